This design comes from an exercise in tuning for small area on the open sky130 flow, not from production work.
Function was checked by simulation only, so behaviour that the tests miss may differ from the original.
Order is by start time. A run may have started before the one above it ended, and the first run may already hold edits.
Some runs may be left out. An edit can pass the tests and still lose a function that they never use.
The clock cells of runs 5 to 9 come from the design's own scripts or RTL, not from TritonCTS.
The clock port is modelled as an ideal driver, which makes a skipped or thinned clock tree look cheaper than it is; a real chip needs a root buffer or a tree.
Power is estimated from default activity; no workload was simulated.

$ cat design/flow/config.mk
export PLATFORM = sky130hd
export DESIGN_NAME = I2S_DAC
export DESIGN_NICKNAME = I2S_DAC
export VERILOG_FILES = /design/flow/design.v
export SDC_FILE = /design/flow/constraint.sdc
export NUM_CORES = 4
export LEC_CHECK = 0
export CAP_MARGIN = 20
export CORE_MARGIN = 2
export CORE_UTILIZATION = 40
export SLEW_MARGIN = 20
$ cat design/flow/constraint.sdc
create_clock -name core_clock -period 20.0 [get_ports {clk50M}]
set_input_delay 4.0000 -clock core_clock [delete_from_list [all_inputs] [get_ports {clk50M}]]
set_output_delay 4.0000 -clock core_clock [all_outputs]
set_load 0.01 [all_outputs]
$ cat design/flow/design.v
module key_filter(
    clk,
    rst_n,
    Key,
    Key_R_Flag
    );
    input clk;
    input rst_n;
    input Key;
    output reg Key_R_Flag;
    reg [1:0]sync_Key;
    always@(posedge clk)
        sync_Key <= {sync_Key[0],Key};
    reg [1:0]r_Key;
    always@(posedge clk)
        r_Key <= {r_Key[0],sync_Key[1]};   
    wire pedge_key;
    assign pedge_key = r_Key == 2'b01;
    wire nedge_key;
    assign nedge_key = r_Key == 2'b10;
    reg [19:0]cnt;
        localparam IDLE = 0;
        localparam P_FILTER = 1;
        localparam WAIT_R = 2;
        localparam R_FILTER = 3;
    reg [1:0]state;
    always@(posedge clk or negedge rst_n)
    if(!rst_n)begin
        state      <= 0;
        Key_R_Flag <= 1'b0;
        cnt <= 0;
    end
    else begin
        case(state)
            IDLE:
                begin
                    Key_R_Flag <= 1'b0;
                if(nedge_key)
                    state <= 1;
                else
                    state <= 0;
                end
            P_FILTER:
                if((pedge_key) && (cnt < 1000000 - 1))begin
                    state <= 1;
                    cnt   <= 0;
                end
                else if(cnt >= 1000000 - 1)begin
                    state <= 2;
                    cnt   <= 0;
                end
                else begin
                    cnt <= cnt + 1'b1;
                    state <= 1;
                end
            WAIT_R:
                begin
                if(pedge_key)
                    state <= 3;
                else
                    state <= 2;
                end
            R_FILTER:
                if((nedge_key) && (cnt < 1000000 - 1))begin
                    state <= 2;
                    cnt   <= 0;
                end
                else if(cnt >= 1000000 - 1)begin
                    state      <= 0;
                    cnt        <= 0;
                    Key_R_Flag <= 1'b1;
                end
                else begin
                    cnt <= cnt + 1'b1;
                    state <= 3;
                end
        endcase
    end
endmodule
module DAC(
    input wire dac_clk,
    input wire rst_n,
    input wire [11:0] din,
    output wire dac_out 
);
    parameter COUNT_MAX = 12'd4095;
    reg [11:0] count;
    always@(posedge	dac_clk or negedge rst_n)
        if(!rst_n)
            count <= 12'd0;
        else if(count == COUNT_MAX)
            count <= 12'd0;
        else
            count <= count + 1'b1;
    assign dac_out = (count <= din)?1'b1:1'b0;
endmodule
module I2S(
    input clk,
    input rst_n,
    output reg [23:0] ldata,
    output reg [23:0] rdata,
    input key,
    output reg State,
    output mic_sck,    
    output mic_ws,     
    input  mic_sd      
);
   wire Key_R_Flag;
   key_filter key_filter_u(
      .clk(clk),
      .rst_n(rst_n),
      .Key(key),
      .Key_R_Flag(Key_R_Flag)
   );
   parameter div_clk = 28;
   parameter div_ws  = div_clk * 64;
   reg [15:0] sck_cnt;
   reg [21:0] ws_cnt;
   reg [23:0] shift_reg_l;
   reg [23:0] shift_reg_r;
   reg led;
   assign mic_sck = (sck_cnt > div_clk/2-1) ? 1'b1 : 1'b0;
   assign mic_ws  = (ws_cnt > div_ws/2-1) ? 1'b1 : 1'b0;
   always @(posedge clk or negedge rst_n) begin
      if(!rst_n) begin
            sck_cnt <= 0;
      end
      else begin
         if(sck_cnt == div_clk-1) begin
            sck_cnt <= 0;
         end
         else begin
            sck_cnt <= sck_cnt + 1;
         end
      end
   end
    always @(posedge clk or negedge rst_n) begin
      if(!rst_n) begin
         ws_cnt <= 0;
      end
      else begin
         if(ws_cnt == div_ws-1) begin
            ws_cnt <= 0;
         end
         else begin
            ws_cnt <= ws_cnt + 1;
         end
      end
   end
   always @(posedge clk or negedge rst_n) begin
      if(!rst_n) begin
         shift_reg_l <= 0;
         shift_reg_r <= 0;
      end
      else begin
         case(ws_cnt)    
            div_clk*1+div_clk/2-1 : begin shift_reg_l <= {shift_reg_l[22:0],mic_sd}; shift_reg_r <= shift_reg_r; end
            div_clk*2+div_clk/2-1 : begin shift_reg_l <= {shift_reg_l[22:0],mic_sd}; shift_reg_r <= shift_reg_r; end
            div_clk*3+div_clk/2-1 : begin shift_reg_l <= {shift_reg_l[22:0],mic_sd}; shift_reg_r <= shift_reg_r; end
            div_clk*4+div_clk/2-1 : begin shift_reg_l <= {shift_reg_l[22:0],mic_sd}; shift_reg_r <= shift_reg_r; end
            div_clk*5+div_clk/2-1 : begin shift_reg_l <= {shift_reg_l[22:0],mic_sd}; shift_reg_r <= shift_reg_r; end
            div_clk*6+div_clk/2-1 : begin shift_reg_l <= {shift_reg_l[22:0],mic_sd}; shift_reg_r <= shift_reg_r; end
            div_clk*7+div_clk/2-1 : begin shift_reg_l <= {shift_reg_l[22:0],mic_sd}; shift_reg_r <= shift_reg_r; end
            div_clk*8+div_clk/2-1 : begin shift_reg_l <= {shift_reg_l[22:0],mic_sd}; shift_reg_r <= shift_reg_r; end
            div_clk*9+div_clk/2-1 : begin shift_reg_l <= {shift_reg_l[22:0],mic_sd}; shift_reg_r <= shift_reg_r; end
            div_clk*10+div_clk/2-1: begin shift_reg_l <= {shift_reg_l[22:0],mic_sd}; shift_reg_r <= shift_reg_r; end
            div_clk*11+div_clk/2-1: begin shift_reg_l <= {shift_reg_l[22:0],mic_sd}; shift_reg_r <= shift_reg_r; end
            div_clk*12+div_clk/2-1: begin shift_reg_l <= {shift_reg_l[22:0],mic_sd}; shift_reg_r <= shift_reg_r; end
            div_clk*13+div_clk/2-1: begin shift_reg_l <= {shift_reg_l[22:0],mic_sd}; shift_reg_r <= shift_reg_r; end
            div_clk*14+div_clk/2-1: begin shift_reg_l <= {shift_reg_l[22:0],mic_sd}; shift_reg_r <= shift_reg_r; end
            div_clk*15+div_clk/2-1: begin shift_reg_l <= {shift_reg_l[22:0],mic_sd}; shift_reg_r <= shift_reg_r; end
            div_clk*16+div_clk/2-1: begin shift_reg_l <= {shift_reg_l[22:0],mic_sd}; shift_reg_r <= shift_reg_r; end
            div_clk*17+div_clk/2-1: begin shift_reg_l <= {shift_reg_l[22:0],mic_sd}; shift_reg_r <= shift_reg_r; end
            div_clk*18+div_clk/2-1: begin shift_reg_l <= {shift_reg_l[22:0],mic_sd}; shift_reg_r <= shift_reg_r; end
            div_clk*19+div_clk/2-1: begin shift_reg_l <= {shift_reg_l[22:0],mic_sd}; shift_reg_r <= shift_reg_r; end
            div_clk*20+div_clk/2-1: begin shift_reg_l <= {shift_reg_l[22:0],mic_sd}; shift_reg_r <= shift_reg_r; end
            div_clk*21+div_clk/2-1: begin shift_reg_l <= {shift_reg_l[22:0],mic_sd}; shift_reg_r <= shift_reg_r; end
            div_clk*22+div_clk/2-1: begin shift_reg_l <= {shift_reg_l[22:0],mic_sd}; shift_reg_r <= shift_reg_r; end
            div_clk*23+div_clk/2-1: begin shift_reg_l <= {shift_reg_l[22:0],mic_sd}; shift_reg_r <= shift_reg_r; end
            div_clk*24+div_clk/2-1: begin shift_reg_l <= {shift_reg_l[22:0],mic_sd}; shift_reg_r <= shift_reg_r; end
            div_clk*33+div_clk/2-1: begin shift_reg_l <= shift_reg_l; shift_reg_r <= {shift_reg_r[22:0],mic_sd}; end
            div_clk*34+div_clk/2-1: begin shift_reg_l <= shift_reg_l; shift_reg_r <= {shift_reg_r[22:0],mic_sd}; end
            div_clk*35+div_clk/2-1: begin shift_reg_l <= shift_reg_l; shift_reg_r <= {shift_reg_r[22:0],mic_sd}; end
            div_clk*36+div_clk/2-1: begin shift_reg_l <= shift_reg_l; shift_reg_r <= {shift_reg_r[22:0],mic_sd}; end
            div_clk*37+div_clk/2-1: begin shift_reg_l <= shift_reg_l; shift_reg_r <= {shift_reg_r[22:0],mic_sd}; end
            div_clk*38+div_clk/2-1: begin shift_reg_l <= shift_reg_l; shift_reg_r <= {shift_reg_r[22:0],mic_sd}; end
            div_clk*39+div_clk/2-1: begin shift_reg_l <= shift_reg_l; shift_reg_r <= {shift_reg_r[22:0],mic_sd}; end
            div_clk*40+div_clk/2-1: begin shift_reg_l <= shift_reg_l; shift_reg_r <= {shift_reg_r[22:0],mic_sd}; end
            div_clk*41+div_clk/2-1: begin shift_reg_l <= shift_reg_l; shift_reg_r <= {shift_reg_r[22:0],mic_sd}; end
            div_clk*42+div_clk/2-1: begin shift_reg_l <= shift_reg_l; shift_reg_r <= {shift_reg_r[22:0],mic_sd}; end
            div_clk*43+div_clk/2-1: begin shift_reg_l <= shift_reg_l; shift_reg_r <= {shift_reg_r[22:0],mic_sd}; end
            div_clk*44+div_clk/2-1: begin shift_reg_l <= shift_reg_l; shift_reg_r <= {shift_reg_r[22:0],mic_sd}; end
            div_clk*45+div_clk/2-1: begin shift_reg_l <= shift_reg_l; shift_reg_r <= {shift_reg_r[22:0],mic_sd}; end
            div_clk*46+div_clk/2-1: begin shift_reg_l <= shift_reg_l; shift_reg_r <= {shift_reg_r[22:0],mic_sd}; end
            div_clk*47+div_clk/2-1: begin shift_reg_l <= shift_reg_l; shift_reg_r <= {shift_reg_r[22:0],mic_sd}; end
            div_clk*48+div_clk/2-1: begin shift_reg_l <= shift_reg_l; shift_reg_r <= {shift_reg_r[22:0],mic_sd}; end
            div_clk*49+div_clk/2-1: begin shift_reg_l <= shift_reg_l; shift_reg_r <= {shift_reg_r[22:0],mic_sd}; end
            div_clk*50+div_clk/2-1: begin shift_reg_l <= shift_reg_l; shift_reg_r <= {shift_reg_r[22:0],mic_sd}; end
            div_clk*51+div_clk/2-1: begin shift_reg_l <= shift_reg_l; shift_reg_r <= {shift_reg_r[22:0],mic_sd}; end
            div_clk*52+div_clk/2-1: begin shift_reg_l <= shift_reg_l; shift_reg_r <= {shift_reg_r[22:0],mic_sd}; end
            div_clk*53+div_clk/2-1: begin shift_reg_l <= shift_reg_l; shift_reg_r <= {shift_reg_r[22:0],mic_sd}; end
            div_clk*54+div_clk/2-1: begin shift_reg_l <= shift_reg_l; shift_reg_r <= {shift_reg_r[22:0],mic_sd}; end
            div_clk*55+div_clk/2-1: begin shift_reg_l <= shift_reg_l; shift_reg_r <= {shift_reg_r[22:0],mic_sd}; end
            div_clk*56+div_clk/2-1: begin shift_reg_l <= shift_reg_l; shift_reg_r <= {shift_reg_r[22:0],mic_sd}; end
            default: begin shift_reg_l <= shift_reg_l; shift_reg_r <= shift_reg_r; end
         endcase
      end
   end
   always @(posedge clk or negedge rst_n) begin
      if(!rst_n)
         State <= 1'b0;
      else if(Key_R_Flag)
         State <= ~State;
   end
   always @(posedge clk or negedge rst_n) begin
      if(!rst_n) begin
         ldata <= 0;
         rdata <= 0;
      end
      else begin
         if(State) begin
            if((ws_cnt == div_clk*56+div_clk/2)) begin
               ldata <= shift_reg_l;
               rdata <= shift_reg_r;
            end
            else begin
               ldata <= ldata;
               rdata <= rdata;
            end
         end
         else begin
            ldata <= 0;
            rdata <= 0;
         end
      end
   end
endmodule
module I2S_DAC(
   input  clk50M,
   input  rst_n,
   input  Key,
   input  mic_sd,
   output mic_sck,
   output mic_ws,
   output led,
   output mic_out
);
   wire signed [23:0] mic_data;
   wire [11:0] dac_data;
   assign dac_data = $unsigned((mic_data >>> 12) + 2047);
I2S I2S_under(
   .clk(clk50M),
   .rst_n(rst_n),
   .ldata(),
   .rdata(mic_data[23:0]),
   .key(Key),
   .State(led),
   .mic_sck(mic_sck),
   .mic_ws(mic_ws),
   .mic_sd(mic_sd)
);
DAC DAC_under(
   .dac_clk(clk50M),
   .rst_n(rst_n),
   .din(dac_data),
   .dac_out(mic_out)
);
endmodule
$ cat design/flow/run.sh
#!/bin/bash
# synth_recipe.tcl (not shown) runs the flow's synth.tcl, then flattens the netlist and writes it again
# the make line also repeats each setting of config.mk as NAME=value (left out here)
make -C /OpenROAD-flow-scripts/flow DESIGN_CONFIG=/design/flow/config.mk WORK_HOME=/design/flow/orfs CLKGATE_MAP_FILE= SYNTH_SCRIPT=/design/flow/synth_recipe.tcl finish
==> flow_summary.yaml, run 1 <==
synth:
  synth_area_leaders: "dfrtp_1 47%, xnor2_1 5.3%, ha_1 4.4%"
  syn_area_mm2: 0.00592
  synth_top_area_share_pct: 46.5
  synth_cells: 564
  ys_ff_latch: 114
  yosysTopAreaCell: "dfrtp_1"
  async_reset_ff_share_pct: 96.5
  ys_types: 57
  synth-seq-area-share_pct: 47.9
  synth_flop_cell: "dfrtp_1"
  synthesis.nets: 589
  ys_warn_count: 3
  avgSynthCellArea_um2: 10.5
  synth-edff-count: 0
sta:
  whs_ns: 0.325
  setup_violations: 0
  clock_skew_ns: 0.00676
  post-route-min-period_ns: 7.59
  post-route-period-util_pct: 38.0
  tns_ns: 0
  report.final.hold_viol_count: 0
  tightest_slew_ns: 0.885
  fmax_mhz: 132
  slew_violations: 0
  rsz0062_at_grt: "no"
  slew_headroom_pct: 41.0
clock_network:
  clk_pin_slew_worst_paths_ns: 0.05
  cts-root-buf: "clkbuf_16"
  insertion_delay_ns: 0.41
  cts_buffers: 17
  h-tree-depth: 4
  post_cts_buffers: 0
  numClockSinks: 114
  cts_tree: "yes"
  cts_max_path_buffers: 2
  cts_hold_buf: 0
  cts_resized: 0
power_and_ir_drop:
  internal_power_uw: 469
  power.density_mw_per_mm2: 85.9
  switching_share_pct: 19.6
  vdd_drop_max_mv: 0.0609
  netSwitchingPower_uw: 114
  pwr-share-clk_pct: 57.2
  p_leak_uw: 0.00306
  seqPwrFrac_pct: 40.8
  combinationalPowerShare_pct: 2.1
finish:
  nets: 596
  fin_cells: 768
  syn_to_final_growth_pct: 14.8
  drive_above_1_share_pct: 11.5
  n_antenna_cell: 0
worst_setup_path:
  crit_chain: "nor3_1 -> nand2_1 -> or2_2 -> nor4_1 -> xnor2_1 -> ha_1 -> a21o_1 -> a21o_1 -> a21oi_1 -> o221ai_1 -> o21ai_0 -> clkdlybuf4s50_1"
  slowest_stage: "clkdlybuf4s50_1"
  worstSetupEndpointType: "output pin"
  r2r_slack_ns: 17.11
  crit_cells: 12
  crit_family: "simple AND/OR/NAND/NOR gates"
  critPathMaxFanout: 4
  crit_type: "register to output pin"
  cp.arrival_ns: 3.59
  r2r_cells: 7
  critical-path-max-stage-delay_ns: 0.57
  r2r_end: "I2S_under.key_filter_u.cnt[2]$_DFFE_PN0P_"
  cp-start-kind: "register"
  cp_common_cell: "a21o_1"
  crit_required_ns: 16.00
  crit-reg2reg-launch: "I2S_under.key_filter_u.cnt[0]$_DFFE_PN0P_"
  critPathBufInv: 1
grt:
  grt_max_degree: 73
  antenna_found_initial: 0
  grt_pass1_wl_um: 19200
  grt_usage_pct: 14.8
  grt-ovfl-total: 0
  grt_pass1_vias: 4142
route:
  num_vias: 4113
  antenna_left: 0
  drc: 0
  drt-initial-drc-count: 253
  wl_per_cell_um: 14.2
  wl_um: 10900
  dr.pass1.iters: 5
  viasPerCell: 5.36
worst_hold_path:
  min_path_cells: 0
  min_from: "I2S_under.key_filter_u.sync_Key[0]$_DFF_P_"
  min_to: "I2S_under.key_filter_u.sync_Key[1]$_DFF_P_"
  hp-class: "register to register"
run:
  drv_cap: 0
placed_design:
  dp.cells: 736
  io_buffer_count: 7
  hpwl_um: 7270
  place.gp.congestion: 0.787
floorplan:
  die_y_um: 126
  placementRows: 44
  io_pins: 8
  die_w_um: 126
  core-area_mm2: 0.0145
  die-area_mm2: 0.0158
  start_util_pct: 40.9
run_status:
  status: "no timing/DRC/antenna violations"
[cells in the final DEF, fill, tap and decap left out, types with 4 or more instances in the layout]
cell and n:
o31ai_1 9, mux2_2 23, dfrtp_1 110, ha_1 21, o21ai_0 20, xor2_1 25, a21o_1 6, buf_4 4
and4_1 5, nor3b_1 5, dfxtp_1 4, or2_2 5, nor2b_1 25, nand2b_1 5, a21oi_1 8, bufinv_16 5
nor4b_1 5, nor4_1 7, inv_1 15, nand4_1 15, mux2i_1 13, a31oi_1 6, clkbuf_16 17, and3_1 17
xnor2_1 36, clkdlybuf4s50_1 6, nand3_1 29, nor2_1 43, nor3_1 8, nand2_1 35
[per-stage QoR]
stage,utilization (%),power (uW),area [um2],setup slack [ns]
final,46.9,583,6790,12.41
after global routing,46.9,605,6790,12.22
after CTS,46.9,591,6790,12.41
after detailed placement,42.4,254,6140,12.85
after global placement,42.4,253,6140,12.94
after floorplan,-,247,5920,13.59
[area by class of cell]
class | count | area [um2]
clock inverters | 9 | 176
inverters | 15 | 56.3
multi-input cells | 413 | 2930
fillers | 1325 | 7690
repair buffers | 10 | 90.1
clock buffers | 23 | 478
well taps | 184 | 230
flip-flops and latches | 114 | 2830
[Yosys cell counts, drive strengths merged, types with 2 or more instances]
| library cell | n |
|---|---|
| nor2b | 25 |
| o2111ai | 3 |
| nand2b | 5 |
| and4 | 5 |
| dfxtp | 4 |
| nand3b | 2 |
| and4b | 2 |
| or2 | 5 |
| a21o | 6 |
| o211ai | 2 |
| nand2 | 35 |
| nand4 | 15 |
| nor3 | 8 |
| o21ai | 20 |
| o21a | 2 |
| clkbuf | 18 |
| a2111oi | 2 |
| xor2 | 25 |
| and2 | 3 |
| nor4 | 8 |
| or3 | 3 |
| nor3b | 5 |
| xnor2 | 36 |
| mux2i | 13 |
| buf | 4 |
| a31oi | 6 |
| mux2 | 25 |
| dfrtp | 110 |
| nor4b | 5 |
| nand3 | 29 |
| nor2 | 43 |
| nor4bb | 2 |
| and3b | 2 |
| ha | 21 |
| a21oi | 8 |
| inv | 15 |
| o311ai | 2 |
| o31ai | 9 |
| and3 | 17 |
[power groups by stage]
stage	clock network [uW]	registers (uW)	logic, uW
5_1_grt	352	238	14.8
4_1_cts	341	238	12.6
6_report	333	238	12.0
2_1_floorplan	0	241	6.20
3_3_place_gp	0	241	12.1
3_5_place_dp	0	241	12.5
[cells by family after synthesis]
logic type	count (synthesis)	synth area share, %
buf+inv	37	2.75
fa+ha+maj	21	4.44
flops	114	47.9
simple gates	222	20.5
xor+xnor	61	9.03
mux	38	6.96
compound gates	71	8.44
[registers in the layout, summed over array words and instances (netlist names)]
name / flops
I2S_under.ws_cnt: 22
I2S_under.sck_cnt: 16
I2S_under.key_filter_u.r_Key: 2
I2S_under.key_filter_u.sync_Key: 2
I2S_under.key_filter_u.Key_R_Flag: 1
I2S_under.key_filter_u.cnt: 20
I2S_under.shift_reg_r: 24
I2S_under.rdata: 12
I2S_under.key_filter_u.state: 2
DAC_under.count: 12
I2S_under.State: 1
[metal layers]
| metal | track usage (%) | vias up | routed length (um) |
|---|---|---|---|
| met2 | 23.9 | 42 | 5260 |
| met4 | 5.69 | 0 | 134 |
| met5 | 0 | - | 0 |
| li1 | - | 2028 | - |
| met3 | 4.59 | 12 | 346 |
| met1 | 18.6 | 2031 | 5180 |
[worst max-delay path by stage]
stage | to | start
finish | mic_out | I2S_under.rdata[14]$_DFFE_PN0P_
global route | mic_out | I2S_under.rdata[14]$_DFFE_PN0P_
detailed placement | mic_out | I2S_under.rdata[14]$_DFFE_PN0P_
CTS | mic_out | I2S_under.rdata[14]$_DFFE_PN0P_
global placement | mic_out | I2S_under.rdata[14]$_DFFE_PN0P_
floorplan | mic_out | I2S_under.rdata[14]$_DFFE_PN0P_
==> inputs of run 2 (changes only) <==
==> design/flow/design.v (replaced) <==
module I2S_DAC(
   input  clk50M,
   input  rst_n,
   input  Key,
   input  mic_sd,
   output mic_sck,
   output mic_ws,
   output led,
   output mic_out
);
   reg [11:0] c;
   reg [2:0]  m;
   reg        ws;
   wire tog = (c[6:0] == 7'd127) && (m == 3'b100);
   always @(posedge clk50M or negedge rst_n)
      if (!rst_n) begin
         c  <= 12'd0;
         m  <= 3'b000;
         ws <= 1'b0;
      end
      else begin
         c  <= c + 1'b1;
         m  <= {m[1:0], ~(m[2] ^ m[1])};
         ws <= ws ^ tog;
      end
   assign mic_ws = ws;
   reg sck;
   always @* begin
      case ({c[1:0], m})
         5'b00000: sck = 1'b0;  
         5'b00001: sck = 1'b0;  
         5'b00011: sck = 1'b1;  
         5'b00110: sck = 1'b1;  
         5'b00101: sck = 1'b0;  
         5'b00010: sck = 1'b0;  
         5'b00100: sck = 1'b1;  
         5'b01000: sck = 1'b1;  
         5'b01001: sck = 1'b0;  
         5'b01011: sck = 1'b0;  
         5'b01110: sck = 1'b1;  
         5'b01101: sck = 1'b1;  
         5'b01010: sck = 1'b0;  
         5'b01100: sck = 1'b0;  
         5'b10000: sck = 1'b1;  
         5'b10001: sck = 1'b1;  
         5'b10011: sck = 1'b0;  
         5'b10110: sck = 1'b0;  
         5'b10101: sck = 1'b1;  
         5'b10010: sck = 1'b1;  
         5'b10100: sck = 1'b0;  
         5'b11000: sck = 1'b0;  
         5'b11001: sck = 1'b1;  
         5'b11011: sck = 1'b1;  
         5'b11110: sck = 1'b0;  
         5'b11101: sck = 1'b0;  
         5'b11010: sck = 1'b1;  
         5'b11100: sck = 1'b1;  
         default: sck = 1'b0;
      endcase
   end
   assign mic_sck = sck;
   wire sh_evt = (c[1:0] == 2'b01) && (m == 3'b100);
   wire w_set  = sh_evt && (c[7:2] == 6'b110111);
   wire cap    = (c[7:0] == 8'd46) && (m == 3'b000);
   reg w;
   always @(posedge clk50M)
      w <= w_set | (w & ~tog);
   reg [11:0] s;
   always @(posedge clk50M)
      if (sh_evt && !w)
         s <= {s[10:0], mic_sd};
   reg        led_r;
   reg [11:0] p;
   always @(posedge clk50M)
      if (!led_r)
         p <= 12'd0;
      else if (cap)
         p <= s;
   wire [11:0] d = p + 12'd2047;
   assign mic_out = (c <= d);
   reg [1:0] k;
   reg [1:0] r;
   always @(posedge clk50M) begin
      k <= {k[0], Key};
      r <= {r[0], k[1]};
   end
   wire pedge = ~r[1] &  r[0];
   wire nedge =  r[1] & ~r[0];
   reg [1:0]  st;
   reg [19:0] cnt;       
   reg        flag;
   wire done = (cnt == 20'hc3af5);    
   wire run  = st[0] & ~done & ~(st[1] ? nedge : pedge);
   always @(posedge clk50M or negedge rst_n)
      if (!rst_n)
         st <= 2'd0;
      else
         case (st)
            2'd0: st <= nedge ? 2'd1 : 2'd0;
            2'd1: st <= done ? 2'd2 : 2'd1;
            2'd2: st <= pedge ? 2'd3 : 2'd2;
            2'd3: st <= done ? 2'd0 : (nedge ? 2'd2 : 2'd3);
         endcase
   always @(posedge clk50M) begin
      cnt  <= run ? {cnt[18:0], ~(cnt[19] ^ cnt[16])} : 20'd0;
      flag <= (st == 2'd3) & done;
   end
   always @(posedge clk50M or negedge rst_n)
      if (!rst_n)
         led_r <= 1'b0;
      else if (flag)
         led_r <= ~led_r;
   assign led = led_r;
endmodule
==> run 2 against run 1 <==
Still clean. Die area down 48%. Global-route usage decreased by 2.1 points. Non-clock buffer count is 2 lower. Critical path type unchanged. Largest power group is now registers.
==> flow_summary.yaml, run 2 <==
grt:
  globalRouteMet1Util_pct: 15.7
  met2_usage_pct: 20.1
  grt_max_degree: 22
  grt-ovfl-total: 0
  grt_pass1_vias: 1774
  antenna_found_initial: 0
  grt_busiest_layer: "met2"
  grtUsageMet3_pct: 4.59
  grt_usage_pct: 12.6
  grt_pass1_wl_um: 8250
sta:
  rsz0062_at_grt: "no"
  slew_headroom_pct: 29.3
  report.final.hold_viol_count: 0
  clock_skew_ns: 0.0104
  slew_violations: 0
  tns_ns: 0
  fmax_mhz: 136
  post-route-min-period_ns: 7.33
  setup_violations: 0
  tightest_slew_ns: 1.05
  post-route-period-util_pct: 36.7
finish:
  syn_to_final_growth_pct: 12.3
  largest_reg_flops: 20
  drive_above_1_share_pct: 8.71
  top_register: "cnt"
  nets: 306
  layout_common_cells: "38 x dfxtp_1, 28 x inv_1, 23 x nor3_1"
  final_common_cell: "dfxtp_1"
  n_antenna_cell: 0
  fill_cells: 711
  fin_cells: 386
route:
  dr.pass1.iters: 4
  wl_um: 4700
  wl_per_cell_um: 12.2
  drc: 0
  viasPerCell: 4.86
  num_vias: 1875
  drt-initial-drc-count: 64
  antenna_left: 0
worst_hold_path:
  hp-class: "register to register"
clock_network:
  cts-root-buf: "clkbuf_8"
  cts_tree: "yes"
  cts_max_path_buffers: 2
  clk_pin_slew_worst_paths_ns: 0.07
  numClockSinks: 69
  cts_resized: 0
  cts_hold_buf: 0
  insertion_delay_ns: 0.34
  cts_buffers: 9
  h-tree-depth: 3
  post_cts_buffers: 0
floorplan:
  die_w_um: 90.5
  die_y_um: 90.5
  die-area_mm2: 0.00819
  start_util_pct: 41.3
  core-area_mm2: 0.00725
  io_pins: 8
  placementRows: 31
power_and_ir_drop:
  vdd_drop_max_mv: 0.0421
  power.density_mw_per_mm2: 76.2
  p_leak_uw: 0.00137
synth:
  synth_cells: 269
  synth-seq-area-share_pct: 53.3
  ys_ff_latch: 69
  synth_area_leaders: "dfxtp_1 25%, dfrtp_1 16%, edfxtp_1 12%"
  synth_commonest_cells: "38 x dfxtp_1, 28 x inv_1, 23 x nor3_1"
  synth_top_area_share_pct: 25.4
  synth_most_common_cell: "dfxtp_1"
  async_reset_ff_share_pct: 27.5
  synth-edff-count: 12
  synthesis.nets: 293
  yosysTopAreaCell: "dfxtp_1"
  ys_warn_count: 1
  synth_flop_cell: "dfxtp_1"
  avgSynthCellArea_um2: 11.1
  syn_area_mm2: 0.00299
  ys_types: 39
worst_setup_path:
  crit_required_ns: 16.00
  critPathMaxFanout: 4
  worstSetupEndpointType: "output pin"
  crit_type: "register to output pin"
  cp-start-kind: "register"
  cp.arrival_ns: 3.33
run_status:
  status: "no timing/DRC/antenna violations"
placed_design:
  place.gp.congestion: 0.717
  io_buffer_count: 7
  hpwl_um: 3280
  dp.cells: 370
run:
  drv_cap: 0
[run 2: cell count changes after synthesis, moves of 13 or more]
cell and delta:
dfrtp_1 -91, nor2_1 -36, dfxtp_1 +34, nand2_1 -24, mux2_2 -23, nand3_1 -19
o21ai_0 -19, xnor2_1 -19, xor2_1 -18, clkbuf_1 -15, nor3_1 +15, and3_1 -13
inv_1 +13
[run 2: worst paths after layout]
kind                              startpoint                end  slack (ns)  cells after the start
setup reg to reg              m[0]$_DFF_PN0_  p[8]$_SDFFE_PN0P_       17.71                      7
max in group asynchronous              rst_n    st[1]$_DFF_PN0_       15.32                      1
setup / recovery           p[0]$_SDFFE_PN0P_            mic_out       12.67                     12
min in group asynchronous              rst_n     c[8]$_DFF_PN0_        4.14                      1
hold / removal                  k[0]$_DFF_P_       k[1]$_DFF_P_        0.33                      0
hold reg to reg                 k[0]$_DFF_P_       k[1]$_DFF_P_        0.33                      0
[run 2: cells by family (layout without fill, tap and decap cells)]
group	Yosys count	in the layout	share of synthesized area, %
muxes	13	13	4.77
and+or+nand+nor	91	91	17.3
xor gates and xnor gates	24	24	7.02
adders and majority gates	20	20	8.36
DFF	69	69	53.3
buffers and inverters	34	52	4.89
AOI/OAI and AO/OA	18	18	4.35
[run 2: layout make-up]
type	instances	area [um2]	share of cell area, %
tap	99	124	3.68
sequential	69	1600	47.5
inverter	28	105	3.13
multi-input combinational	166	1270	37.7
clock inverter	5	30.0	0.893
timing repair buffer	8	77.6	2.31
clock buffer	11	163	4.84
[run 2: stage by stage]
stage	cell area [um2]	util [%]	setup WS (ns)	hold WS (ns)	power (uW)
2_1_floorplan	2990	-	13.69	0.310	150
3_3_place_gp	3170	43.7	13.12	0.310	152
3_5_place_dp	3170	43.7	13.04	0.312	152
4_1_cts	3360	46.3	12.65	0.331	260
5_1_grt	3360	46.4	12.42	0.349	267
6_report	3360	46.4	12.67	0.330	256
[run 2: worst max-delay path: stages, from the launching register on]
cell	delay (ns)
dfxtp_1	0.33
inv_1	0.08
ha_1	0.17
nor3b_1	0.40
nand2_1	0.14
nor4_1	0.26
xnor2_1	0.16
ha_1	0.27
a21oi_1	0.15
nand2_1	0.07
a21o_1	0.18
o31ai_1	0.21
clkdlybuf4s50_1	0.58
[run 2: per-layer routing]
layer,vias up,part of all wire (%)
met5,-,0
met3,6,3.6
met4,0,1.4
met1,889,48
met2,23,47
li1,957,-
[run 2: report_power, final]
part           internal (uW)  total [uW]  switching [uW]
Combinational           1.91        4.23            2.32
Clock                   55.8         107            51.5
Sequential               144         145            1.17
==> inputs of run 3 (changes only) <==
--- a/design/flow/design.v
+++ b/design/flow/design.v
@@ -76,8 +76,14 @@
          p <= 12'd0;
       else if (cap)
          p <= s;
-   wire [11:0] d = p + 12'd2047;
-   assign mic_out = (c <= d);
+   wire [11:0] q = p ^ 12'h800;
+   wire [12:0] lt;
+   assign lt[0] = 1'b0;
+   genvar i;
+   generate for (i = 0; i < 12; i = i + 1) begin : g_cmp
+      assign lt[i+1] = q[i] ? (~c[i] | lt[i]) : (~c[i] & lt[i]);
+   end endgenerate
+   assign mic_out = lt[12] | (q == 12'd0);
    reg [1:0] k;
    reg [1:0] r;
    always @(posedge clk50M) begin
@@ -87,7 +93,9 @@
    wire pedge = ~r[1] &  r[0];
    wire nedge =  r[1] & ~r[0];
    reg [1:0]  st;
-   reg [19:0] cnt;       
+   localparam [19:0] INV = 20'haaaaa;
+   reg  [19:0] y;
+   wire [19:0] cnt = y ^ INV;
    reg        flag;
    wire done = (cnt == 20'hc3af5);    
    wire run  = st[0] & ~done & ~(st[1] ? nedge : pedge);
@@ -102,7 +110,7 @@
             2'd3: st <= done ? 2'd0 : (nedge ? 2'd2 : 2'd3);
          endcase
    always @(posedge clk50M) begin
-      cnt  <= run ? {cnt[18:0], ~(cnt[19] ^ cnt[16])} : 20'd0;
+      y    <= (run ? {cnt[18:0], ~(cnt[19] ^ cnt[16])} : 20'd0) ^ INV;
       flag <= (st == 2'd3) & done;
    end
    always @(posedge clk50M or negedge rst_n)
--- a/design/flow/config.mk
+++ b/design/flow/config.mk
@@ -5,6 +5,7 @@
 export SDC_FILE = /design/flow/constraint.sdc
 export NUM_CORES = 4
 export LEC_CHECK = 0
+export ABC_AREA = 1
 export CAP_MARGIN = 20
 export CORE_MARGIN = 2
 export CORE_UTILIZATION = 40
==> run 3 against run 2 <==
Critical path depth grew 6. Global-route usage grew 0.70 points. Total power shrank 2.3%. Critical path type unchanged. Synthesized cell count grew 3.3%. Sequential power is essentially flat. Hold slack gained 0.00089 ns. Core utilization grew 0.24 points. Die area shrank 11%. Clock skew shrank 0.00090 ns. Still clean. Critical endpoint unchanged. Setup slack gained 1.1 ns.
==> flow_summary.yaml, run 3 <==
run_status:
  status: "no timing/DRC/antenna violations"
grt:
  grt-ovfl-total: 0
  grt_usage_pct: 13.3
  antenna_found_initial: 0
  grt_busiest_layer: "met1"
  grt_pass1_wl_um: 7580
  grt_max_degree: 21
  grtUsageMet3_pct: 3.50
  grt_pass1_vias: 1655
  met2_usage_pct: 17.8
  globalRouteMet1Util_pct: 19.3
clock_network:
  cts_tree: "yes"
  insertion_delay_ns: 0.35
  cts_max_path_buffers: 2
  cts_hold_buf: 0
  post_cts_buffers: 0
  cts_resized: 0
  cts_buffers: 9
  clk_pin_slew_worst_paths_ns: 0.08
  h-tree-depth: 3
  cts-root-buf: "clkbuf_8"
  numClockSinks: 69
synth:
  synth_most_common_cell: "nand2_1"
  syn_area_mm2: 0.00265
  synth-edff-count: 12
  yosysTopAreaCell: "dfxtp_1"
  synth_cells: 278
  synth_flop_cell: "dfxtp_1"
  synthesis.nets: 289
  synth_compound_area_share_pct: 7.75
  ys_warn_count: 1
  synthMuxAreaShare_pct: 0
  avgSynthCellArea_um2: 9.52
  synth_top_area_share_pct: 28.7
  async_reset_ff_share_pct: 27.5
  synth-seq-area-share_pct: 60.3
  synthSimpleGateAreaFrac_pct: 18.4
  synth_commonest_cells: "56 x nand2_1, 38 x dfxtp_1, 34 x nor2_1"
  ys_types: 27
  synthXorXnorAreaFrac_pct: 4.63
  synthAdderAreaFrac_pct: 3.31
  ys_ff_latch: 69
  synth_area_leaders: "dfxtp_1 29%, dfrtp_1 18%, edfxtp_1 14%"
  synth_top_family_by_area: "simple AND/OR/NAND/NOR gates"
placed_design:
  io_buffer_count: 7
  place.gp.congestion: 0.738
  hpwl_um: 2970
floorplan:
  io_pins: 8
  die-area_mm2: 0.00728
  placementRows: 29
  core-area_mm2: 0.00639
  start_util_pct: 41.4
  die_y_um: 85.3
  die_w_um: 85.3
route:
  antenna_left: 0
  drc: 0
  dr.pass1.iters: 4
  wl_per_cell_um: 11.2
  num_vias: 1740
  drt-initial-drc-count: 76
  viasPerCell: 4.65
  wl_um: 4190
worst_hold_path:
  min_from: "k[1]$_DFF_P_"
  hp-class: "register to register"
  min_path_cells: 0
  min_to: "r[0]$_DFF_P_"
sta:
  fmax_mhz: 160
  setup_violations: 0
  slew_headroom_pct: 32.6
  post-route-period-util_pct: 31.3
  post-route-min-period_ns: 6.26
  tns_ns: 0
  rsz0062_at_grt: "no"
  clock_skew_ns: 0.00953
  report.final.hold_viol_count: 0
  tightest_slew_ns: 1.01
  slew_violations: 0
finish:
  n_antenna_cell: 0
  drive_above_1_share_pct: 8.75
  nets: 303
  layout_common_cells: "56 x nand2_1, 38 x dfxtp_1, 34 x nor2_1"
  top_register: "y"
  final_common_cell: "nand2_1"
  largest_reg_flops: 20
  syn_to_final_growth_pct: 12.4
worst_setup_path:
  r2r_slack_ns: 17.87
  cp-start-kind: "register"
  crit_required_ns: 16.00
  r2r_end: "s[0]$_DFFE_PP_"
  r2r_cells: 5
  critPathMaxFanout: 5
  crit_type: "register to output pin"
  worstSetupEndpointType: "output pin"
  cp.arrival_ns: 2.26
  crit-reg2reg-launch: "m[1]$_DFF_PN0_"
power_and_ir_drop:
  power.density_mw_per_mm2: 84.2
  total_power_uw: 250
  vdd_drop_max_mv: 0.0485
  p_leak_uw: 0.00125
run:
  drv_cap: 0
-- run 3: layout make-up --
class / instances / area (um2)
fillers: 617 / 3410
flip-flops and latches: 69 / 1600
multi-input cells: 170 / 902
inverters: 35 / 131
clock buffers: 9 / 124
well taps: 77 / 96.3
repair buffers: 7 / 70.1
clock inverters: 7 / 55.1
-- run 3: worst max-delay path, stage by stage (launching register included) --
cell and delay, ns:
dfrtp_1 0.41, inv_1 0.19, nand2_1 0.07, nand2_1 0.06, inv_1 0.03, nand2_1 0.05, nand2_1 0.04, nand2_1 0.05
nand2_1 0.05, nand2_1 0.05, nand2_1 0.05, nand2_1 0.05, nand2_1 0.05, nand2_1 0.05, nand2_1 0.05, nand2_1 0.05
nand2_1 0.04, nand2_1 0.05, clkdlybuf4s50_1 0.52
-- run 3: how the worst max path moves through the flow --
stage	startpoint	slack, ns	depth (start not counted)	end
after floorplan	c[1]$_DFF_PN0_	14.72	17	mic_out
final	c[1]$_DFF_PN0_	13.74	18	mic_out
after detailed placement	c[1]$_DFF_PN0_	14.11	18	mic_out
after CTS	c[1]$_DFF_PN0_	13.71	18	mic_out
after global placement	c[1]$_DFF_PN0_	14.13	18	mic_out
after global routing	c[1]$_DFF_PN0_	13.52	18	mic_out
-- run 3: metrics by stage --
step	cell area [um2]	hold WS, ns	std cells	worst slack (ns)	util (%)
after global routing	2980	0.341	374	13.52	46.6
final	2980	0.331	374	13.74	46.6
after global placement	2800	0.312	358	14.13	43.8
after detailed placement	2800	0.316	358	14.11	43.8
after CTS	2980	0.334	374	13.71	46.6
after floorplan	2650	0.310	278	14.72	-
-- run 3: cells by family (layout without fill, tap and decap cells) --
kind of cell               after synthesis  in the layout
AOI/OAI and AO/OA                       38             38
buffers and inverters                   39             58
adders and majority gates                7              7
and+or+nand+nor                        111            111
xor gates and xnor gates                14             14
DFF                                     69             69
-- run 3: where the power goes --
part           switching [uW]  internal, uW
Sequential               1.06           143
Combinational            2.09          1.21
Clock                    56.1          46.5
-- run 3: routing by layer --
metal  vias up  share of wire [%]
li1        923                  -
met1       788                 54
met2        18                 40
met3        11                2.8
met4         0                2.9
met5         -                  0
==> inputs of run 4 (changes only) <==
--- a/design/flow/design.v
+++ b/design/flow/design.v
@@ -24,42 +24,15 @@
          ws <= ws ^ tog;
       end
    assign mic_ws = ws;
-   reg sck;
-   always @* begin
-      case ({c[1:0], m})
-         5'b00000: sck = 1'b0;  
-         5'b00001: sck = 1'b0;  
-         5'b00011: sck = 1'b1;  
-         5'b00110: sck = 1'b1;  
-         5'b00101: sck = 1'b0;  
-         5'b00010: sck = 1'b0;  
-         5'b00100: sck = 1'b1;  
-         5'b01000: sck = 1'b1;  
-         5'b01001: sck = 1'b0;  
-         5'b01011: sck = 1'b0;  
-         5'b01110: sck = 1'b1;  
-         5'b01101: sck = 1'b1;  
-         5'b01010: sck = 1'b0;  
-         5'b01100: sck = 1'b0;  
-         5'b10000: sck = 1'b1;  
-         5'b10001: sck = 1'b1;  
-         5'b10011: sck = 1'b0;  
-         5'b10110: sck = 1'b0;  
-         5'b10101: sck = 1'b1;  
-         5'b10010: sck = 1'b1;  
-         5'b10100: sck = 1'b0;  
-         5'b11000: sck = 1'b0;  
-         5'b11001: sck = 1'b1;  
-         5'b11011: sck = 1'b1;  
-         5'b11110: sck = 1'b0;  
-         5'b11101: sck = 1'b0;  
-         5'b11010: sck = 1'b1;  
-         5'b11100: sck = 1'b1;  
-         default: sck = 1'b0;
-      endcase
-   end
+   wire sck_tog = c[0] && (m == 3'b100);
+   reg  sck;
+   always @(posedge clk50M or negedge rst_n)
+      if (!rst_n)
+         sck <= 1'b0;
+      else
+         sck <= sck ^ sck_tog;
    assign mic_sck = sck;
-   wire sh_evt = (c[1:0] == 2'b01) && (m == 3'b100);
+   wire sh_evt = sck_tog && !sck;
    wire w_set  = sh_evt && (c[7:2] == 6'b110111);
    wire cap    = (c[7:0] == 8'd46) && (m == 3'b000);
    reg w;
@@ -96,9 +69,9 @@
    localparam [19:0] INV = 20'haaaaa;
    reg  [19:0] y;
    wire [19:0] cnt = y ^ INV;
-   reg        flag;
    wire done = (cnt == 20'hc3af5);    
-   wire run  = st[0] & ~done & ~(st[1] ? nedge : pedge);
+   wire run  = st[0] & (st[1] ? (done | ~nedge) : (~done & ~pedge));
+   wire flag = (st == 2'd0) & cnt[1];
    always @(posedge clk50M or negedge rst_n)
       if (!rst_n)
          st <= 2'd0;
@@ -111,7 +84,6 @@
          endcase
    always @(posedge clk50M) begin
       y    <= (run ? {cnt[18:0], ~(cnt[19] ^ cnt[16])} : 20'd0) ^ INV;
-      flag <= (st == 2'd3) & done;
    end
    always @(posedge clk50M or negedge rst_n)
       if (!rst_n)
==> design/flow/flow/run.sh (new file) <==
#!/bin/bash
set -euo pipefail
W=$PWD
F=$W/flow
{ printf 'proc abc {args} {\n  set i [lsearch -exact $args -script]\n  lset args [expr {$i + 1}] %s\n  set i [lsearch -exact $args -D]\n  if {$i >= 0} { set args [lreplace $args $i [expr {$i + 1}]] }\n  yosys abc {*}$args\n}\n' "$F/area.abc"
  cat "$W/synth_recipe.tcl"; } > "$W/synth_area.tcl"
make -C "$FLOW_HOME" DESIGN_CONFIG="$W/config.mk" WORK_HOME="$W/orfs" CLKGATE_MAP_FILE= \
  SYNTH_SCRIPT="$W/synth_area.tcl" synth > "$W/synth.log" 2>&1
export BUFFER_PORTS_ARGS="-buffer_cell sky130_fd_sc_hd__buf_1"
export CTS_ARGS="-sink_clustering_enable -repair_clock_nets -dont_use_dummy_load -buf_list sky130_fd_sc_hd__clkbuf_4 -sink_clustering_size 30 -sink_clustering_max_diameter 100"
bash "$W/standard.sh" > "$W/layout.log" 2>&1
==> design/flow/flow/area.abc (new file) <==
strash
&get -n
&st
&deepsyn -T 20
&dch -f
&nf -p -R 1000
&put
topo
==> design/flow/standard.sh (new file) <==
#!/bin/bash
# synth_recipe.tcl (not shown) runs the flow's synth.tcl, then flattens the netlist and writes it again
# the make line also repeats each setting of config.mk as NAME=value (left out here)
make -C /OpenROAD-flow-scripts/flow DESIGN_CONFIG=/design/flow/config.mk WORK_HOME=/design/flow/orfs CLKGATE_MAP_FILE= SYNTH_SCRIPT=/design/flow/synth_recipe.tcl "${@:-finish}"
removed: design/flow/run.sh
==> run 4 against run 3 <==
Sequential cell count unchanged. Clock power down 42%. Global-route usage up 0.36 points. Critical path depth down 5. Area after synthesis down 9.5%. Clock-buffer cell count unchanged. Total power down 15%. Die area down 9.1%. Clock skew up 0.028 ns. Register-to-register slack worse by 0.24 ns. Largest power group unchanged.
==> flow_summary.yaml, run 4 <==
sta:
  rsz0062_at_grt: "no"
  whs_ns: 0.341
  post-route-period-util_pct: 35.9
  slew_headroom_pct: 44.5
  tightest_slew_ns: 0.831
  post-route-min-period_ns: 7.19
  fmax_mhz: 139
  report.final.hold_viol_count: 0
  tns_ns: 0
  slew_violations: 0
  clock_skew_ns: 0.0372
  setup_violations: 0
synth:
  synthesis.nets: 202
  synth_most_common_cell: "dfxtp_1"
  synthMuxAreaShare_pct: 0
  syn_area_mm2: 0.00239
  synthSimpleGateAreaFrac_pct: 13.1
  ys_warn_count: 1
  synth-edff-count: 12
  synth-seq-area-share_pct: 66.9
  synth_flop_cell: "dfxtp_1"
  synth_compound_area_share_pct: 9.87
  synth_area_leaders: "dfxtp_1 31%, dfrtp_1 21%, edfxtp_1 15%"
  ys_ff_latch: 69
  yosysTopAreaCell: "dfxtp_1"
  synthXorXnorAreaFrac_pct: 4.75
  synth_commonest_cells: "37 x dfxtp_1, 20 x dfrtp_1, 18 x nand2_1"
  ys_types: 33
  synthAdderAreaFrac_pct: 3.24
  synth_top_area_share_pct: 30.9
  avgSynthCellArea_um2: 12.3
  synth_cells: 195
  async_reset_ff_share_pct: 29.0
  synth_top_family_by_area: "simple AND/OR/NAND/NOR gates"
floorplan:
  placementRows: 28
  die_y_um: 81.4
  die-area_mm2: 0.00662
  die_w_um: 81.4
  io_pins: 8
  start_util_pct: 40.9
  core-area_mm2: 0.00585
worst_setup_path:
  r2r_slack_ns: 17.63
  crit-reg2reg-launch: "y[5]$_DFF_P_"
  crit_type: "register to output pin"
  crit_chain: "clkinv_1 -> nand2_1 -> maj3_1 -> maj3_1 -> o21ai_0 -> a21oi_1 -> a221oi_1 -> o22ai_1 -> maj3_1 -> maj3_1 -> o21ai_0 -> a21o_1 -> buf_1"
  r2r_end: "y[0]$_SDFF_PN0_"
  cp-start-kind: "register"
  slowest_stage: "dfrtp_1"
  cp.arrival_ns: 3.19
  r2r_cells: 6
  cp_common_cell: "maj3_1"
  worstSetupEndpointType: "output pin"
  critical-path-max-stage-delay_ns: 0.43
  critPathMaxFanout: 5
  crit_required_ns: 16.00
finish:
  fill_cells: 560
  fin_cells: 286
  layout_common_cells: "37 x dfxtp_1, 20 x dfrtp_1, 18 x nand2_1"
  drive_above_1_share_pct: 5.21
  final_common_cell: "dfxtp_1"
  syn_to_final_growth_pct: 7.99
  n_antenna_cell: 0
  top_register: "y"
  nets: 220
  register_area_mm2: 0.00160
  largest_reg_flops: 20
  multi_input_area_um2: 743
  fin_util_pct: 44.2
clock_network:
  insertion_delay_ns: 0.40
  cts_buffers: 9
  cts-root-buf: "clkbuf_4"
  cts_resized: 0
  clk_pin_slew_worst_paths_ns: 0.11
  cts_max_path_buffers: 2
  post_cts_buffers: 0
  numClockSinks: 69
  cts_hold_buf: 0
  h-tree-depth: 3
  cts_tree: "yes"
placed_design:
  dp.cells: 277
  io_buffer_count: 7
  place.gp.congestion: 0.722
  hpwl_um: 2640
grt:
  grt_usage_pct: 13.7
  met2_usage_pct: 20.7
  grt_busiest_layer: "met2"
  grt_max_degree: 21
  grt_pass1_wl_um: 6650
  globalRouteMet1Util_pct: 16.5
  antenna_found_initial: 0
  grtUsageMet3_pct: 7.44
  grt_pass1_vias: 1464
  grt-ovfl-total: 0
route:
  viasPerCell: 5.13
  wl_per_cell_um: 13.2
  dr.pass1.iters: 4
  num_vias: 1466
  wl_um: 3780
  drc: 0
  drt-initial-drc-count: 50
  antenna_left: 0
worst_hold_path:
  min_to: "k[1]$_DFF_P_"
  hp-class: "register to register"
  min_path_cells: 0
  min_from: "k[0]$_DFF_P_"
power_and_ir_drop:
  power.density_mw_per_mm2: 82.5
  total_power_uw: 213
  p_leak_uw: 0.000954
  vdd_drop_max_mv: 0.0643
run_status:
  status: "no timing/DRC/antenna violations"
run:
  drv_cap: 0
-- run 4: cell types whose count changed after synthesis, sizes merged, moves of 5 or more --
cell / before / now
nand2: 58 / 18
inv: 34 / 0
nor2: 35 / 14
o21ai: 20 / 4
a22o: 0 / 13
clkinv: 1 / 14
a21oi: 11 / 2
xor2: 10 / 2
xnor2: 4 / 11
nor3: 7 / 2
-- run 4: critical path, delay by kind of cell, from the launching register on --
family | cells | cell delay, ns
AO/OA/AOI/OAI | 6 | 0.70
adder cells (fa/ha/maj) | 4 | 1.41
buffers and inverters | 2 | 0.23
flip-flops | 1 | 0.43
AND/OR/NAND/NOR | 1 | 0.06
-- run 4: final cells by class --
| class | count | area share [%] |
|---|---|---|
| flip-flops and latches | 69 | 61.9 |
| well taps | 75 | 3.63 |
| repair buffers | 7 | 1.06 |
| inverters | 14 | 2.03 |
| clock buffers | 9 | 2.61 |
| multi-input cells | 112 | 28.7 |
-- run 4: how the worst max path moves through the flow --
stage	end	from	slack (ns)	cells past startpoint
after detailed placement	mic_out	c[0]$_DFF_PN0_	13.18	13
after global routing	mic_out	c[0]$_DFF_PN0_	12.55	13
final	mic_out	c[0]$_DFF_PN0_	12.81	13
after CTS	mic_out	c[0]$_DFF_PN0_	12.75	13
after floorplan	mic_out	c[0]$_DFF_PN0_	13.41	12
after global placement	mic_out	c[0]$_DFF_PN0_	13.22	13
-- run 4: per-layer routing --
| metal | vias up | part of all wire [%] |
|---|---|---|
| met4 | 0 | 1.6 |
| met2 | 18 | 45 |
| met3 | 7 | 4.4 |
| li1 | 729 | - |
| met1 | 712 | 49 |
| met5 | - | 0 |
-- run 4: cells by family (layout without fill, tap and decap cells) --
| logic type | count (synthesis) | count (layout) |
|---|---|---|
| adder cells (fa/ha/maj) | 7 | 7 |
| AO/OA/AOI/OAI | 31 | 31 |
| flip-flops | 69 | 69 |
| buffers and inverters | 14 | 30 |
| XOR/XNOR | 13 | 13 |
| AND/OR/NAND/NOR | 61 | 61 |
-- run 4: stage by stage --
step / area, um2 / worst slack, ns
2_1_floorplan: 2390 / 13.41
3_3_place_gp: 2510 / 13.22
3_5_place_dp: 2510 / 13.18
5_1_grt: 2590 / 12.55
6_report: 2590 / 12.81
4_1_cts: 2580 / 12.75
-- run 4: power breakdown --
part,switching (uW),internal [uW],total (uW),leakage [uW]
Sequential,1.87,144,146,0.000662
Clock,39.3,20.9,60.2,0.0000414
Combinational,5.22,1.87,7.09,0.000250
Total,46.4,167,213,0.000954
==> inputs of run 5 (changes only) <==
--- a/design/flow/design.v
+++ b/design/flow/design.v
@@ -43,20 +43,20 @@
       if (sh_evt && !w)
          s <= {s[10:0], mic_sd};
    reg        led_r;
-   reg [11:0] p;
+   reg [11:0] pn;
    always @(posedge clk50M)
       if (!led_r)
-         p <= 12'd0;
+         pn <= 12'hfff;
       else if (cap)
-         p <= s;
-   wire [11:0] q = p ^ 12'h800;
-   wire [12:0] lt;
-   assign lt[0] = 1'b0;
+         pn <= ~s;
+   wire [11:0] qn = pn ^ 12'h800;
+   wire [12:0] nlt;
+   assign nlt[0] = 1'b1;
    genvar i;
    generate for (i = 0; i < 12; i = i + 1) begin : g_cmp
-      assign lt[i+1] = q[i] ? (~c[i] | lt[i]) : (~c[i] & lt[i]);
+      assign nlt[i+1] = (qn[i] & c[i]) | (nlt[i] & (qn[i] | c[i]));
    end endgenerate
-   assign mic_out = lt[12] | (q == 12'd0);
+   assign mic_out = ~nlt[12] | (qn == 12'hfff);
    reg [1:0] k;
    reg [1:0] r;
    always @(posedge clk50M) begin
--- a/design/flow/flow/run.sh
+++ b/design/flow/flow/run.sh
@@ -7,5 +7,7 @@
 make -C "$FLOW_HOME" DESIGN_CONFIG="$W/config.mk" WORK_HOME="$W/orfs" CLKGATE_MAP_FILE= \
   SYNTH_SCRIPT="$W/synth_area.tcl" synth > "$W/synth.log" 2>&1
 export BUFFER_PORTS_ARGS="-buffer_cell sky130_fd_sc_hd__buf_1"
-export CTS_ARGS="-sink_clustering_enable -repair_clock_nets -dont_use_dummy_load -buf_list sky130_fd_sc_hd__clkbuf_4 -sink_clustering_size 30 -sink_clustering_max_diameter 100"
+export PRE_CTS_TCL="$F/cts_manual.tcl"
+export CLK_NBUF=${CLK_NBUF:-4}
+export CLK_BUF=${CLK_BUF:-sky130_fd_sc_hd__clkbuf_8}
 bash "$W/standard.sh" > "$W/layout.log" 2>&1
==> design/flow/flow/cts_manual.tcl (new file) <==
# Sourced before CTS (PRE_CTS_TCL). It replaces clock_tree_synthesis with a flat clock tree:
# the clock port drives CLK_NBUF buffers of type CLK_BUF, and each buffer drives the clock pins
# of one group of registers (k-means on their placed locations), placed at the group's centre.
# Every register gets the clock through exactly one buffer, so the clock reaches all registers
# through the same kind of path.
proc clock_tree_synthesis { args } {
  set nbuf $::env(CLK_NBUF)
  set block [ord::get_db_block]
  set db [ord::get_db]
  set master [$db findMaster $::env(CLK_BUF)]
  set port [$block findBTerm clk50M]
  set clk [$port getNet]
  set sinks {}
  foreach it [$clk getITerms] {
    set loc [[$it getInst] getLocation]
    lappend sinks [list $it [lindex $loc 0] [lindex $loc 1]]
  }
  set n [llength $sinks]
  puts "manual cts: $n sinks, $nbuf buffers of $::env(CLK_BUF)"
  # initial centres: sinks sorted by x, split evenly
  set sorted [lsort -integer -index 1 $sinks]
  set centres {}
  for {set k 0} {$k < $nbuf} {incr k} {
    set s [lindex $sorted [expr {int(($k + 0.5) * $n / $nbuf)}]]
    lappend centres [list [lindex $s 1] [lindex $s 2]]
  }
  for {set iter 0} {$iter < 20} {incr iter} {
    set sx [lrepeat $nbuf 0.0]; set sy [lrepeat $nbuf 0.0]; set cnt [lrepeat $nbuf 0]
    set assign {}
    foreach s $sinks {
      set best 0; set bd 1e30
      for {set k 0} {$k < $nbuf} {incr k} {
        set c [lindex $centres $k]
        set d [expr {abs([lindex $s 1] - [lindex $c 0]) + abs([lindex $s 2] - [lindex $c 1])}]
        if {$d < $bd} { set bd $d; set best $k }
      }
      lappend assign $best
      lset sx $best [expr {[lindex $sx $best] + [lindex $s 1]}]
      lset sy $best [expr {[lindex $sy $best] + [lindex $s 2]}]
      lset cnt $best [expr {[lindex $cnt $best] + 1}]
    }
    for {set k 0} {$k < $nbuf} {incr k} {
      if {[lindex $cnt $k] > 0} {
        lset centres $k [list [expr {int([lindex $sx $k] / [lindex $cnt $k])}] [expr {int([lindex $sy $k] / [lindex $cnt $k])}]]
      }
    }
  }
  $clk setSigType CLOCK
  for {set k 0} {$k < $nbuf} {incr k} {
    set inst [odb::dbInst_create $block $master "clkbuf_manual_$k"]
    set net [odb::dbNet_create $block "clknet_manual_$k"]
    $net setSigType CLOCK
    [$inst findITerm A] connect $clk
    [$inst findITerm X] connect $net
    set c [lindex $centres $k]
    $inst setLocation [lindex $c 0] [lindex $c 1]
    $inst setPlacementStatus PLACED
    set members 0
    foreach s $sinks a $assign {
      if {$a == $k} {
        set it [lindex $s 0]
        $it disconnect
        $it connect $net
        incr members
      }
    }
    puts "manual cts: buffer $k at $c drives $members sinks"
  }
  set_propagated_clock [all_clocks]
}
==> run 5 against run 4 <==
Still clean on timing, DRC and antenna. Combinational power down 2%. Largest power group unchanged. Clock skew decreased by 0.011 ns. Area after synthesis decreased by 1.6%. Critical endpoint unchanged. Die area fell by 1.5%. Largest cell class unchanged. Critical path type unchanged. Sequential cell count did not move. Clock power is 16% lower.
==> flow_summary.yaml, run 5 <==
synth:
  ys_ff_latch: 69
  synth_flop_cell: "dfxtp_1"
  synth_top_area_share_pct: 31.4
  ys_warn_count: 1
  async_reset_ff_share_pct: 29.0
  yosysTopAreaCell: "dfxtp_1"
  syn_area_mm2: 0.00236
  avgSynthCellArea_um2: 11.8
  synth_commonest_cells: "37 x dfxtp_1, 28 x nor2_1, 20 x dfrtp_1"
  ys_types: 33
  synthesis.nets: 206
  synth_area_leaders: "dfxtp_1 31%, dfrtp_1 21%, edfxtp_1 15%"
  synth_cells: 199
  synth_most_common_cell: "dfxtp_1"
  synth-seq-area-share_pct: 68.0
  synth-edff-count: 12
finish:
  fill_cells: 545
  nets: 219
  multi_input_area_um2: 742
  syn_to_final_growth_pct: 7.44
  top_register: "y"
  register_area_mm2: 0.00160
  layout_common_cells: "37 x dfxtp_1, 28 x nor2_1, 20 x dfrtp_1"
  final_common_cell: "dfxtp_1"
  drive_above_1_share_pct: 2.86
  n_antenna_cell: 0
  largest_reg_flops: 20
sta:
  post-route-period-util_pct: 29.3
  tightest_slew_ns: 0.792
  report.final.hold_viol_count: 0
  clock_skew_ns: 0.0262
  post-route-min-period_ns: 5.86
  rsz0062_at_grt: "no"
  tns_ns: 0
  setup_violations: 0
  slew_headroom_pct: 47.1
  fmax_mhz: 171
  slew_violations: 0
route:
  dr.pass1.iters: 4
  antenna_left: 0
  wl_per_cell_um: 12.6
  drc: 0
  drt-initial-drc-count: 49
  viasPerCell: 5.07
  wl_um: 3560
  num_vias: 1430
grt:
  antenna_found_initial: 0
  grt-ovfl-total: 0
  grtUsageMet3_pct: 1.11
  grt_pass1_vias: 1417
  grt_busiest_layer: "met2"
  grt_max_degree: 22
  grt_pass1_wl_um: 6260
  globalRouteMet1Util_pct: 15.2
  grt_usage_pct: 11.5
  met2_usage_pct: 21.5
placed_design:
  place.gp.congestion: 0.753
  io_buffer_count: 7
  hpwl_um: 2550
worst_setup_path:
  cp_common_cell: "o21ai_0"
  crit_chain: "a211oi_1 -> o21ai_0 -> o221ai_1 -> a21oi_1 -> a221oi_1 -> o21ai_0 -> o21ai_0 -> a211oi_1 -> a21oi_1 -> buf_1"
  crit_type: "register to output pin"
  crit_required_ns: 16.00
  slowest_stage: "dfrtp_1"
  cp.arrival_ns: 1.86
  critical-path-max-stage-delay_ns: 0.46
  crit_family: "compound AO/OA/AOI/OAI gates"
  r2r_slack_ns: 17.48
  critPathMaxFanout: 7
  critPathBufInv: 1
  cp-start-kind: "register"
  worstSetupEndpointType: "output pin"
power_and_ir_drop:
  vdd_drop_max_mv: 0.0712
  total_power_uw: 204
  p_leak_uw: 0.000946
  power.density_mw_per_mm2: 80.4
floorplan:
  placementRows: 27
  die_w_um: 80.7
  die-area_mm2: 0.00652
  start_util_pct: 42.0
  die_y_um: 80.7
  core-area_mm2: 0.00561
  io_pins: 8
run:
  drv_cap: 0
clock_network:
  cts_resized: 0
  cts_hold_buf: 0
  post_cts_buffers: 0
  insertion_delay_ns: 0.17
  clk_pin_slew_worst_paths_ns: 0.09
run_status:
  status: "no timing/DRC/antenna violations"
worst_hold_path:
  hp-class: "register to register"
[run 5: changes by cell type in the layout (fill, tap and decap cells not counted), sizes merged, moves of 2 or more]
cell	delta
a21oi	+14
nor2	+14
a22o	-12
clkinv	-10
clkbuf	-5
maj3	-4
nor4	-3
a211oi	+2
[run 5: metrics by stage]
step | setup slack, ns | utilization, % | instances | hold slack [ns] | area (um2)
after floorplan | 14.47 | - | 199 | 0.310 | 2360
after global placement | 14.32 | 44.1 | 278 | 0.312 | 2470
after detailed placement | 14.31 | 44.1 | 278 | 0.315 | 2470
after CTS | 14.12 | 45.1 | 282 | 0.339 | 2530
after global routing | 13.87 | 45.1 | 282 | 0.346 | 2530
final | 14.14 | 45.1 | 282 | 0.335 | 2530
[run 5: final timing paths]
path | startpoint | endpoint | cells after the start
min in group asynchronous | rst_n | c[6]$_DFF_PN0_ | 1
max in group asynchronous | rst_n | c[1]$_DFF_PN0_ | 1
min | k[1]$_DFF_P_ | r[0]$_DFF_P_ | 0
max reg2reg | y[7]$_DFF_P_ | y[0]$_SDFF_PN0_ | 5
max | c[1]$_DFF_PN0_ | mic_out | 10
min reg2reg | k[1]$_DFF_P_ | r[0]$_DFF_P_ | 0
[run 5: layout make-up]
type                    count  share of cell area [%]
plain buffers               4                    2.17
flip-flops and latches     69                    63.3
repair buffers              7                    1.09
multi-input cells         126                    29.3
inverters                   4                   0.593
well taps                  72                    3.56
[run 5: power breakdown]
| group | leakage (uW) | internal, uW | switching (uW) |
|---|---|---|---|
| sequential | 0.000662 | 144 | 1.86 |
| clock | 0.0000288 | 18.6 | 32.0 |
| combinational | 0.000255 | 1.90 | 5.06 |
[run 5: per-layer routing]
layer	wire length [um]	up-vias
li1	-	733
met1	1690	683
met2	1770	12
met3	91	2
met4	14	0
met5	0	-
[run 5: cells by family (layout without fill, tap and decap cells)]
kind of cell	count (synthesis)	after routing	share of synthesized area, %
simple gates	73	73	15.1
flops	69	69	68.0
compound gates	37	37	9.83
xor+xnor	13	13	4.83
buf+inv	4	15	0.637
fa+ha+maj	3	3	1.59
==> inputs of run 6 (changes only) <==
--- a/design/flow/design.v
+++ b/design/flow/design.v
@@ -11,6 +11,7 @@
    reg [11:0] c;
    reg [2:0]  m;
    reg        ws;
+   wire [12:0] c_cy = {c & c_cy[11:0], 1'b1};
    wire tog = (c[6:0] == 7'd127) && (m == 3'b100);
    always @(posedge clk50M or negedge rst_n)
       if (!rst_n) begin
@@ -19,7 +20,7 @@
          ws <= 1'b0;
       end
       else begin
-         c  <= c + 1'b1;
+         c  <= c ^ c_cy[11:0];
          m  <= {m[1:0], ~(m[2] ^ m[1])};
          ws <= ws ^ tog;
       end
==> run 6 against run 5 <==
Sequential power is essentially flat. Fmax fell by 1.8%. Global-route usage shrank 0.10 points. Sequential cell count did not move. Combinational power is essentially flat. Critical path type unchanged. Critical endpoint unchanged.
==> flow_summary.yaml, run 6 <==
sta:
  slew_headroom_pct: 40.4
  report.final.hold_viol_count: 0
  fmax_mhz: 168
  post-route-min-period_ns: 5.97
  setup_ws_ns: 14.03
  setup_violations: 0
  slew_violations: 0
  rsz0062_at_grt: "no"
  clock_skew_ns: 0.0137
  post-route-period-util_pct: 29.8
  tns_ns: 0
  whs_ns: 0.340
  tightest_slew_ns: 0.894
power_and_ir_drop:
  power.density_mw_per_mm2: 81.4
  p_leak_uw: 0.00102
  vdd_drop_max_mv: 0.0635
  total_power_uw: 204
worst_setup_path:
  crit_required_ns: 16.00
  endpoint: "mic_out"
  r2r_slack_ns: 17.46
  crit_cells: 11
  cp-start-kind: "register"
  critPathBufInv: 1
  critical-path-max-stage-delay_ns: 0.43
  cp.arrival_ns: 1.97
  worstSetupEndpointType: "output pin"
  r2r_end: "c[11]$_DFF_PN0_"
  crit_family: "compound AO/OA/AOI/OAI gates"
  cp_common_cell: "o21ai_0"
  crit_type: "register to output pin"
  crit_chain: "a211oi_1 -> o21ai_0 -> o221ai_1 -> a21oi_1 -> a221oi_1 -> o21ai_0 -> o21ai_0 -> a21oi_1 -> a21o_1 -> o31ai_1 -> buf_1"
  r2r_cells: 11
  crit_start: "c[0]$_DFF_PN0_"
  critPathMaxFanout: 4
  slowest_stage: "dfrtp_1"
  crit-reg2reg-launch: "c[0]$_DFF_PN0_"
floorplan:
  die_y_um: 80.4
  die-area_mm2: 0.00646
  io_pins: 8
  start_util_pct: 41.9
  placementRows: 27
  die_w_um: 80.4
  core-area_mm2: 0.00557
grt:
  grt_pass1_wl_um: 6130
  grt-ovfl-total: 0
  antenna_found_initial: 0
  grt_usage_pct: 11.4
  grt_pass1_vias: 1375
  grt_max_degree: 21
finish:
  final_common_cell: "dfxtp_1"
  largest_reg_flops: 20
  fin_util_pct: 45.0
  fill_cells: 541
  top_register: "y"
  drive_above_1_share_pct: 3.00
  nets: 218
  syn_to_final_growth_pct: 7.51
  layout_common_cells: "37 x dfxtp_1, 24 x nor2_1, 20 x dfrtp_1"
  n_antenna_cell: 0
synth:
  synth-edff-count: 12
  async_reset_ff_share_pct: 29.0
  ys_ff_latch: 69
  synth_top_area_share_pct: 31.7
  synth_flop_cell: "dfxtp_1"
  synth-seq-area-share_pct: 68.6
  ys_types: 28
  avgSynthCellArea_um2: 12.3
  synth_commonest_cells: "37 x dfxtp_1, 24 x nor2_1, 20 x dfrtp_1"
  ys_warn_count: 1
  synth_most_common_cell: "dfxtp_1"
  yosysTopAreaCell: "dfxtp_1"
  synthesis.nets: 205
  synth_area_leaders: "dfxtp_1 32%, dfrtp_1 21%, edfxtp_1 15%"
  syn_area_mm2: 0.00233
  synth_cells: 189
placed_design:
  place.gp.congestion: 0.751
  hpwl_um: 2490
  io_buffer_count: 7
  pre_cts_slack_ns: 14.21
route:
  antenna_left: 0
  viasPerCell: 5.06
  wl_um: 3450
  dr.pass1.iters: 4
  drt-initial-drc-count: 64
  num_vias: 1376
  drc: 0
  wl_per_cell_um: 12.7
run_status:
  status: "no timing/DRC/antenna violations"
clock_network:
  clk_pin_slew_worst_paths_ns: 0.11
  cts_resized: 0
  post_cts_buffers: 0
  insertion_delay_ns: 0.16
  cts_hold_buf: 0
worst_hold_path:
  min_from: "k[1]$_DFF_P_"
  hp-class: "register to register"
run:
  drv_cap: 0
-- run 6: layout make-up --
cell class / count / area [um2] / area share, %
multi-input combinational: 115 / 716 / 28.5
sequential: 69 / 1600 / 63.8
timing repair buffer: 7 / 27.5 / 1.10
tap: 72 / 90.1 / 3.59
inverter: 5 / 18.8 / 0.748
buffer: 4 / 55.1 / 2.19
-- run 6: kinds of logic after synthesis --
group,count (synthesis),synth area share [%]
buf+inv,5,0.804
xor+xnor,5,1.88
simple gates,64,13.2
compound gates,34,9.01
fa+ha+maj,12,6.43
flops,69,68.6
-- run 6: routing by layer --
| layer | vias up | track usage (%) | wire, um |
|---|---|---|---|
| met3 | 6 | 1.12 | 107 |
| met1 | 658 | 16.5 | 1780 |
| met2 | 15 | 19.0 | 1510 |
| met5 | - | 0 | 0 |
| li1 | 697 | - | - |
| met4 | 0 | 1.69 | 62 |
-- run 6: worst min path at each step --
stage	depth (start not counted)	end	slack, ns
after floorplan	0	k[1]$_DFF_P_	0.31
after global placement	0	r[0]$_DFF_P_	0.31
after detailed placement	0	r[0]$_DFF_P_	0.32
after CTS	0	r[0]$_DFF_P_	0.35
after global routing	0	r[0]$_DFF_P_	0.35
final	0	r[0]$_DFF_P_	0.34
-- run 6: power breakdown --
part	internal (uW)	switching, uW	leakage, uW
Clock	18.6	32.7	0.0000288
Combinational	1.86	5.13	0.000324
Sequential	144	1.91	0.000662
-- run 6: stage by stage --
| step | instances | instance area, um2 |
|---|---|---|
| 2_1_floorplan | 189 | 2330 |
| 3_3_place_gp | 268 | 2450 |
| 3_5_place_dp | 268 | 2450 |
| 4_1_cts | 272 | 2500 |
| 5_1_grt | 272 | 2510 |
| 6_report | 272 | 2510 |
==> inputs of run 7 (changes only) <==
==> design/flow/flow/area.abc (replaced) <==
strash
&get -n
&st
&deepsyn -T 60 -S 7
&dch -f
&nf -p -R 1000
&put
topo
==> run 7 against run 6 <==
Sequential cell count is the same. Final cell count is 0.37% lower. Global-route usage up 0.77 points. Largest cell class unchanged. Hold slack got worse by 0.00086 ns. Via count down 0.51%. Critical path type unchanged.
==> flow_summary.yaml, run 7 <==
floorplan:
  start_util_pct: 41.8
  placementRows: 27
  core-area_mm2: 0.00557
  die_y_um: 80.3
  die-area_mm2: 0.00645
  io_pins: 8
  die_w_um: 80.3
sta:
  rsz0062_at_grt: "no"
  post-route-period-util_pct: 29.0
  setup_violations: 0
  setup_ws_ns: 14.20
  tns_ns: 0
  fmax_mhz: 172
  clock_skew_ns: 0.0166
  slew_headroom_pct: 43.1
  slew_violations: 0
  post-route-min-period_ns: 5.80
  report.final.hold_viol_count: 0
  whs_ns: 0.339
  tightest_slew_ns: 0.852
placed_design:
  io_buffer_count: 7
  hpwl_um: 2650
  place.gp.congestion: 0.708
  pre_cts_slack_ns: 14.37
route:
  dr.max_layer_used: "met4"
  drc: 0
  num_vias: 1369
  dr.pass1.iters: 4
  wl_per_cell_um: 13.5
  wl_um: 3650
  wl_met2_um: 1610
  antenna_left: 0
  route.met3.wl_um: 141
  drt-met1-wl_um: 1860
  viasPerCell: 5.05
  drt-initial-drc-count: 73
worst_setup_path:
  cp-start-kind: "register"
  crit_required_ns: 16.00
  cp.arrival_ns: 1.80
  worstSetupEndpointType: "output pin"
  crit_type: "register to output pin"
  critPathMaxFanout: 5
clock_network:
  cts_hold_buf: 0
  cts_resized: 0
  clk_pin_slew_worst_paths_ns: 0.10
  insertion_delay_ns: 0.16
  post_cts_buffers: 0
synth:
  async_reset_ff_share_pct: 29.0
  synth-seq-area-share_pct: 68.7
  synth_area_leaders: "dfxtp_1 32%, dfrtp_1 21%, edfxtp_1 15%"
  synth-edff-count: 12
  avgSynthCellArea_um2: 12.4
  synthesis.nets: 204
  synth_most_common_cell: "dfxtp_1"
  synth_flop_cell: "dfxtp_1"
  ys_ff_latch: 69
  synth_commonest_cells: "37 x dfxtp_1, 26 x nor2_1, 20 x dfrtp_1"
  ys_warn_count: 1
  synth_cells: 188
  synth_top_area_share_pct: 31.8
  syn_area_mm2: 0.00233
  yosysTopAreaCell: "dfxtp_1"
  ys_types: 29
worst_hold_path:
  hp-class: "register to register"
power_and_ir_drop:
  power.density_mw_per_mm2: 81.7
  vdd_drop_max_mv: 0.0570
  p_leak_uw: 0.00101
  total_power_uw: 205
grt:
  grt_usage_pct: 12.2
  grt-ovfl-total: 0
  grt_max_degree: 21
  antenna_found_initial: 0
  grt_pass1_vias: 1381
  grt_pass1_wl_um: 6470
run_status:
  status: "no timing/DRC/antenna violations"
finish:
  layout_common_cells: "37 x dfxtp_1, 26 x nor2_1, 20 x dfrtp_1"
  drive_above_1_share_pct: 3.02
  nets: 217
  final_common_cell: "dfxtp_1"
  largest_reg_flops: 20
  top_register: "y"
  n_antenna_cell: 0
  syn_to_final_growth_pct: 7.51
run:
  drv_cap: 0
==> run 7: path summary, 6_finish.rpt <==
path / startpoint / to / slack (ns) / depth (start not counted)
worst max-delay path: c[2]$_DFF_PN0_ / mic_out / 14.20 / 9
worst min-delay path: k[1]$_DFF_P_ / r[0]$_DFF_P_ / 0.34 / 0
min in group asynchronous: rst_n / c[11]$_DFF_PN0_ / 3.77 / 1
worst max register to register: c[0]$_DFF_PN0_ / c[11]$_DFF_PN0_ / 17.49 / 11
worst min register to register: k[1]$_DFF_P_ / r[0]$_DFF_P_ / 0.34 / 0
max in group asynchronous: rst_n / c[1]$_DFF_PN0_ / 15.89 / 1
==> run 7: where the power goes <==
part	internal (uW)	switching [uW]	leakage, uW
clock	18.6	32.9	0.0000288
sequential	144	2.16	0.000662
combinational	1.86	5.02	0.000320
==> run 7: final cells by class <==
class	count	area, um2
Fill cell	532	3070
Timing Repair Buffer	7	27.5
Sequential cell	69	1600
Tap cell	72	90.1
Buffer	4	55.1
Multi-Input combinational cell	114	713
Inverter	5	18.8
==> run 7: critical path: stages, from the launching register on <==
cell and delay (ns):
dfrtp_1 0.43, o22ai_1 0.09, o21ai_0 0.15, o221ai_1 0.14
a21oi_1 0.14, a221oi_1 0.05, o21ai_0 0.19, o221ai_1 0.15
a21o_1 0.18, buf_1 0.12
==> run 7: logic make-up after synthesis <==
group / share of synthesized area (%)
buf+inv: 0.805
xor+xnor: 1.88
compound gates: 9.29
fa+ha+maj: 6.44
simple gates: 12.9
flops: 68.7
==> run 7: routing by layer <==
metal	GRT usage, %	vias up
met1	17.8	649
met4	1.69	0
met5	0	-
met3	1.12	5
li1	-	695
met2	20.2	20
==> run 7: per-stage QoR <==
| step | util (%) | cells | instance area, um2 |
|---|---|---|---|
| 6_report | 45.0 | 271 | 2510 |
| 5_1_grt | 45.0 | 271 | 2510 |
| 4_1_cts | 44.9 | 271 | 2500 |
| 3_5_place_dp | 43.9 | 267 | 2450 |
| 3_3_place_gp | 43.9 | 267 | 2450 |
| 2_1_floorplan | - | 188 | 2330 |
==> inputs of run 8 (changes only) <==
--- a/design/flow/design.v
+++ b/design/flow/design.v
@@ -68,11 +68,15 @@
    wire nedge =  r[1] & ~r[0];
    reg [1:0]  st;
    localparam [19:0] INV = 20'haaaaa;
-   reg  [19:0] y;
+   reg  [19:7] y_hi;
+   reg         y_6;
+   reg  [5:0]  y_lo;
+   wire [19:0] y = {y_hi, y_6, y_lo};
    wire [19:0] cnt = y ^ INV;
+   wire [19:0] y_next = (run ? {cnt[18:0], ~(cnt[19] ^ cnt[16])} : 20'd0) ^ INV;
    wire done = (cnt == 20'hc3af5);    
    wire run  = st[0] & (st[1] ? (done | ~nedge) : (~done & ~pedge));
-   wire flag = (st == 2'd0) & cnt[1];
+   wire flag = (st == 2'd0) & cnt[6];
    always @(posedge clk50M or negedge rst_n)
       if (!rst_n)
          st <= 2'd0;
@@ -84,8 +88,14 @@
             2'd3: st <= done ? 2'd0 : (nedge ? 2'd2 : 2'd3);
          endcase
    always @(posedge clk50M) begin
-      y    <= (run ? {cnt[18:0], ~(cnt[19] ^ cnt[16])} : 20'd0) ^ INV;
+      y_hi <= y_next[19:7];
+      y_lo <= y_next[5:0];
    end
+   always @(posedge clk50M or negedge rst_n)
+      if (!rst_n)
+         y_6 <= 1'b0;
+      else
+         y_6 <= y_next[6];
    always @(posedge clk50M or negedge rst_n)
       if (!rst_n)
          led_r <= 1'b0;
==> run 8 against run 7 <==
Fmax shrank 2.5%. Largest cell class unchanged. Synthesized cell count grew 1.1%. Critical path depth grew 1. Largest power group unchanged. Cell area grew 0.65%. Core utilization grew 0.29 points. First-iteration DRC count grew 41%. Area after synthesis grew 0.43%. Setup slack lost 0.15 ns.
==> flow_summary.yaml, run 8 <==
finish:
  drive_above_1_share_pct: 2.97
  layout_common_cells: "36 x dfxtp_1, 26 x nor2_1, 21 x dfrtp_1"
  fill_cells: 534
  top_register: "y_hi"
  fin_util_pct: 45.3
  syn_to_final_growth_pct: 7.75
  largest_reg_flops: 13
  nets: 220
  final_common_cell: "dfxtp_1"
  register_area_mm2: 0.00161
  multi_input_area_um2: 718
  n_antenna_cell: 0
sta:
  slew_violations: 0
  setup_ws_ns: 14.05
  rsz0062_at_grt: "no"
  fmax_mhz: 168
  post-route-min-period_ns: 5.95
  setup_violations: 0
  whs_ns: 0.335
  post-route-period-util_pct: 29.8
  report.final.hold_viol_count: 0
  slew_headroom_pct: 41.5
  clock_skew_ns: 0.0348
  tightest_slew_ns: 0.878
  tns_ns: 0
floorplan:
  io_pins: 8
  core-area_mm2: 0.00557
  start_util_pct: 42.0
  placementRows: 27
  die_y_um: 80.5
  die-area_mm2: 0.00648
  die_w_um: 80.5
synth:
  synth_top_area_share_pct: 30.8
  synthesis.nets: 206
  async_reset_ff_share_pct: 30.4
  synth_flop_cell: "dfxtp_1"
  syn_area_mm2: 0.00234
  avgSynthCellArea_um2: 12.3
  synth_area_leaders: "dfxtp_1 31%, dfrtp_1 22%, edfxtp_1 15%"
  yosysTopAreaCell: "dfxtp_1"
  synth_commonest_cells: "36 x dfxtp_1, 26 x nor2_1, 21 x dfrtp_1"
  synth-seq-area-share_pct: 68.6
  ys_ff_latch: 69
  ys_types: 28
  ys_warn_count: 1
  synth_most_common_cell: "dfxtp_1"
  synth-edff-count: 12
  synth_cells: 190
clock_network:
  clk_pin_slew_worst_paths_ns: 0.08
  insertion_delay_ns: 0.18
  cts_resized: 0
  cts_hold_buf: 0
  post_cts_buffers: 0
run:
  drv_cap: 0
placed_design:
  place.gp.congestion: 0.745
  pre_cts_slack_ns: 14.22
  io_buffer_count: 7
  hpwl_um: 2470
grt:
  grt_pass1_vias: 1308
  grt_usage_pct: 11.3
  grt_pass1_wl_um: 6100
  antenna_found_initial: 0
  grt-ovfl-total: 0
  grt_max_degree: 24
worst_setup_path:
  r2r_slack_ns: 17.46
  cp-start-kind: "register"
  r2r_end: "c[11]$_DFF_PN0_"
  worstSetupEndpointType: "output pin"
  crit_type: "register to output pin"
  cp.arrival_ns: 1.95
  crit-reg2reg-launch: "c[1]$_DFF_PN0_"
  critPathMaxFanout: 5
  crit_required_ns: 16.00
  r2r_cells: 11
worst_hold_path:
  min_from: "k[1]$_DFF_P_"
  hp-class: "register to register"
  min_to: "r[0]$_DFF_P_"
  min_path_cells: 0
route:
  dr.pass1.iters: 4
  viasPerCell: 5.02
  antenna_left: 0
  drt-initial-drc-count: 103
  drc: 0
  wl_per_cell_um: 12.6
  num_vias: 1376
  wl_um: 3450
power_and_ir_drop:
  p_leak_uw: 0.000992
  vdd_drop_max_mv: 0.0547
  power.density_mw_per_mm2: 79.0
run_status:
  status: "no timing/DRC/antenna violations"
## run 8: changes by cell type in the layout (fill, tap and decap cells not counted), moves of 2 or more
cell	previous run	this run
xor2_1	3	1
xnor2_1	2	5
nand2_1	14	18
nor4b_1	0	2
## run 8: layout make-up
class | instances | share of cell area, %
buffer | 4 | 2.18
timing repair buffer | 8 | 1.34
tap | 72 | 3.57
multi-input combinational | 116 | 28.5
inverter | 5 | 0.744
sequential | 69 | 63.7
## run 8: worst max-delay path by stage
stage / start / endpoint / slack, ns / depth (start not counted)
after floorplan: c[2]$_DFF_PN0_ / mic_out / 14.43 / 9
after CTS: c[2]$_DFF_PN0_ / mic_out / 14.03 / 10
after detailed placement: c[2]$_DFF_PN0_ / mic_out / 14.22 / 10
after global routing: c[2]$_DFF_PN0_ / mic_out / 13.81 / 10
after global placement: c[2]$_DFF_PN0_ / mic_out / 14.21 / 10
final: c[2]$_DFF_PN0_ / mic_out / 14.05 / 10
## run 8: metrics by stage
| step | total power (uW) | instances | instance area [um2] |
|---|---|---|---|
| floorplan | 149 | 190 | 2340 |
| global placement | 151 | 270 | 2460 |
| detailed placement | 151 | 270 | 2460 |
| CTS | 201 | 274 | 2520 |
| global route | 207 | 274 | 2520 |
| finish | 199 | 274 | 2520 |
## run 8: per-layer routing
metal	wire length [um]	track usage [%]
met2	1380	16.7
met1	1870	18.1
met4	74	2.20
met5	0	0
met3	130	1.01
## run 8: cells by family (layout without fill, tap and decap cells)
group / count (synthesis) / after routing / share of synthesized area, %
adder cells (fa/ha/maj): 12 / 12 / 6.41
flip-flops: 69 / 69 / 68.6
AND/OR/NAND/NOR: 65 / 65 / 13.0
AO/OA/AOI/OAI: 33 / 33 / 8.93
buffers and inverters: 5 / 17 / 0.802
XOR/XNOR: 6 / 6 / 2.24
## run 8: critical path, cell delays in order, from the launching register on
cell	delay (ns)
dfrtp_1	0.43
a22oi_1	0.20
a21oi_1	0.09
a221o_1	0.25
o21ai_0	0.07
a21oi_1	0.09
a221oi_1	0.20
o21ai_0	0.13
o221ai_1	0.08
a21o_1	0.14
buf_1	0.14
## run 8: report_power, final
part           switching [uW]  leakage, uW  internal (uW)  total (uW)
Sequential               1.16     0.000671            144         145
Clock                    32.7    0.0000288           18.6        51.3
Combinational            2.24     0.000292           1.12        3.36
==> inputs of run 9 (changes only) <==
--- a/design/flow/flow/cts_manual.tcl
+++ b/design/flow/flow/cts_manual.tcl
@@ -1,6 +1,7 @@
 # Sourced before CTS (PRE_CTS_TCL). It replaces clock_tree_synthesis with a flat clock tree:
 # the clock port drives CLK_NBUF buffers of type CLK_BUF, and each buffer drives the clock pins
-# of one group of registers (k-means on their placed locations), placed at the group's centre.
+# of one group of registers (k-means on their placed locations, with groups of equal size),
+# placed at the group's centre.
 # Every register gets the clock through exactly one buffer, so the clock reaches all registers
 # through the same kind of path.
 proc clock_tree_synthesis { args } {
@@ -24,20 +25,30 @@
     set s [lindex $sorted [expr {int(($k + 0.5) * $n / $nbuf)}]]
     lappend centres [list [lindex $s 1] [lindex $s 2]]
   }
+  # balanced k-means: each group holds at most cap registers
+  set cap [expr {($n + $nbuf - 1) / $nbuf}]
   for {set iter 0} {$iter < 20} {incr iter} {
-    set sx [lrepeat $nbuf 0.0]; set sy [lrepeat $nbuf 0.0]; set cnt [lrepeat $nbuf 0]
-    set assign {}
-    foreach s $sinks {
-      set best 0; set bd 1e30
+    set pairs {}
+    for {set j 0} {$j < $n} {incr j} {
+      set s [lindex $sinks $j]
       for {set k 0} {$k < $nbuf} {incr k} {
         set c [lindex $centres $k]
-        set d [expr {abs([lindex $s 1] - [lindex $c 0]) + abs([lindex $s 2] - [lindex $c 1])}]
-        if {$d < $bd} { set bd $d; set best $k }
+        lappend pairs [list [expr {abs([lindex $s 1] - [lindex $c 0]) + abs([lindex $s 2] - [lindex $c 1])}] $j $k]
       }
-      lappend assign $best
-      lset sx $best [expr {[lindex $sx $best] + [lindex $s 1]}]
-      lset sy $best [expr {[lindex $sy $best] + [lindex $s 2]}]
-      lset cnt $best [expr {[lindex $cnt $best] + 1}]
+    }
+    set assign [lrepeat $n -1]
+    set cnt [lrepeat $nbuf 0]
+    foreach pr [lsort -integer -index 0 $pairs] {
+      lassign $pr d j k
+      if {[lindex $assign $j] < 0 && [lindex $cnt $k] < $cap} {
+        lset assign $j $k
+        lset cnt $k [expr {[lindex $cnt $k] + 1}]
+      }
+    }
+    set sx [lrepeat $nbuf 0.0]; set sy [lrepeat $nbuf 0.0]
+    foreach s $sinks a $assign {
+      lset sx $a [expr {[lindex $sx $a] + [lindex $s 1]}]
+      lset sy $a [expr {[lindex $sy $a] + [lindex $s 2]}]
     }
     for {set k 0} {$k < $nbuf} {incr k} {
       if {[lindex $cnt $k] > 0} {
==> run 9 against run 8 <==
Still clean on timing, DRC and antenna. Clock power rose by 2%. Total power rose by 0.51%. Sequential power barely moved. Sequential cell count did not move. Clock skew fell by 0.026 ns. Critical path depth did not move. Hold slack improved by 0.0053 ns. First-iteration DRC count fell by 22%. Critical path type unchanged.
==> flow_summary.yaml, run 9 <==
run_status:
  status: "no timing/DRC/antenna violations"
worst_hold_path:
  hp-class: "register to register"
  min_path_cells: 0
floorplan:
  core-area_mm2: 0.00557
  die_w_um: 80.5
  placementRows: 27
  io_pins: 8
  start_util_pct: 42.0
  die_y_um: 80.5
  die-area_mm2: 0.00648
power_and_ir_drop:
  p_leak_uw: 0.000992
  power.density_mw_per_mm2: 79.4
  switching_share_pct: 18.5
  combinationalPowerShare_pct: 1.7
  netSwitchingPower_uw: 37.1
  internal_power_uw: 163
  vdd_drop_max_mv: 0.0602
  seqPwrFrac_pct: 72.2
  pwr-share-clk_pct: 26.1
grt:
  antenna_found_initial: 0
  grt_usage_pct: 11.4
  globalRouteMet1Util_pct: 17.7
  grt-ovfl-total: 0
  grtUsageMet3_pct: 1.12
  grt_max_degree: 22
  grt_pass1_vias: 1314
  grt_pass1_wl_um: 6150
  grt_busiest_layer: "met1"
  met2_usage_pct: 17.6
sta:
  post-route-period-util_pct: 29.9
  slew_violations: 0
  rsz0062_at_grt: "no"
  report.final.hold_viol_count: 0
  slew_headroom_pct: 45.6
  post-route-min-period_ns: 5.98
  tightest_slew_ns: 0.816
  setup_violations: 0
  tns_ns: 0
  clock_skew_ns: 0.00854
  fmax_mhz: 167
route:
  drt-initial-drc-count: 80
  viasPerCell: 5.05
  wl_per_cell_um: 12.7
  antenna_left: 0
  num_vias: 1383
  dr.pass1.iters: 4
  drc: 0
  wl_um: 3480
worst_setup_path:
  r2r_end: "c[11]$_DFF_PN0_"
  crit_required_ns: 16.00
  crit_cells: 10
  slowest_stage: "dfrtp_1"
  critPathMaxFanout: 5
  crit_type: "register to output pin"
  cp-start-kind: "register"
  crit_family: "compound AO/OA/AOI/OAI gates"
  worstSetupEndpointType: "output pin"
  endpoint: "mic_out"
  r2r_slack_ns: 17.47
  cp.arrival_ns: 1.98
  critPathBufInv: 1
  r2r_cells: 11
  critical-path-max-stage-delay_ns: 0.43
  crit-reg2reg-launch: "c[0]$_DFF_PN0_"
  crit_start: "c[2]$_DFF_PN0_"
  crit_chain: "a22oi_1 -> a21oi_1 -> a221o_1 -> o21ai_0 -> a21oi_1 -> a221oi_1 -> o21ai_0 -> o221ai_1 -> a21o_1 -> buf_1"
finish:
  drive_above_1_share_pct: 2.97
  register_area_mm2: 0.00161
  top_register: "y_hi"
  design_area_mm2: 0.00252
  fill_cells: 532
  largest_reg_flops: 13
  final_common_cell: "dfxtp_1"
  layout_common_cells: "36 x dfxtp_1, 26 x nor2_1, 21 x dfrtp_1"
  syn_to_final_growth_pct: 7.75
  multi_input_area_um2: 718
  n_antenna_cell: 0
  nets: 220
clock_network:
  post_cts_buffers: 0
  clk_pin_slew_worst_paths_ns: 0.10
  cts_resized: 0
  cts_hold_buf: 0
  insertion_delay_ns: 0.16
run:
  drv_cap: 0
synth:
  ys_ff_latch: 69
  ys_types: 28
  ys_warn_count: 1
  avgSynthCellArea_um2: 12.3
  synth_area_leaders: "dfxtp_1 31%, dfrtp_1 22%, edfxtp_1 15%"
  synth_cells: 190
  synth-seq-area-share_pct: 68.6
  syn_area_mm2: 0.00234
  synth_top_area_share_pct: 30.8
  synth-edff-count: 12
  synthesis.nets: 206
  yosysTopAreaCell: "dfxtp_1"
  synth_flop_cell: "dfxtp_1"
  synth_most_common_cell: "dfxtp_1"
  async_reset_ff_share_pct: 30.4
  synth_commonest_cells: "36 x dfxtp_1, 26 x nor2_1, 21 x dfrtp_1"
placed_design:
  hpwl_um: 2470
  io_buffer_count: 7
  place.gp.congestion: 0.745
  placed_area_mm2: 0.00246
run 9: cells by family (layout without fill, tap and decap cells):
family / count (synthesis) / after routing / share of synthesized area [%]
xor gates and xnor gates: 6 / 6 / 2.24
and+or+nand+nor: 65 / 65 / 13.0
buffers and inverters: 5 / 17 / 0.802
DFF: 69 / 69 / 68.6
AOI/OAI and AO/OA: 33 / 33 / 8.93
adders and majority gates: 12 / 12 / 6.41
run 9: power groups by stage:
stage / logic (uW) / registers [uW] / clock network, uW
after floorplan: 1.77 / 148 / 0
after global placement: 3.46 / 148 / 0
after detailed placement: 3.49 / 148 / 0
after CTS: 3.49 / 145 / 54.8
after global routing: 4.02 / 145 / 59.1
final: 3.37 / 145 / 52.3
run 9: worst min path at each step:
stage	slack, ns	startpoint	end
2_1_floorplan	0.31	k[0]$_DFF_P_	k[1]$_DFF_P_
3_3_place_gp	0.31	k[0]$_DFF_P_	k[1]$_DFF_P_
3_5_place_dp	0.31	k[0]$_DFF_P_	k[1]$_DFF_P_
4_1_cts	0.34	k[1]$_DFF_P_	r[0]$_DFF_P_
5_1_grt	0.35	k[1]$_DFF_P_	r[0]$_DFF_P_
6_report	0.34	k[1]$_DFF_P_	r[0]$_DFF_P_
run 9: cell type report:
type                            instances  area share (%)
Buffer                                  4            2.18
Inverter                                5           0.744
Multi-Input combinational cell        116            28.5
Sequential cell                        69            63.7
Tap cell                               72            3.57
Timing Repair Buffer                    8            1.34
run 9: per-stage QoR:
step / std cells / total power (uW) / utilization [%] / hold slack (ns) / setup slack (ns)
after floorplan: 190 / 149 / - / 0.310 / 14.43
after global placement: 270 / 151 / 44.2 / 0.312 / 14.21
after detailed placement: 270 / 151 / 44.2 / 0.314 / 14.22
after CTS: 274 / 203 / 45.2 / 0.345 / 14.00
after global routing: 274 / 208 / 45.3 / 0.348 / 13.79
final: 274 / 200 / 45.3 / 0.340 / 14.02
run 9: worst register-to-register path: stages, from the launching register on:
cell and delay (ns):
dfrtp_1 0.43, ha_1 0.24, ha_1 0.19, ha_1 0.18
ha_1 0.18, ha_1 0.18, ha_1 0.18, ha_1 0.17
ha_1 0.18, ha_1 0.17, ha_1 0.19, xor2_1 0.14
run 9: per-layer routing:
metal / vias to the layer above / part of all wire (%)
li1: 699 / -
met2: 17 / 42
met3: 6 / 3.4
met1: 661 / 53
met4: 0 / 1.6
met5: - / 0

[static timing again, ports no longer ideal]
How much do the figures lean on ideal ports? The routed layouts below were timed once more, with nothing changed but the port constraints. Step 1: set_driving_cell puts a clkbuf_16 on clk50M and a buf_2 on each other input, an assumption about the parent block. Step 2 times the ports against the registers' clock, not the clock port: input delays grow and output delays shrink by t, the midpoint of the rising clock arrivals with the driver on. Slacks: ideal / step 1 / step 2; pairs: ideal / step 1.
| run | t, ns | setup WS [ns] | hold slack, ns | clock arrival spread, ns |
|---|---|---|---|---|
| run 1 | 0.449 | 12.407 / 12.366 / 12.815 | 0.325 / 0.325 / 0.325 | 0.010 / 0.010 |
| run 2 | 0.361 | 12.666 / 12.639 / 13.000 | 0.330 / 0.330 / 0.330 | 0.010 / 0.010 |
| run 3 | 0.370 | 13.739 / 13.712 / 14.082 | 0.331 / 0.331 / 0.331 | 0.013 / 0.013 |
| run 4 | 0.410 | 12.811 / 12.786 / 13.196 | 0.341 / 0.341 / 0.341 | 0.037 / 0.037 |
| run 5 | 0.207 | 14.141 / 14.093 / 14.299 | 0.335 / 0.335 / 0.335 | 0.026 / 0.027 |
| run 6 | 0.210 | 14.033 / 13.978 / 14.188 | 0.340 / 0.340 / 0.340 | 0.015 / 0.014 |
| run 7 | 0.207 | 14.199 / 14.147 / 14.354 | 0.339 / 0.339 / 0.339 | 0.017 / 0.017 |
| run 8 | 0.212 | 14.050 / 13.996 / 14.208 | 0.335 / 0.335 / 0.335 | 0.035 / 0.035 |
| run 9 | 0.208 | 14.021 / 13.970 / 14.178 | 0.340 / 0.340 / 0.340 | 0.009 / 0.009 |
After both steps setup and hold are still met in every run listed.
